What follows belongs to an exercise in optimizing a design on an open flow for small area, a short achievable clock period and few clock cycles; a production flow would make more cautious choices.
The RTL was checked by simulation tests, not by an equivalence proof against the original design.
The runs stand in the order in which they began. Some may have run side by side, so a run need not build on the results above it, and the first need not be the original design.
The series may have gaps, and a smaller design here may also do less where the tests do not look.
Power is estimated from default activity; no workload was simulated.

`design/flow/design.v`:
```
`timescale 1ns/1ps
module register
	# (parameter width = 16)
	(input logic clk, reset, load_en,
		input logic [width-1:0] D,
		output logic [width-1:0] Q);
		always_ff @(posedge clk)
			if (reset) Q <= 0;
			else if (load_en) Q <= D;
endmodule
`timescale 1ns/1ps  
module reg_file
	#(parameter N=5, M=32)
	(clk, we, rdAddr0, rdAddr1, wrAddr, rdData0, rdData1, wrData);
	input logic clk, we;
	input logic[N-1:0] rdAddr0, rdAddr1, wrAddr;
	input logic[M-1:0] wrData;
	output logic [M-1:0] rdData0, rdData1;
	logic [M-1:0] mem[2**N-1:0];
	always @(posedge clk)
		if (we) mem[wrAddr] <= wrData;
	assign rdData0 = (rdAddr0 == 0) ? 0 : mem[rdAddr0];
	assign rdData1 = (rdAddr1 == 0) ? 0 : mem[rdAddr1];
endmodule
`timescale 1ns/1ps  
module alu
	#(parameter N = 32)
	(a, b, aluControl, shamt, aluResult, zero);
	input logic [N-1:0] a, b;
	input logic [3:0] aluControl;
	input logic [4:0] shamt;
	output logic [N-1:0] aluResult;
	output logic zero;
	assign zero = (aluResult == 0);
	always_comb
		case (aluControl)
			0: aluResult = a + b;
			1: aluResult = a - b;
			2: aluResult = a & b;
			3: aluResult = a | b;
			4: aluResult = ~(a | b);
			5: begin
			 if (a[N-1] && !b[N-1])
			     aluResult = 1;
			 else if (!a[N-1] && !b[N-1])
			     aluResult = a[N-2: 0] < b[N-2: 0];
			 else if (a[N-1] && b[N-1]) begin
			     aluResult = b[N-2:0] < a[N-2:0];
			 end else
			     aluResult = 0;
			end
			6: aluResult = b << shamt;
			7: aluResult = b >> shamt;
			8: aluResult = a && b;
			default: aluResult = a;
		endcase
endmodule
`timescale 1ns/1ps  
module alu_control (funct, aluop, alucontrol);
	input logic [5:0] funct;
	input logic [2:0] aluop;
	output logic [3:0] alucontrol;
	always_comb
		case (aluop)
			3'b000:	alucontrol = 4'b0000;
			3'b001:	alucontrol = 4'b0001;
			3'b010:	case(funct)
							6'b000000: alucontrol = 4'b0110;
							6'b000010: alucontrol = 4'b0111;
							6'b100000: alucontrol = 4'b0000;
							6'b100001: alucontrol = 4'b0000;
							6'b100010: alucontrol = 4'b0001;
							6'b100011: alucontrol = 4'b0001;
							6'b100100: alucontrol = 4'b0010;
							6'b100101: alucontrol = 4'b0011;
							6'b100111: alucontrol = 4'b0100;
							6'b101010: alucontrol = 4'b0101;
							6'b101011: alucontrol = 4'b0101;
							default: alucontrol = 4'b0000;
						endcase
			3'b011: 	alucontrol = 4'b1000;
			3'b100:	alucontrol = 4'b0000;
			3'b101:	alucontrol = 4'b0101;
			3'b110:	alucontrol = 4'b0010;
			3'b111:	alucontrol = 4'b0011;
		endcase
endmodule
`timescale 1ns/1ps  
module mips_control(clk, reset, op, memwrite, memread, alusrca, alusrcb, pcwrite, pcwriteCond, pcsource, memtoreg, regdst, iord, regwrite, irwrite, aluop);
	input logic clk, reset;
	input logic [5:0] op;
	output logic memwrite, memread, alusrca, pcwrite, pcwriteCond, memtoreg, regdst, iord, regwrite, irwrite;
	output logic [1:0] alusrcb, pcsource;
	output logic [2:0] aluop;
	typedef enum logic [3:0] {IF, ID, EXI, RCI, MAC, MAR, MAW, WB, EX, RC, BC, BNC, JC} statetype;
	statetype CS, NS;
	always_ff @(posedge clk)
	begin: state_ffs
		if (reset) CS <= IF;
		else CS <= NS;
	end  
	always_comb
	begin: state_table
		case (CS)
			IF: 	NS = ID;
			ID: 	casez (op)
						6'b000000: 	NS = EX;
						6'b1?????: 	NS = MAC;
						6'b000100: 	NS = BC;
						6'b000101:	NS = BNC;
						6'b00001?: 	NS = JC;
						6'b001???:	NS = EXI;
						default:		NS = IF;
					endcase
			MAC:	if (op[3]) NS = MAW;
					else NS = MAR;
			MAR:	NS = WB;
			MAW:	NS = IF;
			WB:	NS = IF;
			EX:	NS = RC;
			EXI:	NS = RCI;
			RC:	NS = IF;
			RCI:	NS = IF;
			BC:	NS = IF;
			BNC:	NS = IF;
			JC:	NS = IF;
		default: NS = IF;
		endcase
	end
	always_comb
	begin: aluop_table
		case (CS)
			IF:	aluop = 3'b000;
			ID:	aluop = 3'b000;
			MAC:	aluop = 3'b000;
			MAR:	aluop = 3'b000;
			MAW:	aluop = 3'b000;
			WB:	aluop = 3'b000;
			EX:	aluop = 3'b010;
			EXI:	case (op[2:0])
						3'b000:	aluop = 3'b100;
						3'b100:	aluop = 3'b110;
						3'b101:	aluop = 3'b111;
						3'b010:	aluop = 3'b101;
					default: aluop = 3'b000;
					endcase
			RC:	aluop = 3'b010;
			RCI:	case (op[2:0])
						3'b000:	aluop = 3'b100;
						3'b100:	aluop = 3'b110;
						3'b101:	aluop = 3'b111;
						3'b010:	aluop = 3'b101;
					default: aluop = 3'b000;
					endcase
			BC:	aluop = 3'b001;
			BNC:	aluop = 3'b011;
			JC:	aluop = 3'b000;
		default:	aluop = 3'b111;
		endcase
	end
	assign memwrite = 	(CS == MAW);
	assign memread = 		(CS == IF) || (CS == MAR) || (CS == WB);
	assign pcwrite = 		(CS == IF) || (CS == JC);
	assign pcwriteCond=	(CS == BC) || (CS == BNC);
	assign memtoreg = 	(CS == WB);
	assign regdst = 		(CS == RC);
	assign iord = 			(CS > MAC) && (CS < EX);
	assign regwrite =		(CS == RC) || (CS == RCI) || (CS == WB);
	assign irwrite = 		(CS == IF);
	assign alusrca =		(CS > ID) && (CS < JC);
	assign alusrcb = 		((CS > WB) && (CS < JC)) ? 2'b00 :
								((CS > ID) && (CS < EX)) ? 2'b10 :
								(CS == ID) ? 2'b11:
								2'b01;	
	assign pcsource =		(CS == JC) ? 2'b10 :
								((CS == BC) || (CS == BNC)) ? 2'b01 :
								2'b00;
endmodule
`timescale 1ns/1ps  
module mips_datapath (clk, reset, memdata, alusrca, alusrcb, pcwrite, pcwriteCond, pcsource, memtoreg, regdst, iord, regwrite, irwrite, alucontrol,
								addr, writedata, op, zero, funct);
	input logic clk, reset, alusrca, pcwrite, pcwriteCond, memtoreg, regdst, iord, regwrite, irwrite;
	input logic [1:0] alusrcb, pcsource;
	input logic [3:0] alucontrol;
	input logic [31:0] memdata;
	output logic zero;
	output logic [5:0] op, funct;
	output logic [31:0] addr, writedata;
	logic [31:0] pcIn, pcOut, instruct, memOut, aluInA, aluInB, aluOut, Ain, Aout, Bin, Bout, wrData, aluResult;
	logic [4:0] wrAddr, shamt;
	logic pc_enable, pcen;
	assign pcen = pcwriteCond & zero;
	assign pc_enable = pcwrite | pcen;
	register #(32) PC(clk, reset, pc_enable, pcIn, pcOut);
	register #(32) IR(clk, reset, irwrite, memdata, instruct); 
	register #(32) MDR(clk, reset, 1'b1, memdata, memOut);
	register #(32) A(clk, reset, 1'b1, Ain, Aout);
	register #(32) B(clk, reset, 1'b1, Bin, Bout);
	reg_file Registers(clk, regwrite, instruct[25:21], instruct[20:16], wrAddr, Ain, Bin, wrData);
	assign wrAddr = (regdst) ? instruct[15:11] : instruct[20:16];
	assign wrData = (memtoreg) ? memOut : aluOut;
	assign shamt = instruct[10:6];
	assign aluInA = (alusrca) ? Aout : pcOut;
	assign aluInB = (alusrcb == 2'b00) ? Bout : 
							(alusrcb == 2'b10) ? {16'h0000,instruct[15:0]} :
							(alusrcb == 2'b11) ? {16'h0000,instruct[15:0]} : 32'd1;
	alu m_alu (aluInA, aluInB, alucontrol, shamt, aluResult, zero);
	register #(32) aluOutReg(clk, reset, 1'b1, aluResult, aluOut);
	assign pcIn = (pcsource == 2'b00) ? aluResult :
						(pcsource == 2'b01) ? aluOut :
						(pcsource == 2'b10) ? {6'd0,instruct[25:0]}: 32'd0;
	assign op = instruct[31:26];
	assign funct = instruct[5:0];
	assign addr = (iord) ? aluOut : pcOut;
	assign writedata = Bout;
endmodule
`timescale 1ns/1ps
module mips_processor (clk, reset, memdata, addr, memread, memwrite, writedata);
	input logic clk, reset;
	input logic [31:0] memdata;
	output logic memread, memwrite;
	output logic [31:0] addr, writedata;
	logic alusrca, pcwrite, pcwriteCond, memtoreg, regdst, iord, regwrite, irwrite, zero;
	logic [1:0] alusrcb, pcsource;
	logic [2:0] aluop;
	logic [3:0] alucontrol;
	logic [5:0] op, funct;
	mips_control control(clk, reset, op, memwrite, memread, alusrca, alusrcb, pcwrite, pcwriteCond, pcsource, memtoreg, regdst, iord, regwrite, irwrite, aluop);
	alu_control a_control(funct, aluop, alucontrol);
	mips_datapath datapath(clk, reset, memdata, alusrca, alusrcb, pcwrite, pcwriteCond, pcsource, memtoreg, regdst, iord, regwrite, irwrite, alucontrol,
								addr, writedata, op, zero, funct);
endmodule
```
`design/flow/run.sh`:
```
#!/bin/bash
# synth_recipe.tcl (not shown) runs the flow's synth.tcl, then flattens the netlist and writes it again
# the make line also repeats each setting of config.mk as NAME=value (left out here)
make -C /OpenROAD-flow-scripts/flow DESIGN_CONFIG=/design/flow/config.mk WORK_HOME=/design/flow/orfs CLKGATE_MAP_FILE= SYNTH_SCRIPT=/design/flow/synth_recipe.tcl finish
```
`design/flow/config.mk`:
```
export PLATFORM = sky130hd
export DESIGN_NAME = mips_processor
export DESIGN_NICKNAME = mips_processor
export VERILOG_FILES = /design/flow/design.v
export SDC_FILE = /design/flow/constraint.sdc
export NUM_CORES = 4
export LEC_CHECK = 0
export CAP_MARGIN = 20
export CORE_MARGIN = 2
export CORE_UTILIZATION = 40
export SLEW_MARGIN = 20
```
`design/flow/constraint.sdc`:
```
create_clock -name core_clock -period 12.0 [get_ports {clk}]
set_input_delay 2.4000 -clock core_clock [delete_from_list [all_inputs] [get_ports {clk}]]
set_output_delay 2.4000 -clock core_clock [all_outputs]
set_load 0.01 [all_outputs]
```
==> impl_metrics.tcl, run 1 <==
set metrics [dict create \
    nNetsFinal 4896 \
    maxSlewViolCount 0 \
    rsz0062_at_grt "false" \
    grt_max_degree 93 \
    ant_nets 0 \
    core_area_sq_um 163000 \
    path_clk_slew_ps 60 \
    end_kind "flip-flop" \
    cts_root_buffer "clkbuf_16" \
    drv_cap 0 \
    area_delta_synth_final_pct 12.8 \
    viasPerCell 6.72 \
    fp.dieW_microns 409 \
    dp.cells 6773 \
    pin_count 100 \
    crit_fanout 36 \
    cp.required_ps 12680 \
    critical_path.cell_chain "or3b_2, o21a_1, inv_1, nand3_1, nor4_1, and2_1, nand3_1, o31ai_1, xnor2_1, ha_1, nand4_1, inv_1, nand2_1, a2111oi_0, nor2_1, o211ai_1, nor3_1, nor4_1, nand3_1, o41a_2, buf_4, mux2_4" \
    ys.warnings.count 5 \
    top_layer_used "met5" \
    outcome "no timing/DRC/antenna violations" \
    ir_worst_vdd_mv 0.180 \
    die_h_microns 409 \
    clk_latency_ps 800 \
    worstPathArrival_ps 8900 \
    grtUsageTotal_pct 31.7 \
    synth_cells 4736 \
    ys_seq_area_share_pct 52.8 \
    critical_path.startpoint_type "flip-flop" \
    hpwl_microns 176000 \
    postCtsResizedCells 0 \
    synth_area_sq_um 65600 \
    grt_pass1_vias 45800 \
    rows 148 \
    final_util_pct 45.5 \
    path_common_cell "nand3_1" \
    crit_family "simple AND/OR/NAND/NOR gates" \
    overflow 0 \
    slew_headroom_pct 19.0 \
    fin_crit_sh_pct 68.4 \
    clock.fmax_mhz 122 \
    die-area_sq_um 167000 \
    met3_length_microns 25800 \
    mappedNetlistNets 4896 \
    wl_microns 269000 \
    cts_tree "built" \
    async_flop_share_pct 0 \
    cts_made_buffers 136 \
    synth_edf_count 1024 \
    cts_setup_buffers 0 \
    finalSetupTns_ps 0 \
    rrSetupSlack_ps 3790 \
    clock_path_buffers 3 \
    period_needed_ps 8210 \
    via_count 47300 \
    grt_pass1_wl_microns 370000 \
    critPathBufInv 3 \
    drc 0 \
    ctsHoldBuffers 0 \
    drt_first_iter_violations 6422 \
    antenna_found_initial 10 \
    wl_per_cell_microns 38.3 \
    synth_flop_cell "edfxtp_1" \
    wl_met2_microns 124000 \
    ys_seq_elements 1220 \
    p_leak_nw 24.0 \
    path_class "reg -> reg" \
    synth.distinct_cells 91 \
    hp-class "reg -> reg" \
    gp_congestion 1.04 \
    avgSynthCellArea_sq_um 13.9 \
    wl_met1_microns 105000 \
    worst_pin_slew_ps 1210 \
    setup_violations 0 \
    drive_gt1_share_pct 22.7 \
    htree_levels 4 \
    stdcell_count 7033 \
    drtPass1Iterations 6 \
    cts.sinks 1220 \
    critical_path.max_stage_delay_ps 960 \
    hold_viol_final 0 \
    portBuffers 99 \
    cp_slowest_cell "a2111oi_0" \
    clock_skew_ps 34.4 \
    start_util_pct 40.3 \
    powerDensity_nw_per_um2 239 \
]
metal layers:
| metal | global-route usage [%] | vias to the layer above |
|---|---|---|
| li1 | - | 19200 |
| met1 | 41.7 | 24600 |
| met2 | 49.6 | 2813 |
| met3 | 6.96 | 615 |
| met4 | 15.2 | 4 |
| met5 | 0 | - |
synthesized netlist by cell type, types with 15 or more instances:
library cell  number  share of area (%)
a2111oi_0         21               0.28
o221ai_1          50               0.67
nand2b_1          45               0.43
nand3b_1          27               0.31
dfxtp_1          196                6.0
o2111ai_1         15               0.20
or3_1             17               0.16
a21oi_1          185                1.4
o211ai_1          83               0.95
a32oi_1           19               0.25
xnor2_1           34               0.45
a31oi_1           18               0.17
ha_1             125                2.4
edfxtp_1        1024                 47
buf_1             96               0.55
a211o_1           40               0.53
mux4_2           468                 16
nor4_1            29               0.28
a22o_1            21               0.28
clkbuf_1         266                1.5
a211oi_1          77               0.88
nand3_1           41               0.31
o31ai_1           19               0.22
nand2_1          247                1.4
and2_1            25               0.24
mux2i_1          309                4.7
nor2b_1           69               0.66
mux2_2           164                2.8
nor3_1            73               0.56
inv_1             88               0.50
nor2_1           270                1.5
buf_2             31               0.24
o21ai_0          108               0.82
o22ai_1           81               0.77
a221oi_1          69               0.92
nand4_1           32               0.31
a21o_1            16               0.18
state kept, by name, summed over array words and instances, names as in the netlist:
register and count:
datapath.PC.Q 32, datapath.Registers.mem 1024, datapath.IR.Q 32, datapath.B.Q 32, datapath.A.Q 32, datapath.aluOutReg.Q 32
datapath.MDR.Q 32, control.CS 4
area by class of cell:
class                      count  area, sq um
sequential                  1220        34700
fill                       14400        88700
clock inverter                53          636
clock buffer                 198         3880
timing repair buffer         258         2260
antenna                        9         22.5
tap                         2175         2720
multi-input combinational   3026        29400
inverter                      94          353
report_power, final:
group,switching [mW],internal (mW),leakage [nW]
Combinational,5.05,2.82,10.8
Sequential,0.516,5.06,11.0
Clock,1.78,2.46,2.19
Total,7.35,10.3,24.0
final timing paths:
kind | start | to | cells after the start
worst min-delay path | datapath.IR.Q[31] | datapath.IR.Q[31] | 2
worst min register to register | datapath.IR.Q[31] | datapath.IR.Q[31] | 2
worst max-delay path | control.CS[3] | datapath.PC.Q[27] | 22
worst max register to register | control.CS[3] | datapath.PC.Q[27] | 22
logic make-up after synthesis:
| kind of cell | Yosys count | share of synthesized area [%] |
|---|---|---|
| buffers and inverters | 490 | 2.89 |
| AOI/OAI and AO/OA | 961 | 10.4 |
| xor gates and xnor gates | 43 | 0.574 |
| muxes | 947 | 23.7 |
| and+or+nand+nor | 949 | 7.12 |
| DFF | 1220 | 52.8 |
| adders and majority gates | 126 | 2.41 |
worst reg2reg max path: stages (launching register included):
cell and delay [ps]:
dfxtp_2 750, or3b_2 550, o21a_1 210, inv_1 340
nand3_1 200, nor4_1 680, and2_1 310, nand3_1 230
o31ai_1 350, xnor2_1 110, ha_1 460, nand4_1 220
inv_1 150, nand2_1 80, a2111oi_0 960, nor2_1 170
o211ai_1 360, nor3_1 100, nor4_1 350, nand3_1 180
o41a_2 640, buf_4 370, mux2_4 360
cells in the final DEF (no fill, tap or decap), drive strengths merged, types with 50 or more instances in the layout:
master / count
edfxtp: 1024
mux4: 468
mux2i: 309
nor2: 270
nand2: 247
clkbuf: 198
dfxtp: 196
a21oi: 185
mux2: 170
buf: 160
ha: 125
o21ai: 116
clkdlybuf4s50: 98
inv: 96
o211ai: 83
o22ai: 81
a211oi: 79
nor3: 75
a221oi: 69
nor2b: 69
o221ai: 50
per-stage QoR:
stage	total power, mW	area, sq um	hold slack [ps]	setup slack (ps)
CTS	17.5	74000	475	3930
global route	18.3	74000	494	3310
detailed placement	13.3	69500	464	3960
floorplan	10.2	65600	446	5690
global placement	13.3	69500	460	4070
finish	17.7	74000	477	3790
Testbench counts, summed over its fixed seeds: cycles 90,529.
==> inputs of run 2 (changes only) <==
==> design/flow/design.v (replaced) <==
`timescale 1ns/1ps
module reg_file (
  input  logic        clk,
  input  logic        we,
  input  logic [4:0]  wa,
  input  logic [31:0] wd,
  input  logic [4:0]  ra0,
  input  logic [4:0]  ra1,
  output logic [31:0] rd0,
  output logic [31:0] rd1
);
  logic [31:0] mem [1:31];
  always_ff @(posedge clk)
    if (we && wa != 5'd0) mem[wa] <= wd;
  assign rd0 = (ra0 == 5'd0) ? 32'd0 : mem[ra0];
  assign rd1 = (ra1 == 5'd0) ? 32'd0 : mem[ra1];
endmodule
`timescale 1ns/1ps
module alu (
  input  logic [31:0] a,
  input  logic [31:0] b,        
  input  logic [31:0] sb,       
  input  logic [4:0]  shamt,
  input  logic [7:0]  sel,
  output logic [31:0] sum,      
  output logic [31:0] y
);
  logic [31:0] diff, lg;
  logic lt, gt, slt;
  assign sum  = a + b;
  assign diff = a - b;
  assign lt   = a[30:0] < b[30:0];
  assign gt   = b[30:0] < a[30:0];
  assign slt  = (a[31] & ~b[31]) | (~a[31] & ~b[31] & lt) | (a[31] & b[31] & gt);
  always_comb begin
    y = 32'd0;
    if (sel[0]) y = y | sum;
    if (sel[1]) y = y | diff;
    if (sel[2]) y = y | (a & b);
    if (sel[3]) y = y | (a | b);
    if (sel[4]) y = y | ~(a | b);
    if (sel[5]) y = y | {31'd0, slt};
    if (sel[6]) y = y | (sb << shamt);
    if (sel[7]) y = y | (sb >> shamt);
  end
endmodule
`timescale 1ns/1ps
module mips_processor (clk, reset, memdata, addr, memread, memwrite, writedata);
  input  logic clk, reset;
  input  logic [31:0] memdata;
  output logic memread, memwrite;
  output logic [31:0] addr, writedata;
  logic [31:0] addr_q;         
  logic        rd_q, wr_q;     
  logic [31:0] wd_q;           
  logic        m_q;            
  logic        mld_q;          
  logic [4:0]  mrt_q;          
  logic        vD;
  logic [31:0] ir;
  logic [31:0] pc1D;           
  logic        vX;
  logic [31:0] xa, xb;
  logic [15:0] ximm;
  logic [4:0]  xshamt, xrs, xrt, xdst;
  logic        xuseimm, xwr, xld, xst, xbeq, xbne;
  logic [7:0]  xsel;
  logic [31:0] xbt;            
  assign addr      = addr_q;
  assign memread   = rd_q;
  assign memwrite  = wr_q;
  assign writedata = wd_q;
  logic [31:0] op2, sum, res;
  assign op2 = xuseimm ? {16'd0, ximm} : xb;
  alu u_alu (.a(xa), .b(op2), .sb(xb), .shamt(xshamt), .sel(xsel), .sum(sum), .y(res));
  logic taken, ldst, xwe;
  assign taken = vX & ((xbeq & (xa == xb)) | (xbne & ((xa == 32'd0) | (xb == 32'd0))));
  assign ldst  = vX & (xld | xst);
  assign xwe   = vX & xwr & (xdst != 5'd0);
  logic        we;
  logic [4:0]  wa;
  logic [31:0] wdat;
  assign we   = m_q ? mld_q : xwe;
  assign wa   = m_q ? mrt_q : xdst;
  assign wdat = m_q ? memdata : res;
  logic [5:0] op;
  logic [4:0] rs, rt, rd;
  assign op = ir[31:26];
  assign rs = ir[25:21];
  assign rt = ir[20:16];
  assign rd = ir[15:11];
  logic [31:0] rf0, rf1, va, vb;
  reg_file u_rf (.clk(clk), .we(we), .wa(wa), .wd(wdat), .ra0(rs), .ra1(rt), .rd0(rf0), .rd1(rf1));
  assign va = (xwe && xdst == rs) ? res : rf0;
  assign vb = (xwe && xdst == rt) ? res : rf1;
  logic d_r, d_mem, d_beq, d_bne, d_imm;
  assign d_r   = (op == 6'b000000);
  assign d_mem = op[5];
  assign d_beq = (op == 6'b000100);
  assign d_bne = (op == 6'b000101);
  assign d_imm = (op[5:3] == 3'b001);
  logic [7:0] rsel, isel, dsel;
  always_comb begin
    case (ir[5:0])
      6'b000000:            rsel = 8'b0100_0000;
      6'b000010:            rsel = 8'b1000_0000;
      6'b100010, 6'b100011: rsel = 8'b0000_0010;
      6'b100100:            rsel = 8'b0000_0100;
      6'b100101:            rsel = 8'b0000_1000;
      6'b100111:            rsel = 8'b0001_0000;
      6'b101010, 6'b101011: rsel = 8'b0010_0000;
      default:              rsel = 8'b0000_0001;
    endcase
    case (op[2:0])
      3'b100:  isel = 8'b0000_0100;
      3'b101:  isel = 8'b0000_1000;
      3'b010:  isel = 8'b0010_0000;
      default: isel = 8'b0000_0001;
    endcase
    dsel = d_r ? rsel : isel;
  end
  logic        fjmp;
  logic [31:0] fnext;
  assign fjmp  = (memdata[31:27] == 5'b00001);
  assign fnext = fjmp ? {6'd0, memdata[25:0]} : addr_q + 32'd1;
  always_ff @(posedge clk) begin
    if (reset) begin
      addr_q <= 32'd0;
      rd_q   <= 1'b1;
      wr_q   <= 1'b0;
      m_q    <= 1'b0;
      vD     <= 1'b0;
      vX     <= 1'b0;
    end else if (m_q) begin
      m_q    <= 1'b0;
      addr_q <= pc1D;
      rd_q   <= 1'b1;
      wr_q   <= 1'b0;
    end else if (taken) begin
      vD     <= 1'b0;
      vX     <= 1'b0;
      addr_q <= xbt;
    end else begin
      vD     <= ~fjmp;
      vX     <= vD;
      pc1D   <= fnext;
      if (ldst) begin
        addr_q <= sum;
        m_q    <= 1'b1;
        rd_q   <= xld;
        wr_q   <= xst;
      end else begin
        addr_q <= fnext;
      end
    end
  end
  always_ff @(posedge clk) begin
    if (m_q) begin
      if (mld_q && mrt_q != 5'd0 && mrt_q == xrs) xa <= memdata;
      if (mld_q && mrt_q != 5'd0 && mrt_q == xrt) xb <= memdata;
    end else if (!taken) begin
      ir      <= memdata;
      xa      <= va;
      xb      <= vb;
      ximm    <= ir[15:0];
      xshamt  <= ir[10:6];
      xrs     <= rs;
      xrt     <= rt;
      xdst    <= d_r ? rd : rt;
      xuseimm <= ~d_r;
      xwr     <= d_r | d_imm;
      xld     <= d_mem & ~op[3];
      xst     <= d_mem & op[3];
      xbeq    <= d_beq;
      xbne    <= d_bne;
      xsel    <= (d_r | d_imm) ? dsel : 8'b0000_0001;
      xbt     <= pc1D + {16'd0, ir[15:0]};
      if (ldst) begin
        wd_q  <= xb;
        mld_q <= xld;
        mrt_q <= xdst;
      end
    end
  end
endmodule
==> impl_metrics.tcl, run 2 <==
set metrics [dict create \
    cts_tree "built" \
    critPathBufInv 2 \
    crit_fanout 32 \
    final_cell_mix "1235 x edfxtp_1, 571 x mux4_2, 297 x nor2_1" \
    outcome "no timing/DRC/antenna violations" \
    ctsHoldBuffers 0 \
    p_leak_nw 25.4 \
    hpwl_microns 150000 \
    clk_latency_ps 790 \
    clock.fmax_mhz 182 \
    fin_ws_ps 6510 \
    path_common_cell "a221oi_1" \
    core_area_sq_um 169000 \
    cp_slowest_cell "o21ai_4" \
    ant_nets 0 \
    synth_top_area_share_pct 54.6 \
    grt_max_degree 105 \
    ys_seq_area_share_pct 56.0 \
    cts_setup_buffers 0 \
    fin_hold_ws_ps 485 \
    end_kind "flip-flop" \
    synth_most_common_cell "edfxtp_1" \
    fin_crit_sh_pct 45.7 \
    design_area_sq_um 76300 \
    rsz0062_at_grt "false" \
    start_util_pct 40.2 \
    async_flop_share_pct 0 \
    clock_path_buffers 3 \
    ys_seq_elements 1282 \
    period_needed_ps 5490 \
    htree_levels 4 \
    cp.required_ps 12440 \
    overflow 0 \
    fp.dieW_microns 416 \
    regMostFlops "u_rf.mem" \
    hp-class "reg -> reg" \
    ys.warnings.count 3 \
    path_clk_slew_ps 60 \
    synth.distinct_cells 90 \
    finalSetupTns_ps 0 \
    crit_family "compound AO/OA/AOI/OAI gates" \
    pin_count 100 \
    synth_cells 4531 \
    cts_root_buffer "clkbuf_16" \
    synth_flop_cell "edfxtp_1" \
    critical_path.cell_chain "buf_4, mux2i_1, inv_1, ha_1, fa_1, or2_2, a221oi_1, nand2_1, nand3_1, a221oi_1, a21oi_1, a211oi_1, o211ai_1, o2bb2ai_1, o21ai_4" \
    path_class "reg -> reg" \
    critical_path.startpoint_type "flip-flop" \
    cts.sinks 1282 \
    synth_edf_count 1235 \
    area_delta_synth_final_pct 12.3 \
    synthTopCellsByCount "1235 x edfxtp_1, 571 x mux4_2, 330 x nor2_1" \
    grt_pass1_vias 43800 \
    hold_viol_final 0 \
    drtPass1Iterations 6 \
    grtUsageTotal_pct 27.3 \
    avgSynthCellArea_sq_um 15.0 \
    clock_skew_ps 57.1 \
    die_h_microns 416 \
    via_count 44900 \
    synth_area_sq_um 67900 \
    synth_top_area_cell "edfxtp_1" \
    setup_violations 0 \
    drt_first_iter_violations 6124 \
    ir_worst_vdd_mv 0.106 \
    wl_microns 239000 \
    wl_per_cell_microns 34.7 \
    mappedNetlistNets 4701 \
    synth_area_leaders "edfxtp_1 55%, mux4_2 19%, mux2i_1 3.3%, ha_1 2.4%, nor2_1 1.8%" \
    dp_slack_ps 6610 \
    grt_pass1_wl_microns 336000 \
    largest_reg_flops 992 \
    worst_pin_slew_ps 1190 \
    gp_congestion 0.989 \
    viasPerCell 6.50 \
    antenna_found_initial 7 \
    final_util_pct 45.1 \
    worstPathArrival_ps 5930 \
    cts_made_buffers 141 \
    nNetsFinal 4731 \
    drv_cap 0 \
    critical_path.max_stage_delay_ps 720 \
    die-area_sq_um 173000 \
    post_dp_cell_area_sq_um 71700 \
    powerDensity_nw_per_um2 168 \
    drc 0 \
    portBuffers 99 \
    drive_gt1_share_pct 21.7 \
    rows 151 \
    postCtsResizedCells 0 \
    maxSlewViolCount 0 \
    slew_headroom_pct 20.9 \
    final_common_cell "edfxtp_1" \
    nFillCells 14600 \
]
==> run 2: cell types whose count changed in the layout (fill, tap and decap cells not counted), sizes merged, moves of 61 or more <==
cell    before   now
edfxtp    1024  1235
dfxtp      196    47
mux2       170    50
mux4       468   571
mux2i      309   223
xor2         9    77
o22ai       81    15
nand2      247   186
nor2       270   331
==> run 2: per-stage QoR <==
step	power [mW]	cells
6_report	12.8	6897
5_1_grt	13.2	6894
4_1_cts	12.8	6890
3_5_place_dp	8.46	6634
3_3_place_gp	8.45	6634
2_1_floorplan	7.31	4531
==> run 2: routing by layer <==
| layer | wire length, microns | GRT usage [%] | share of wire (%) | up-vias |
|---|---|---|---|---|
| li1 | - | - | - | 18400 |
| met1 | 92300 | 36.2 | 39 | 23400 |
| met2 | 114000 | 43.5 | 48 | 2527 |
| met3 | 20500 | 4.73 | 8.6 | 486 |
| met4 | 12800 | 13.8 | 5.3 | 2 |
| met5 | 19 | 0 | 0.0079 | - |
==> run 2: final cells by class <==
type / instances / area (sq um) / area share (%)
multi-input combinational: 2786 / 28500 / 37.3
antenna: 5 / 12.5 / 0.0164
clock inverter: 74 / 772 / 1.01
timing repair buffer: 214 / 1900 / 2.49
clock buffer: 182 / 3790 / 4.96
tap: 2218 / 2780 / 3.64
sequential: 1282 / 38100 / 49.9
inverter: 136 / 512 / 0.671
==> run 2: final timing paths <==
| path | to | slack, ps | startpoint | depth (start not counted) |
|---|---|---|---|---|
| setup reg to reg | u_rf.mem[31][30] | 6510 | xuseimm | 15 |
| hold reg to reg | rd_q | 480 | rd_q | 2 |
| setup / recovery | u_rf.mem[31][30] | 6510 | xuseimm | 15 |
| hold / removal | rd_q | 480 | rd_q | 2 |
==> run 2: power by group <==
group / switching (mW) / internal, mW / leakage [nW]
clock network: 1.82 / 2.52 / 2.22
registers: 0.274 / 5.50 / 11.8
logic: 1.79 / 0.884 / 11.4
total: 3.88 / 8.90 / 25.4
==> run 2: cells by family (layout without fill, tap and decap cells) <==
| kind of cell | after synthesis | in the layout | share of synthesized area [%] |
|---|---|---|---|
| buf+inv | 463 | 606 | 2.64 |
| compound gates | 826 | 826 | 8.21 |
| simple gates | 821 | 821 | 5.53 |
| other cells | 0 | 5 | 0 |
| fa+ha+maj | 136 | 136 | 2.54 |
| flops | 1282 | 1282 | 56.0 |
| xor+xnor | 159 | 159 | 2.05 |
| mux | 844 | 844 | 23.1 |
==> run 2: worst reg2reg max path, stage by stage (launching register included) <==
cell	delay, ps
edfxtp_1	320
buf_4	470
mux2i_1	360
inv_1	90
ha_1	220
fa_1	440
or2_2	330
a221oi_1	460
nand2_1	100
nand3_1	320
a221oi_1	240
a21oi_1	450
a211oi_1	180
o211ai_1	190
o2bb2ai_1	210
o21ai_4	720
Testbench counts for the RTL of run 2, summed over its fixed seeds: cycles 31,689.
==> inputs of run 3 (changes only) <==
==> design/flow/design.v (replaced) <==
`timescale 1ns/1ps
module reg_file (
  input  logic        clk,
  input  logic        we,
  input  logic [4:0]  wa,
  input  logic [31:0] wd,
  input  logic [4:0]  ra0,
  input  logic [4:0]  ra1,
  output logic [31:0] rd0,
  output logic [31:0] rd1
);
  logic [31:0] mem [1:31];
  always_ff @(posedge clk)
    if (we && wa != 5'd0) mem[wa] <= wd;
  always_comb begin
    rd0 = 32'd0;
    rd1 = 32'd0;
    for (int i = 1; i < 32; i++) begin
      rd0 = rd0 | ({32{ra0 == 5'(i)}} & mem[i]);
      rd1 = rd1 | ({32{ra1 == 5'(i)}} & mem[i]);
    end
  end
endmodule
`timescale 1ns/1ps
module alu (
  input  logic [31:0] a,
  input  logic [31:0] b,        
  input  logic        sub,      
  input  logic [31:0] sb,       
  input  logic [4:0]  shamt,
  input  logic [6:0]  sel,
  output logic [31:0] sum,      
  output logic [31:0] y
);
  logic [31:0] bx;
  logic        c31, eq31, lt, gt, slt;
  assign bx = b ^ {32{sub}};
  assign {c31, sum[30:0]} = {1'b0, a[30:0]} + {1'b0, bx[30:0]} + {31'd0, sub};
  assign sum[31] = a[31] ^ bx[31] ^ c31;
  assign eq31 = (a[30:0] == b[30:0]);
  assign lt   = ~c31;               
  assign gt   = c31 & ~eq31;        
  assign slt  = (a[31] & ~b[31]) | (~a[31] & ~b[31] & lt) | (a[31] & b[31] & gt);
  always_comb begin
    y = 32'd0;
    if (sel[0]) y = y | sum;
    if (sel[1]) y = y | (a & b);
    if (sel[2]) y = y | (a | b);
    if (sel[3]) y = y | ~(a | b);
    if (sel[4]) y = y | {31'd0, slt};
    if (sel[5]) y = y | (sb << shamt);
    if (sel[6]) y = y | (sb >> shamt);
  end
endmodule
`timescale 1ns/1ps
module mips_processor (clk, reset, memdata, addr, memread, memwrite, writedata);
  input  logic clk, reset;
  input  logic [31:0] memdata;
  output logic memread, memwrite;
  output logic [31:0] addr, writedata;
  logic [31:0] addr_q;         
  logic        rd_q, wr_q;     
  logic [31:0] wd_q;           
  logic        m_q;            
  logic        mld_q;          
  logic [4:0]  mrt_q;          
  logic        vD;             
  logic [31:0] ir;             
  logic [31:0] pcD;
  logic        vX;
  logic [31:0] xa, xb;
  logic [15:0] ximm;
  logic [4:0]  xrs, xrt;
  logic        xr, xuseimm, xsub, xwr, xld, xst, xbeq, xbne;
  logic [6:0]  xsel;
  assign addr      = addr_q;
  assign memread   = rd_q;
  assign memwrite  = wr_q;
  assign writedata = wd_q;
  logic [31:0] op2, sum, res;
  logic [4:0]  xdst;
  assign op2  = xuseimm ? {16'd0, ximm} : xb;
  assign xdst = xr ? ximm[15:11] : xrt;
  alu u_alu (.a(xa), .b(op2), .sub(xsub), .sb(xb), .shamt(ximm[10:6]), .sel(xsel), .sum(sum), .y(res));
  logic taken, ldst, xwe;
  assign taken = vX & ((xbeq & (xa == xb)) | (xbne & ((xa == 32'd0) | (xb == 32'd0))));
  assign ldst  = vX & (xld | xst);
  assign xwe   = vX & xwr;
  logic [31:0] btgt;
  assign btgt = pcD + {16'd0, ximm};
  logic        we;
  logic [4:0]  wa;
  logic [31:0] wdat;
  assign we   = m_q ? mld_q : xwe;
  assign wa   = m_q ? mrt_q : xdst;
  assign wdat = m_q ? memdata : res;
  logic [5:0] op;
  logic [4:0] rs, rt, ra0, ra1;
  assign op = ir[31:26];
  assign rs = ir[25:21];
  assign rt = ir[20:16];
  assign ra0 = rs;
  assign ra1 = rt;
  logic [31:0] rf0, rf1, va, vb;
  reg_file u_rf (.clk(clk), .we(we), .wa(wa), .wd(wdat), .ra0(ra0), .ra1(ra1), .rd0(rf0), .rd1(rf1));
  assign va = (we && wa == ra0 && ra0 != 5'd0) ? wdat : rf0;
  assign vb = (we && wa == ra1 && ra1 != 5'd0) ? wdat : rf1;
  logic d_r, d_mem, d_imm;
  assign d_r   = (op == 6'b000000);
  assign d_mem = op[5];
  assign d_imm = (op[5:3] == 3'b001);
  logic [6:0] rsel, isel;
  logic       rsub;
  always_comb begin
    rsub = 1'b0;
    case (ir[5:0])
      6'b000000:            rsel = 7'b010_0000;
      6'b000010:            rsel = 7'b100_0000;
      6'b100010, 6'b100011: begin rsel = 7'b000_0001; rsub = 1'b1; end
      6'b100100:            rsel = 7'b000_0010;
      6'b100101:            rsel = 7'b000_0100;
      6'b100111:            rsel = 7'b000_1000;
      6'b101010, 6'b101011: begin rsel = 7'b001_0000; rsub = 1'b1; end
      default:              rsel = 7'b000_0001;
    endcase
    case (op[2:0])
      3'b100:  isel = 7'b000_0010;
      3'b101:  isel = 7'b000_0100;
      3'b010:  isel = 7'b001_0000;
      default: isel = 7'b000_0001;
    endcase
  end
  logic [31:0] fw, fa, fnext;
  logic        fjmp;
  assign fw    = m_q ? ir  : memdata;
  assign fa    = m_q ? pcD : addr_q;
  assign fjmp  = (fw[31:27] == 5'b00001);
  assign fnext = fjmp ? {6'd0, fw[25:0]} : fa + 32'd1;
  always_ff @(posedge clk) begin
    if (reset) begin
      addr_q <= 32'd0;
      rd_q   <= 1'b1;
      wr_q   <= 1'b0;
      m_q    <= 1'b0;
      vD     <= 1'b0;
      vX     <= 1'b0;
    end else if (m_q) begin
      m_q    <= 1'b0;
      addr_q <= fnext;
      rd_q   <= 1'b1;
      wr_q   <= 1'b0;
    end else if (taken) begin
      vD     <= 1'b0;
      vX     <= 1'b0;
      addr_q <= btgt;
    end else begin
      vD     <= ~fjmp;
      vX     <= vD;
      if (ldst) begin
        addr_q <= sum;
        m_q    <= 1'b1;
        rd_q   <= xld;
        wr_q   <= xst;
      end else begin
        addr_q <= fnext;
      end
    end
  end
  always_ff @(posedge clk) begin
    if (m_q) begin
      if (mld_q && mrt_q != 5'd0 && mrt_q == xrs) xa <= memdata;
      if (mld_q && mrt_q != 5'd0 && mrt_q == xrt) xb <= memdata;
    end else if (!taken) begin
      xa <= va;
      xb <= vb;
    end
    if (!m_q && !taken) begin
      ir      <= memdata;
      pcD     <= addr_q;
      ximm    <= ir[15:0];
      xrs     <= rs;
      xrt     <= rt;
      xr      <= d_r;
      xuseimm <= ~d_r;
      xsub    <= d_r & rsub | d_imm & (op[2:0] == 3'b010);
      xwr     <= d_r | d_imm;
      xld     <= d_mem & ~op[3];
      xst     <= d_mem & op[3];
      xbeq    <= (op == 6'b000100);
      xbne    <= (op == 6'b000101);
      xsel    <= d_r ? rsel : d_imm ? isel : 7'b000_0001;
      if (ldst) begin
        wd_q  <= xb;
        mld_q <= xld;
        mrt_q <= xdst;
      end
    end
  end
endmodule
==> impl_metrics.tcl, run 3 <==
set metrics [dict create \
    start_util_pct 40.3 \
    rr_startpoint "xb[19]" \
    wl_per_cell_microns 43.5 \
    clock.fmax_mhz 191 \
    end_kind "flip-flop" \
    ys_seq_elements 1236 \
    die_h_microns 396 \
    rows 143 \
    worstPathArrival_ps 5660 \
    p_leak_nw 22.7 \
    htree_levels 4 \
    drv_cap 0 \
    r2r_cells 12 \
    cts_tree "built" \
    reg2reg_to "u_rf.mem[19][26]" \
    hold_viol_final 0 \
    core_area_sq_um 152000 \
    rsz0062_at_grt "false" \
    final_common_cell "edfxtp_1" \
    maxSlewViolCount 0 \
    clock_path_buffers 3 \
    die-area_sq_um 157000 \
    gp_congestion 1.00 \
    synth_area_leaders "edfxtp_1 59%, a22oi_1 6.5%, a221oi_1 2.9%, a22o_1 2.7%, ha_1 2.2%" \
    critPathCapture "u_rf.mem[19][26]" \
    antenna_found_initial 15 \
    ctsHoldBuffers 0 \
    crit_fanout 31 \
    finalSetupTns_ps 0 \
    nNetsFinal 4960 \
    grt_max_degree 91 \
    mappedNetlistNets 4923 \
    final_cell_mix "1199 x edfxtp_1, 530 x a22oi_1, 205 x a221oi_1" \
    synthTopCellsByCount "1199 x edfxtp_1, 530 x a22oi_1, 280 x nor2_1" \
    rrSetupSlack_ps 6750 \
    viasPerCell 7.60 \
    fin_crit_sh_pct 43.7 \
    hp-class "reg -> reg" \
    worst_pin_slew_ps 1340 \
    ant_nets 0 \
    synth_top_area_share_pct 58.6 \
    grt_pass1_wl_microns 404000 \
    clk_latency_ps 820 \
    cp.required_ps 12410 \
    synth_most_common_cell "edfxtp_1" \
    drtPass1Iterations 15 \
    path_class "reg -> reg" \
    synth_top_area_cell "edfxtp_1" \
    synth_area_sq_um 61400 \
    grtUsageTotal_pct 37.2 \
    avgSynthCellArea_sq_um 12.9 \
    portBuffers 99 \
    multiInputGateArea_sq_um 23700 \
    synth.distinct_cells 93 \
    path_clk_slew_ps 70 \
    cts_root_buffer "clkbuf_16" \
    critical_path.startpoint_type "flip-flop" \
    period_needed_ps 5250 \
    drive_gt1_share_pct 12.7 \
    drt_first_iter_violations 12500 \
    crit_path_start "xb[19]" \
    cts_setup_buffers 0 \
    synth_edf_count 1199 \
    grt_pass1_vias 48800 \
    fin_hold_ws_ps 462 \
    postCtsResizedCells 0 \
    slew_headroom_pct 10.9 \
    largest_reg_flops 992 \
    synth_cells 4778 \
    wl_microns 302000 \
    regMostFlops "u_rf.mem" \
    ys.warnings.count 3 \
    cts_made_buffers 132 \
    ys_seq_area_share_pct 59.8 \
    via_count 52900 \
    setup_violations 0 \
    drc 0 \
    clock_skew_ps 55.4 \
    overflow 0 \
    synth_flop_cell "edfxtp_1" \
    pin_count 100 \
    cts.sinks 1236 \
    hpwl_microns 178000 \
    seq_area_sq_um 36700 \
    async_flop_share_pct 0 \
    powerDensity_nw_per_um2 179 \
    area_delta_synth_final_pct 14.1 \
    ir_worst_vdd_mv 0.144 \
    outcome "no timing/DRC/antenna violations" \
    nFillCells 13600 \
    fp.dieW_microns 396 \
]
-- run 3: cell count changes after synthesis, sizes merged, moves of 58 or more --
cell    delta
mux4     -522
nand4    +141
a22o     +190
a21oi     -97
clkbuf    +58
a211oi    -70
a22oi    +521
a221oi   +153
nand3     +67
mux2i    -103
-- run 3: area by class of cell --
| class | instances | area share [%] |
|---|---|---|
| Clock inverter | 76 | 1.40 |
| Inverter | 103 | 0.555 |
| Timing Repair Buffer | 258 | 3.16 |
| Clock buffer | 161 | 4.93 |
| Tap cell | 2030 | 3.62 |
| Antenna cell | 9 | 0.0321 |
| Sequential cell | 1236 | 52.4 |
| Multi-Input combinational cell | 3084 | 33.9 |
-- run 3: logic make-up after synthesis --
kind of cell             Yosys count  share of synthesized area [%]
AND/OR/NAND/NOR                 1056                           8.65
AO/OA/AOI/OAI                   1526                           19.1
buffers and inverters            458                           2.93
multiplexers                     222                           4.80
XOR/XNOR                         169                           2.41
adder cells (fa/ha/maj)          111                           2.29
flip-flops                      1236                           59.8
-- run 3: worst min-delay path by stage --
stage	startpoint	endpoint	slack [ps]	depth (start not counted)
finish	ir[13]	ximm[13]	460	0
global route	ir[14]	ximm[14]	470	0
CTS	ir[13]	ximm[13]	460	0
detailed placement	ir[12]	ximm[12]	440	0
global placement	ir[9]	ximm[9]	430	0
floorplan	ir[17]	xrt[1]	420	0
-- run 3: worst max-delay path: stages (launching register included) --
cell      delay, ps
edfxtp_1       1040
nand2b_1        250
xnor2_1         190
ha_1            430
and3_1          320
nand4_1         150
or4_1           490
a21oi_1         210
nor2_1          100
a211o_1         340
xnor2_1         180
a211oi_1        780
a21oi_4         360
-- run 3: layer usage --
| layer | up-vias | part of all wire (%) | wire length (microns) | track usage [%] |
|---|---|---|---|---|
| li1 | 19800 | - | - | - |
| met1 | 25800 | 34 | 102000 | 45.7 |
| met2 | 5747 | 41 | 124000 | 53.2 |
| met3 | 1562 | 17 | 50300 | 16.0 |
| met4 | 26 | 8.4 | 25200 | 23.9 |
| met5 | - | 0.20 | 609 | 1.82 |
-- run 3: report_power, final --
group          switching, mW  leakage (nW)  internal, mW
sequential             0.325          11.4          5.42
combinational           1.82          9.14         0.718
clock                   1.84          2.15          2.42
total                   3.98          22.7          8.56
-- run 3: per-stage QoR --
step	worst slack (ps)	util (%)	instance area [sq um]	cells	power, mW
floorplan	4710	-	61400	4778	6.99
global placement	6300	43.0	65500	6707	8.17
detailed placement	6280	43.0	65500	6710	8.19
CTS	6710	46.0	70000	6947	12.4
global route	6650	46.0	70100	6948	12.8
finish	6750	46.0	70100	6957	12.5
Testbench counts for the RTL of run 3, summed over its fixed seeds: cycles 31,689.
==> inputs of run 4 (changes only) <==
==> design/flow/flow/run.sh (new file) <==
#!/bin/bash
# Standard ORFS layout, with repair_timing asked to keep a larger setup margin
# (the SDC, clock period and I/O constraints are unchanged).
set -euo pipefail
bash standard.sh SETUP_SLACK_MARGIN=8 finish > standard_flow.log 2>&1
==> design/flow/standard.sh (new file) <==
#!/bin/bash
# synth_recipe.tcl (not shown) runs the flow's synth.tcl, then flattens the netlist and writes it again
# the make line also repeats each setting of config.mk as NAME=value (left out here)
make -C /OpenROAD-flow-scripts/flow DESIGN_CONFIG=/design/flow/config.mk WORK_HOME=/design/flow/orfs CLKGATE_MAP_FILE= SYNTH_SCRIPT=/design/flow/synth_recipe.tcl "${@:-finish}"
removed: design/flow/run.sh
==> impl_metrics.tcl, run 4 <==
set metrics [dict create \
    synth_edf_count 1199 \
    slew_headroom_pct 13.8 \
    cts_made_buffers 132 \
    via_count 54400 \
    hold_viol_final 0 \
    cp.required_ps 12510 \
    finalSetupTns_ps 0 \
    largest_reg_flops 992 \
    rows 143 \
    nNetsFinal 5125 \
    core_area_sq_um 152000 \
    drt_first_iter_violations 12500 \
    dp.cells 6731 \
    synth_area_leaders "edfxtp_1 59%, a22oi_1 6.5%, a221oi_1 2.9%, a22o_1 2.7%, ha_1 2.2%" \
    setup_violations 0 \
    crit_fanout 31 \
    pin_count 100 \
    final_cell_mix "1199 x edfxtp_1, 529 x a22oi_1, 251 x buf_4" \
    post_dp_cell_area_sq_um 65800 \
    portBuffers 99 \
    synthTopCellsByCount "1199 x edfxtp_1, 530 x a22oi_1, 280 x nor2_1" \
    synth_cells 4778 \
    clock.fmax_mhz 235 \
    clockPowerShare_pct 32.2 \
    antenna_found_initial 12 \
    clk_latency_ps 810 \
    power_frac_comb_pct 24.6 \
    outcome "no timing/DRC/antenna violations" \
    fin_ws_ps 7740 \
    stdcell_count 7126 \
    drive_gt1_share_pct 18.6 \
    worst_pin_slew_ps 1290 \
    synth_area_sq_um 61400 \
    p_sw_share_pct 32.3 \
    p_seq_share_pct 43.2 \
    synth_most_common_cell "edfxtp_1" \
    end_kind "flip-flop" \
    grt_max_degree 77 \
    ys_seq_elements 1236 \
    htree_levels 4 \
    powerDensity_nw_per_um2 179 \
    gp_congestion 1.04 \
    internal_power_mw 8.84 \
    synth.distinct_cells 93 \
    nFillCells 13200 \
    ant_nets 0 \
    grtUsageTotal_pct 38.1 \
    die-area_sq_um 157000 \
    grt_pass1_wl_microns 414000 \
    overflow 0 \
    ctsHoldBuffers 0 \
    maxSlewViolCount 0 \
    synth_top_area_share_pct 58.6 \
    ir_worst_vdd_mv 0.166 \
    die_h_microns 396 \
    fin_hold_ws_ps 453 \
    design_area_sq_um 73000 \
    drv_cap 0 \
    multiInputGateArea_sq_um 25100 \
    ys.warnings.count 3 \
    clock_path_buffers 3 \
    p_leak_nw 24.1 \
    hp-class "reg -> reg" \
    final_common_cell "edfxtp_1" \
    hpwl_microns 178000 \
    viasPerCell 7.64 \
    final_util_pct 47.9 \
    fp.dieW_microns 396 \
    avgSynthCellArea_sq_um 12.9 \
    wl_microns 312000 \
    mappedNetlistNets 4923 \
    regMostFlops "u_rf.mem" \
    synth_flop_cell "edfxtp_1" \
    async_flop_share_pct 0 \
    cts_tree "built" \
    seq_area_sq_um 36800 \
    ys_seq_area_share_pct 59.8 \
    dp_slack_ps 6460 \
    period_needed_ps 4260 \
    start_util_pct 40.3 \
    critical_path.startpoint_type "flip-flop" \
    area_delta_synth_final_pct 18.8 \
    fin_crit_sh_pct 35.5 \
    drc 0 \
    path_class "reg -> reg" \
    path_clk_slew_ps 60 \
    drtPass1Iterations 13 \
    cts.sinks 1236 \
    clock_skew_ps 64.3 \
    rsz0062_at_grt "true" \
    switchingPower_mw 4.22 \
    power_mw 13.1 \
    worstPathArrival_ps 4760 \
    synth_top_area_cell "edfxtp_1" \
    wl_per_cell_microns 43.8 \
    cts_root_buffer "clkbuf_16" \
    grt_pass1_vias 49900 \
]
==> run 4: cell types whose count changed in the layout (fill, tap and decap cells not counted), moves of 16 or more <==
cell,change
buf_6,+17
dfxtp_1,-19
buf_4,+96
xnor2_1,-17
clkdlybuf4s50_1,-70
mux2i_1,-16
buf_12,+25
dlygate4sd2_1,+64
dfxtp_2,+19
==> run 4: what timing repair did <==
| action | CTS | global route |
|---|---|---|
| gates cloned | 11 | 11 |
| gates resized for setup | 255 | 122 |
| pin swaps | 25 | 45 |
| setup buffers | 67 | 54 |
| endpoints found under the setup margin | 1336 | 1180 |
==> run 4: cell families after synthesis <==
logic type,after synthesis,share of synthesized area (%)
xor gates and xnor gates,169,2.41
and+or+nand+nor,1056,8.65
muxes,222,4.80
AOI/OAI and AO/OA,1526,19.1
buffers and inverters,458,2.93
adders and majority gates,111,2.29
DFF,1236,59.8
==> run 4: path summary, 6_finish.rpt <==
path / to / cells past startpoint / slack, ps / startpoint
setup / recovery: u_rf.mem[10][21] / 15 / 7740 / xuseimm
hold / removal: ximm[12] / 0 / 450 / ir[12]
setup reg to reg: u_rf.mem[10][21] / 15 / 7740 / xuseimm
hold reg to reg: ximm[12] / 0 / 450 / ir[12]
==> run 4: layer usage <==
layer	up-vias	track usage (%)	wire [microns]	part of all wire, %
met2	6057	54.6	127000	41
met4	12	26.9	29800	9.5
met5	-	0.616	295	0.095
li1	20100	-	-	-
met1	26400	45.3	101000	33
met3	1790	17.5	53400	17
==> run 4: area by class of cell <==
type | instances | share of cell area [%]
flip-flops and latches | 1236 | 50.4
multi-input cells | 3101 | 34.4
repair buffers | 406 | 5.17
clock buffers | 153 | 4.69
well taps | 2030 | 3.48
clock inverters | 82 | 1.29
inverters | 103 | 0.540
diodes | 15 | 0.0514
==> run 4: power groups by stage <==
stage / Combinational, mW / Clock, mW / Sequential, mW
floorplan: 1.40 / 0 / 5.60
global placement: 2.43 / 0 / 5.75
detailed placement: 2.45 / 0 / 5.76
CTS: 2.76 / 4.18 / 5.63
global route: 3.26 / 4.36 / 5.64
finish: 3.22 / 4.21 / 5.64
==> run 4: worst max-delay path, cell delays in order (launching register included) <==
cell and delay (ps):
edfxtp_1 460, buf_12 190, buf_12 140, mux2i_1 280, xnor2_1 110, ha_1 390, a21oi_1 220, nand3_1 150
o2111ai_1 280, nand2_2 190, buf_4 180, o21ai_2 280, xnor2_2 220, a221oi_4 440, a21boi_2 100, buf_4 270
==> inputs of run 5 (changes only) <==
--- a/design/flow/design.v
+++ b/design/flow/design.v
@@ -22,6 +22,41 @@
   end
 endmodule
 `timescale 1ns/1ps
+module padd (
+  input  logic [31:0] a,
+  input  logic [31:0] b,
+  input  logic        cin,
+  output logic [31:0] s,
+  output logic        c31
+);
+  logic [31:0] p, g;
+  logic [31:0] gg [0:5];
+  logic [31:0] pp [0:5];
+  logic [32:0] c;
+  assign p = a ^ b;
+  assign g = (a & b) | {31'd0, cin & p[0]};
+  always_comb begin
+    gg[0] = g;
+    pp[0] = p;
+    for (int l = 0; l < 5; l++) begin
+      for (int i = 0; i < 32; i++) begin
+        if (((i >> l) & 1) == 1) begin
+          int j;
+          j = ((i >> l) << l) - 1;
+          gg[l+1][i] = gg[l][i] | (pp[l][i] & gg[l][j]);
+          pp[l+1][i] = pp[l][i] & pp[l][j];
+        end else begin
+          gg[l+1][i] = gg[l][i];
+          pp[l+1][i] = pp[l][i];
+        end
+      end
+    end
+  end
+  assign c[0] = cin;
+  assign c[32:1] = gg[5];
+  assign s   = p ^ {c[31:1], cin};
+  assign c31 = c[31];
+endmodule
 module alu (
   input  logic [31:0] a,
   input  logic [31:0] b,        
@@ -35,11 +70,10 @@
   logic [31:0] bx;
   logic        c31, eq31, lt, gt, slt;
   assign bx = b ^ {32{sub}};
-  assign {c31, sum[30:0]} = {1'b0, a[30:0]} + {1'b0, bx[30:0]} + {31'd0, sub};
-  assign sum[31] = a[31] ^ bx[31] ^ c31;
+  padd u_add (.a(a), .b(bx), .cin(sub), .s(sum), .c31(c31));
   assign eq31 = (a[30:0] == b[30:0]);
-  assign lt   = ~c31;               
-  assign gt   = c31 & ~eq31;        
+  assign lt   = ~c31;
+  assign gt   = c31 & ~eq31;
   assign slt  = (a[31] & ~b[31]) | (~a[31] & ~b[31] & lt) | (a[31] & b[31] & gt);
   always_comb begin
     y = 32'd0;
@@ -68,43 +102,39 @@
   logic [31:0] ir;             
   logic [31:0] pcD;
   logic        vX;
-  logic [31:0] xa, xb;
+  logic [31:0] xa, xb;         
   logic [15:0] ximm;
   logic [4:0]  xrs, xrt;
-  logic        xr, xuseimm, xsub, xwr, xld, xst, xbeq, xbne;
+  logic        xr, xbr, xsub, xwr, xld, xst, xbeq, xbne;
   logic [6:0]  xsel;
+  logic        wv;
+  logic [4:0]  wa_q;
+  logic [31:0] wr_q_d;
   assign addr      = addr_q;
   assign memread   = rd_q;
   assign memwrite  = wr_q;
   assign writedata = wd_q;
-  logic [31:0] op2, sum, res;
+  logic [31:0] sum, res, ea;
   logic [4:0]  xdst;
-  assign op2  = xuseimm ? {16'd0, ximm} : xb;
+  logic        eac, btc;
   assign xdst = xr ? ximm[15:11] : xrt;
-  alu u_alu (.a(xa), .b(op2), .sub(xsub), .sb(xb), .shamt(ximm[10:6]), .sel(xsel), .sum(sum), .y(res));
+  alu u_alu (.a(xa), .b(xb), .sub(xsub), .sb(xb), .shamt(ximm[10:6]), .sel(xsel), .sum(sum), .y(res));
+  padd u_eadd (.a(xa), .b({16'd0, ximm}), .cin(1'b0), .s(ea), .c31(eac));
   logic taken, ldst, xwe;
   assign taken = vX & ((xbeq & (xa == xb)) | (xbne & ((xa == 32'd0) | (xb == 32'd0))));
   assign ldst  = vX & (xld | xst);
-  assign xwe   = vX & xwr;
+  assign xwe   = vX & xwr & (xdst != 5'd0);
   logic [31:0] btgt;
-  assign btgt = pcD + {16'd0, ximm};
-  logic        we;
-  logic [4:0]  wa;
-  logic [31:0] wdat;
-  assign we   = m_q ? mld_q : xwe;
-  assign wa   = m_q ? mrt_q : xdst;
-  assign wdat = m_q ? memdata : res;
+  padd u_badd (.a(pcD), .b({16'd0, ximm}), .cin(1'b0), .s(btgt), .c31(btc));
   logic [5:0] op;
-  logic [4:0] rs, rt, ra0, ra1;
+  logic [4:0] rs, rt;
   assign op = ir[31:26];
   assign rs = ir[25:21];
   assign rt = ir[20:16];
-  assign ra0 = rs;
-  assign ra1 = rt;
   logic [31:0] rf0, rf1, va, vb;
-  reg_file u_rf (.clk(clk), .we(we), .wa(wa), .wd(wdat), .ra0(ra0), .ra1(ra1), .rd0(rf0), .rd1(rf1));
-  assign va = (we && wa == ra0 && ra0 != 5'd0) ? wdat : rf0;
-  assign vb = (we && wa == ra1 && ra1 != 5'd0) ? wdat : rf1;
+  reg_file u_rf (.clk(clk), .we(wv), .wa(wa_q), .wd(wr_q_d), .ra0(rs), .ra1(rt), .rd0(rf0), .rd1(rf1));
+  assign va = (xwe && xdst == rs) ? res : (wv && wa_q == rs) ? wr_q_d : rf0;
+  assign vb = (xwe && xdst == rt) ? res : (wv && wa_q == rt) ? wr_q_d : rf1;
   logic d_r, d_mem, d_imm;
   assign d_r   = (op == 6'b000000);
   assign d_mem = op[5];
@@ -157,7 +187,7 @@
       vD     <= ~fjmp;
       vX     <= vD;
       if (ldst) begin
-        addr_q <= sum;
+        addr_q <= ea;
         m_q    <= 1'b1;
         rd_q   <= xld;
         wr_q   <= xst;
@@ -167,33 +197,38 @@
     end
   end
   always_ff @(posedge clk) begin
+    if (reset) begin
+      wv <= 1'b0;
+    end else begin
+      wv <= m_q ? (mld_q && mrt_q != 5'd0) : xwe;
+    end
+    wa_q   <= m_q ? mrt_q : xdst;
+    wr_q_d <= m_q ? memdata : res;
+  end
+  always_ff @(posedge clk) begin
     if (m_q) begin
       if (mld_q && mrt_q != 5'd0 && mrt_q == xrs) xa <= memdata;
-      if (mld_q && mrt_q != 5'd0 && mrt_q == xrt) xb <= memdata;
-    end else if (!taken) begin
-      xa <= va;
-      xb <= vb;
-    end
-    if (!m_q && !taken) begin
+      if (mld_q && mrt_q != 5'd0 && mrt_q == xrt && xbr) xb <= memdata;
+    end else begin
+      xa      <= va;
+      xb      <= d_imm ? {16'd0, ir[15:0]} : vb;
       ir      <= memdata;
       pcD     <= addr_q;
       ximm    <= ir[15:0];
       xrs     <= rs;
       xrt     <= rt;
       xr      <= d_r;
-      xuseimm <= ~d_r;
+      xbr     <= ~d_imm;
       xsub    <= d_r & rsub | d_imm & (op[2:0] == 3'b010);
       xwr     <= d_r | d_imm;
       xld     <= d_mem & ~op[3];
       xst     <= d_mem & op[3];
       xbeq    <= (op == 6'b000100);
       xbne    <= (op == 6'b000101);
-      xsel    <= d_r ? rsel : d_imm ? isel : 7'b000_0001;
-      if (ldst) begin
-        wd_q  <= xb;
-        mld_q <= xld;
-        mrt_q <= xdst;
-      end
-    end
-  end
-endmodule
+      xsel    <= d_r ? rsel : isel;
+      wd_q    <= xb;
+      mld_q   <= xld;
+      mrt_q   <= xdst;
+    end
+  end
+endmodule
==> design/flow/flow/run.sh (replaced) <==
#!/bin/bash
# Standard ORFS layout (standard.sh), with two changes to how the
# layout is made; the SDC, clock period and I/O constraints are unchanged:
#  - repair_timing is asked to keep a larger setup margin, so that the
#    resizer works on the paths that set the achievable period;
#  - adders are left to ABC as plain gates (no fa/ha cells from the adder map).
set -euo pipefail
bash standard.sh SETUP_SLACK_MARGIN=8.5 TNS_END_PERCENT=10 ADDER_MAP_FILE= finish > standard_flow.log 2>&1
==> impl_metrics.tcl, run 5 <==
set metrics [dict create \
    p_leak_nw 24.5 \
    regMostFlops "u_rf.mem" \
    overflow 0 \
    pin_count 100 \
    ant_nets 0 \
    clock.fmax_mhz 253 \
    drc 0 \
    clk_latency_ps 800 \
    fin_ws_ps 8050 \
    cp.required_ps 12530 \
    grt_pass1_wl_microns 410000 \
    die-area_sq_um 159000 \
    synthTopCellsByCount "1136 x edfxtp_1, 617 x a22oi_1, 426 x nor2_1" \
    ys.warnings.count 6 \
    worstPathArrival_ps 4480 \
    clock_skew_ps 36.3 \
    die_h_microns 398 \
    maxSlewViolCount 0 \
    drtPass1Iterations 12 \
    finalSetupTns_ps 0 \
    critical_path.startpoint_type "flip-flop" \
    final_common_cell "edfxtp_1" \
    fin_hold_ws_ps 460 \
    drive_gt1_share_pct 17.5 \
    synth_area_leaders "edfxtp_1 55%, a22oi_1 7.4%, dfxtp_1 4.3%, nor2_1 2.6%, a221oi_1 2.5%" \
    setup_violations 0 \
    start_util_pct 40.3 \
    avgSynthCellArea_sq_um 11.9 \
    hold_viol_final 0 \
    async_flop_share_pct 0 \
    hp-class "reg -> reg" \
    nFillCells 13800 \
    cts_made_buffers 133 \
    hpwl_microns 174000 \
    ys_seq_elements 1269 \
    grt_max_degree 88 \
    outcome "no timing/DRC/antenna violations" \
    synth_flop_cell "edfxtp_1" \
    cts_root_buffer "clkbuf_16" \
    period_needed_ps 3950 \
    dp.cells 7120 \
    powerDensity_nw_per_um2 185 \
    synth_most_common_cell "edfxtp_1" \
    wl_per_cell_microns 40.4 \
    via_count 55500 \
    synth_top_area_cell "edfxtp_1" \
    mappedNetlistNets 5280 \
    path_class "reg -> reg" \
    cts.sinks 1269 \
    stdcell_count 7552 \
    area_delta_synth_final_pct 17.4 \
    antenna_found_initial 18 \
    drv_cap 0 \
    slew_headroom_pct 9.83 \
    portBuffers 99 \
    worst_pin_slew_ps 1340 \
    synth_edf_count 1136 \
    fin_crit_sh_pct 32.9 \
    clock_path_buffers 3 \
    cts_tree "built" \
    drt_first_iter_violations 12200 \
    dp_slack_ps 6750 \
    end_kind "flip-flop" \
    path_clk_slew_ps 70 \
    synth_area_sq_um 62200 \
    viasPerCell 7.34 \
    htree_levels 4 \
    synth_top_area_share_pct 54.8 \
    grt_pass1_vias 50900 \
    core_area_sq_um 154000 \
    largest_reg_flops 992 \
    fp.dieW_microns 398 \
    final_util_pct 47.4 \
    nNetsFinal 5429 \
    synth_cells 5246 \
    crit_fanout 16 \
    ys_seq_area_share_pct 59.1 \
    rsz0062_at_grt "true" \
    synth.distinct_cells 99 \
    rows 144 \
    grtUsageTotal_pct 37.0 \
    wl_microns 305000 \
    gp_congestion 1.00 \
    ir_worst_vdd_mv 0.151 \
    final_cell_mix "1136 x edfxtp_1, 615 x a22oi_1, 331 x nor2_1" \
]
==> run 5: layer usage <==
layer	global-route usage (%)	vias up	part of all wire, %
met5	0	-	0.11
met4	23.9	28	8.5
met3	15.6	1601	17
met2	53.5	5848	41
met1	45.3	26700	34
li1	-	21300	-
==> run 5: layout make-up <==
type / instances / area, sq um / area share (%)
Antenna cell: 8 / 20.0 / 0.0274
Timing Repair Buffer: 461 / 4000 / 5.48
Multi-Input combinational cell: 3453 / 24900 / 34.1
Clock buffer: 155 / 3500 / 4.80
Inverter: 76 / 302 / 0.413
Tap cell: 2044 / 2560 / 3.50
Sequential cell: 1269 / 36800 / 50.4
Timing Repair inverter: 1 / 5.00 / 0.00685
Clock inverter: 85 / 928 / 1.27
==> run 5: per-stage QoR <==
| stage | cell area [sq um] | total power, mW |
|---|---|---|
| floorplan | 62200 | 7.60 |
| global placement | 66100 | 8.81 |
| detailed placement | 66100 | 8.83 |
| CTS | 72000 | 13.2 |
| global route | 73000 | 13.8 |
| finish | 73000 | 13.5 |
==> run 5: where the power goes <==
| group | leakage (nW) | internal [mW] | switching, mW |
|---|---|---|---|
| clock | 2.16 | 2.40 | 1.88 |
| combinational | 10.8 | 1.11 | 1.97 |
| sequential | 11.6 | 5.56 | 0.625 |
==> run 5: cells by family (layout without fill, tap and decap cells) <==
family	Yosys count	in the layout	share of synthesized area, %
compound gates	1719	1719	20.4
xor+xnor	250	250	3.52
fa+ha+maj	22	22	0.366
buf+inv	525	778	3.29
flops	1269	1269	59.1
mux	170	170	3.43
other cells	0	8	0
simple gates	1291	1292	9.86
==> run 5: critical path, cell delays in order (launching register included) <==
cell and delay (ps):
dfxtp_2 530, or3b_2 620, nor2_4 300, buf_4 480, buf_6 390, a22oi_1 120
nand2_1 90, nor4_1 70, a31o_2 250, nor2_1 80, a21oi_1 50, a21oi_1 180
nor2_1 60, a21oi_1 410
==> run 5: path summary, 6_finish.rpt <==
kind                             start  endpoint  slack (ps)  cells after the start
worst min register to register  ir[13]  ximm[13]         460                      0
worst min-delay path            ir[13]  ximm[13]         460                      0
worst max register to register  ir[17]     xb[1]        8050                     13
worst max-delay path            ir[17]     xb[1]        8050                     13
==> run 5: repair_timing <==
item | CTS | global route
setup endpoints to repair | 199 | 179
resized for setup | 318 | 101
buffers inserted | 113 | 64
hold buffers | 0 | 0
pin swaps | 54 | 50
gates cloned | 4 | 3
Testbench counts for the RTL of run 5, summed over its fixed seeds: cycles 31,689.
==> inputs of run 6 (changes only) <==
--- a/design/flow/design.v
+++ b/design/flow/design.v
@@ -67,8 +67,13 @@
   output logic [31:0] sum,      
   output logic [31:0] y
 );
-  logic [31:0] bx;
+  logic [31:0] bx, sin, sr, sh;
   logic        c31, eq31, lt, gt, slt;
+  always_comb begin
+    for (int i = 0; i < 32; i++) sin[i] = sel[5] ? sb[31-i] : sb[i];
+    sr = sin >> shamt;
+    for (int i = 0; i < 32; i++) sh[i] = sel[5] ? sr[31-i] : sr[i];
+  end
   assign bx = b ^ {32{sub}};
   padd u_add (.a(a), .b(bx), .cin(sub), .s(sum), .c31(c31));
   assign eq31 = (a[30:0] == b[30:0]);
@@ -82,8 +87,7 @@
     if (sel[2]) y = y | (a | b);
     if (sel[3]) y = y | ~(a | b);
     if (sel[4]) y = y | {31'd0, slt};
-    if (sel[5]) y = y | (sb << shamt);
-    if (sel[6]) y = y | (sb >> shamt);
+    if (sel[5] | sel[6]) y = y | sh;
   end
 endmodule
 `timescale 1ns/1ps
@@ -160,15 +164,24 @@
       default: isel = 7'b000_0001;
     endcase
   end
-  logic [31:0] fw, fa, fnext;
+  logic [31:0] inc, fnext_m;
   logic        fjmp;
-  assign fw    = m_q ? ir  : memdata;
-  assign fa    = m_q ? pcD : addr_q;
-  assign fjmp  = (fw[31:27] == 5'b00001);
-  assign fnext = fjmp ? {6'd0, fw[25:0]} : fa + 32'd1;
+  assign inc     = (m_q ? pcD : addr_q) + 32'd1;
+  assign fnext_m = vD ? inc : {6'd0, ir[25:0]};
+  assign fjmp    = (memdata[31:27] == 5'b00001);
+  logic [31:0] anext_o;
+  logic        jsel;
+  always_comb begin
+    if (reset)      anext_o = 32'd0;
+    else if (m_q)   anext_o = fnext_m;
+    else if (taken) anext_o = btgt;
+    else if (ldst)  anext_o = ea;
+    else            anext_o = inc;
+  end
+  assign jsel = ~reset & ~m_q & ~taken & ~ldst & fjmp;
   always_ff @(posedge clk) begin
+    addr_q <= jsel ? {6'd0, memdata[25:0]} : anext_o;
     if (reset) begin
-      addr_q <= 32'd0;
       rd_q   <= 1'b1;
       wr_q   <= 1'b0;
       m_q    <= 1'b0;
@@ -176,23 +189,18 @@
       vX     <= 1'b0;
     end else if (m_q) begin
       m_q    <= 1'b0;
-      addr_q <= fnext;
       rd_q   <= 1'b1;
       wr_q   <= 1'b0;
     end else if (taken) begin
       vD     <= 1'b0;
       vX     <= 1'b0;
-      addr_q <= btgt;
     end else begin
       vD     <= ~fjmp;
       vX     <= vD;
       if (ldst) begin
-        addr_q <= ea;
         m_q    <= 1'b1;
         rd_q   <= xld;
         wr_q   <= xst;
-      end else begin
-        addr_q <= fnext;
       end
     end
   end
==> impl_metrics.tcl, run 6 <==
set metrics [dict create \
    synth_top_area_cell "edfxtp_1" \
    crit_fanout 22 \
    final_cell_mix "1167 x edfxtp_1, 585 x a22oi_1, 357 x buf_4" \
    hp-class "reg -> reg" \
    die-area_sq_um 157000 \
    overflow 0 \
    gp_congestion 0.978 \
    regMostFlops "u_rf.mem" \
    synth.distinct_cells 90 \
    synth_top_family_by_area "compound AO/OA/AOI/OAI gates" \
    switchingPower_mw 4.30 \
    drv_cap 0 \
    end_kind "flip-flop" \
    synthAdderAreaFrac_pct 0.394 \
    grt_max_degree 80 \
    htree_levels 4 \
    largest_reg_flops 992 \
    outcome "no timing/DRC/antenna violations" \
    multiInputGateArea_sq_um 24500 \
    synth_area_sq_um 61700 \
    cts.sinks 1269 \
    ys.warnings.count 6 \
    synth_most_common_cell "edfxtp_1" \
    die_h_microns 397 \
    worstPathArrival_ps 4630 \
    via_count 55200 \
    path_clk_slew_ps 60 \
    clockPowerShare_pct 31.8 \
    drc 0 \
    critical_path.startpoint_type "flip-flop" \
    ys_seq_area_share_pct 60.1 \
    grtUsageTotal_pct 36.9 \
    path_class "reg -> reg" \
    clk_latency_ps 810 \
    synth_top_area_share_pct 56.8 \
    synth-compound-area-share_pct 20.0 \
    fin_crit_sh_pct 33.4 \
    viasPerCell 7.39 \
    synth_flop_cell "edfxtp_1" \
    avgSynthCellArea_sq_um 12.1 \
    synth_edf_count 1167 \
    setup_violations 0 \
    dp_slack_ps 6150 \
    fin_ws_ps 8000 \
    antenna_found_initial 13 \
    synth_mux_area_share_pct 2.87 \
    core_area_sq_um 154000 \
    area_delta_synth_final_pct 19.1 \
    ys_seq_elements 1269 \
    mappedNetlistNets 5116 \
    start_util_pct 40.2 \
    p_seq_share_pct 45.9 \
    pin_count 100 \
    power_mw 13.3 \
    worst_pin_slew_ps 1190 \
    synth-xor-area-share_pct 3.86 \
    slew_headroom_pct 20.7 \
    period_needed_ps 4000 \
    fp.dieW_microns 397 \
    hold_viol_final 0 \
    finalSetupTns_ps 0 \
    ant_nets 0 \
    synth_simple_gate_area_share_pct 9.69 \
    rows 144 \
    nNetsFinal 5345 \
    drt_first_iter_violations 13000 \
    synth_area_leaders "edfxtp_1 57%, a22oi_1 7.1%, dfxtp_1 3.3%, a221oi_1 3.0%, a22o_1 2.6%" \
    cts_root_buffer "clkbuf_16" \
    stdcell_count 7469 \
    clock_path_buffers 3 \
    internal_power_mw 8.97 \
    cts_tree "built" \
    dp.cells 6986 \
    drive_gt1_share_pct 18.3 \
    p_sw_share_pct 32.4 \
    drtPass1Iterations 14 \
    cp.required_ps 12620 \
    hpwl_microns 164000 \
    portBuffers 99 \
    seq_area_sq_um 37100 \
    clock.fmax_mhz 250 \
    powerDensity_nw_per_um2 181 \
    maxSlewViolCount 0 \
    synth_cells 5082 \
    power_frac_comb_pct 22.3 \
    final_common_cell "edfxtp_1" \
    async_flop_share_pct 0 \
    grt_pass1_vias 50600 \
    cts_made_buffers 135 \
    clock_skew_ps 40.9 \
    wl_per_cell_microns 40.6 \
    grt_pass1_wl_microns 405000 \
    synthTopCellsByCount "1167 x edfxtp_1, 586 x a22oi_1, 355 x clkbuf_1" \
    rsz0062_at_grt "true" \
    nFillCells 13600 \
    ir_worst_vdd_mv 0.167 \
    wl_microns 303000 \
    p_leak_nw 24.6 \
]
[run 6: kinds of logic (layout without fill, tap and decap cells)]
kind of cell	after synthesis	count (layout)
AO/OA/AOI/OAI	1645	1645
AND/OR/NAND/NOR	1246	1247
multiplexers	137	137
other	0	13
flip-flops	1269	1269
adder cells (fa/ha/maj)	24	24
buffers and inverters	489	818
XOR/XNOR	272	272
[run 6: path summary, 6_finish.rpt]
kind          start       end  slack, ps  cells after the start
max          ir[23]     xa[5]       8000                     10
min          ir[10]  ximm[10]        520                      0
max reg2reg  ir[23]     xa[5]       8000                     10
min reg2reg  ir[10]  ximm[10]        520                      0
[run 6: worst max-delay path: stages (launching register included)]
cell and delay [ps]:
edfxtp_1 650, or3b_2 630, nor2_4 740, buf_6 510, a22o_1 220, a221oi_1 60
nand4_1 170, nor3_1 110, nor3_1 420, a21oi_1 110, a21oi_1 200
[run 6: cell type report]
| type | count | area share (%) |
|---|---|---|
| Tap cell | 2044 | 3.48 |
| Antenna cell | 13 | 0.0443 |
| Multi-Input combinational cell | 3325 | 33.4 |
| Sequential cell | 1269 | 50.5 |
| Inverter | 59 | 0.322 |
| Clock buffer | 169 | 4.83 |
| Timing Repair Buffer | 521 | 6.35 |
| Clock inverter | 69 | 1.09 |
[run 6: layer usage]
metal,global-route usage (%),part of all wire [%],wire length (microns)
met1,44.3,33,101000
met2,52.5,40,123000
met3,17.4,17,52200
met4,24.5,9.0,27200
met5,2.03,0.20,591
[run 6: power by group through the flow]
stage | sequential (mW) | clock, mW | combinational (mW)
after floorplan | 6.01 | 0 | 1.44
after global placement | 6.23 | 0 | 2.32
after detailed placement | 6.24 | 0 | 2.34
after CTS | 6.05 | 4.21 | 2.68
after global routing | 6.10 | 4.39 | 3.05
final | 6.09 | 4.22 | 2.96
[run 6: per-stage QoR]
step | hold slack, ps | utilization, % | instance area, sq um
floorplan | 421 | - | 61700
finish | 516 | 47.9 | 73500
global route | 524 | 47.8 | 73400
CTS | 518 | 47.2 | 72400
detailed placement | 500 | 42.9 | 65800
global placement | 498 | 42.9 | 65800
[run 6: timing repair]
item,in CTS,in global routing
hold buffers,0,0
buffers inserted,166,52
gates resized for setup,251,125
endpoints found under the setup margin,196,185
pin swaps,65,49
gates cloned,9,5
Testbench counts for the RTL of run 6, summed over its fixed seeds: cycles 31,689.
==> inputs of run 7 (changes only) <==
==> design/flow/flow/run.sh (replaced) <==
#!/bin/bash
# Standard ORFS layout (standard.sh), with two changes to how the
# layout is made; the SDC, clock period and I/O constraints are unchanged:
#  - repair_timing is asked to keep a larger setup margin, so that the
#    resizer works on the paths that set the achievable period;
#  - adders are left to ABC as plain gates (no fa/ha cells from the adder map);
#  - a denser floorplan (50% utilisation).
set -euo pipefail
bash standard.sh SETUP_SLACK_MARGIN=8.5 TNS_END_PERCENT=10 ADDER_MAP_FILE= CORE_UTILIZATION=50 finish > standard_flow.log 2>&1
==> impl_metrics.tcl, run 7 <==
set metrics [dict create \
    portBuffers 99 \
    design_area_sq_um 73000 \
    synth_most_common_cell "edfxtp_1" \
    dp_slack_ps 5920 \
    synthTopCellsByCount "1167 x edfxtp_1, 586 x a22oi_1, 355 x clkbuf_1" \
    grtUsageTotal_pct 46.1 \
    die-area_sq_um 126000 \
    synth_edf_count 1167 \
    critPathBufInv 1 \
    min_delay_path_depth 0 \
    cp.required_ps 12480 \
    grt_pass1_vias 50100 \
    htree_levels 4 \
    synth_cells 5082 \
    gp_congestion 0.996 \
    ir_worst_vdd_mv 0.161 \
    fp.dieW_microns 355 \
    powerDensity_nw_per_um2 181 \
    clk_latency_ps 790 \
    die_h_microns 355 \
    fin_crit_sh_pct 32.8 \
    nNetsFinal 5339 \
    regMostFlops "u_rf.mem" \
    drt_first_iter_violations 12300 \
    post_dp_cell_area_sq_um 65200 \
    wl_microns 299000 \
    avgSynthCellArea_sq_um 12.1 \
    crit_fanout 45 \
    hold_viol_final 0 \
    ant_nets 0 \
    start_util_pct 50.5 \
    grt_max_degree 90 \
    critical_path.max_stage_delay_ps 490 \
    via_count 54700 \
    mappedNetlistNets 5116 \
    ys_seq_area_share_pct 60.1 \
    largest_reg_flops 992 \
    viasPerCell 7.76 \
    critical_path.cell_chain "buf_6, xor2_1, mux2_2, mux4_2, nor2_1, a211oi_1, a21oi_2, o221a_2, o21ai_1, a211o_1, o211ai_1, o21ai_0" \
    period_needed_ps 3930 \
    hp-start "ir[10]" \
    worst_pin_slew_ps 1160 \
    finalSetupTns_ps 0 \
    crit_family "compound AO/OA/AOI/OAI gates" \
    path_clk_slew_ps 60 \
    p_leak_nw 24.6 \
    critical_path.startpoint_type "flip-flop" \
    synth_area_leaders "edfxtp_1 57%, a22oi_1 7.1%, dfxtp_1 3.3%, a221oi_1 3.0%, a22o_1 2.6%" \
    overflow 0 \
    area_delta_synth_final_pct 18.3 \
    hpwl_microns 162000 \
    reg2reg_to "xb[15]" \
    synth_top_area_share_pct 56.8 \
    final_cell_mix "1167 x edfxtp_1, 584 x a22oi_1, 341 x buf_4" \
    drive_gt1_share_pct 18.4 \
    clock_path_buffers 3 \
    fin_ws_ps 8070 \
    worstPathArrival_ps 4420 \
    ys_seq_elements 1269 \
    core_area_sq_um 122000 \
    end_kind "flip-flop" \
    setup_violations 0 \
    pin_count 100 \
    rr_startpoint "xsel[5]" \
    maxSlewViolCount 0 \
    synth_area_sq_um 61700 \
    cts.sinks 1269 \
    nFillCells 9788 \
    path_class "reg -> reg" \
    ys.warnings.count 6 \
    r2r_cells 12 \
    wl_per_cell_microns 42.5 \
    cts_made_buffers 136 \
    grt_pass1_wl_microns 402000 \
    outcome "no timing/DRC/antenna violations" \
    rrSetupSlack_ps 8070 \
    holdPathEnd "ximm[10]" \
    hp-class "reg -> reg" \
    synth_flop_cell "edfxtp_1" \
    rows 128 \
    cp_slowest_cell "mux4_2" \
    slew_headroom_pct 22.6 \
    clock_skew_ps 26.8 \
    async_flop_share_pct 0 \
    final_common_cell "edfxtp_1" \
    drc 0 \
    antenna_found_initial 13 \
    drv_cap 0 \
    ctsHoldBuffers 0 \
    synth.distinct_cells 90 \
    clock.fmax_mhz 254 \
    rsz0062_at_grt "true" \
    drtPass1Iterations 13 \
    synth_top_area_cell "edfxtp_1" \
    cts_root_buffer "clkbuf_16" \
    cts_tree "built" \
]
-- run 7: through the flow --
stage          utilization [%]  hold slack, ps  power [mW]  cells
2_1_floorplan                -             421        7.45   5082
4_1_cts                   58.9             503        12.9   6964
5_1_grt                   59.8             510        13.5   7034
3_3_place_gp              53.5             476        8.55   6561
6_report                  59.8             502        13.2   7043
3_5_place_dp              53.5             486        8.58   6561
-- run 7: power by group --
part	leakage (nW)	total, mW	switching (mW)	internal, mW
logic	10.8	2.98	1.88	1.10
registers	11.7	6.10	0.537	5.57
clock network	2.09	4.11	1.84	2.27
total	24.6	13.2	4.25	8.94
-- run 7: kinds of logic (layout without fill, tap and decap cells) --
family                     Yosys count  count (layout)  share of synthesized area, %
and+or+nand+nor                   1246            1247                          9.69
AOI/OAI and AO/OA                 1645            1645                          20.0
buffers and inverters              489             814                          3.02
other                                0              10                             0
DFF                               1269            1269                          60.1
adders and majority gates           24              24                         0.394
xor gates and xnor gates           272             272                          3.86
muxes                              137             137                          2.87
-- run 7: cell type report --
type	instances	area (sq um)	share of cell area, %
flip-flops and latches	1269	37100	50.9
diodes	10	25.0	0.0343
well taps	1625	2030	2.79
clock buffers	173	3680	5.04
repair buffers	514	4750	6.51
clock inverters	68	597	0.818
multi-input cells	3325	24600	33.6
inverters	59	233	0.319
-- run 7: layer usage --
| layer | track usage (%) | up-vias | part of all wire (%) |
|---|---|---|---|
| met4 | 32.8 | 26 | 9.1 |
| met3 | 20.4 | 1652 | 17 |
| met1 | 56.0 | 26200 | 33 |
| li1 | - | 20900 | - |
| met5 | 2.08 | - | 0.21 |
| met2 | 64.9 | 5875 | 41 |
-- run 7: worst reg2reg max path: stages, from the launching register on --
cell      delay [ps]
edfxtp_1         350
buf_6            390
xor2_1           280
mux2_2           380
mux4_2           490
nor2_1           170
a211oi_1         100
a21oi_2          370
o221a_2          330
o21ai_1          220
a211o_1          350
o211ai_1          90
o21ai_0          130
-- run 7: worst max-delay path by stage --
stage                     start             end  slack (ps)  depth (start not counted)
floorplan               wa_q[4]  u_rf.mem[9][0]        8140                          4
global placement    memdata[31]      addr_q[23]        5970                         10
detailed placement  memdata[31]      addr_q[23]        5920                         10
CTS                  addr_q[19]        addr[19]        8160                          1
global route               xsub          xa[31]        8030                         16
finish                  xsel[5]          xb[15]        8070                         12
-- run 7: what timing repair did --
item | in CTS | in global routing
buffers inserted | 151 | 69
setup endpoints to repair | 199 | 180
resized for setup | 326 | 104
gates cloned | 11 | 0
pin swaps | 66 | 41

[separate check: timing with driven ports]
Ports are ideal in the flow. The routed layouts listed here were re-timed in OpenROAD.
Step 1, drivers: a clkbuf_16 drives clk and a buf_2 each remaining input, both assumed.
Step 2 moves the port delays by t, midway between the first and last clock arrival at a register: inputs arrive t later, outputs are due t later. That takes back most of the time a late clock gives input paths.
Slacks: ideal ports / drivers / drivers and shift; pairs: ideal ports / drivers.
run	t (ns)	setup slack, ns	latest minus earliest clock arrival (ns)	worst data-port slew with drivers (ns)	pins driven straight from the clock port
run 1	0.872	3.787 / 3.787 / 3.787	0.046 / 0.046	0.10	1
run 2	0.851	6.514 / 6.514 / 6.514	0.059 / 0.060	0.13	1
run 3	0.867	6.753 / 6.753 / 6.073	0.057 / 0.057	0.04	1
run 4	0.855	7.743 / 7.743 / 7.196	0.064 / 0.065	0.06	1
run 5	0.867	8.051 / 8.051 / 7.530	0.051 / 0.051	0.14	1
run 6	0.871	7.996 / 7.996 / 7.432	0.042 / 0.042	0.12	1
run 7	0.854	8.066 / 8.066 / 7.626	0.032 / 0.032	0.05	1
After both steps every run listed still meets setup and hold. For run 3, which loses most, drivers alone change the setup slack by 0.000 ns; drivers and shift together by -0.680 ns.
